Background: an optimization exercise with open tools, aiming at small area and a short achievable clock period. Do not read the settings as production practice.
RTL that was checked went through simulation tests only; none was proved equivalent to the original.
The runs stand in the order in which they began. Some may have run side by side, so a run need not build on the results above it, and the first need not be the original design.
The series may have gaps, and a smaller design here may also do less where the tests do not look.
The RTL of runs 1 to 4 and 8 was laid out without a check of its function.
Power is estimated from default activity; no workload was simulated.

--- run.sh ---
#!/bin/bash
# synth_recipe.tcl (not shown) runs the flow's synth.tcl, then flattens the netlist and writes it again
# the make line also repeats each setting of config.mk as NAME=value (left out here)
make -C /OpenROAD-flow-scripts/flow DESIGN_CONFIG=/design/flow/config.mk WORK_HOME=/design/flow/orfs CLKGATE_MAP_FILE= SYNTH_SCRIPT=/design/flow/synth_recipe.tcl finish
--- config.mk ---
export PLATFORM = sky130hd
export DESIGN_NAME = MAIN2
export DESIGN_NICKNAME = MAIN2
export VERILOG_FILES = /design/flow/design.v
export SDC_FILE = /design/flow/constraint.sdc
export NUM_CORES = 4
export LEC_CHECK = 0
export CAP_MARGIN = 20
export CORE_MARGIN = 2
export CORE_UTILIZATION = 30
export SLEW_MARGIN = 20
--- constraint.sdc ---
create_clock -name core_clock -period 14.0 [get_ports {CLK}]
set_input_delay 2.8000 -clock core_clock [delete_from_list [all_inputs] [get_ports {CLK}]]
set_output_delay 2.8000 -clock core_clock [all_outputs]
set_load 0.01 [all_outputs]
--- design.v ---
`timescale 1ns / 1ps
module RegisterFile(clock, rs1, rs2, rd, we, inf, out1, out2);
	input clock;
	input [4:0] rs1, rs2, rd;
	input we;
	input [31:0] inf;
	output [31:0] out1, out2;
	reg [31:0] rf [31:1];
	always @(posedge clock)
		if (we && rd != 5'd0) rf[rd] <= inf;
	assign out1 = (rs1 == 5'd0) ? 32'd0 : rf[rs1];
	assign out2 = (rs2 == 5'd0) ? 32'd0 : rf[rs2];
endmodule
`timescale 1ns / 1ps
module memoria(clock, addr, we_w, we_b, wd, rd);
	input clock;
	input [5:0] addr;
	input we_w;             
	input we_b;             
	input [31:0] wd;        
	output [31:0] rd;       
	wire [1:0] o = addr[1:0];
	wire [3:0] w0 = addr[5:2];
	wire [3:0] w1 = addr[5:2] + 4'd1;
	reg [7:0] b0 [0:15];
	reg [7:0] b1 [0:15];
	reg [7:0] b2 [0:15];
	reg [7:0] b3 [0:15];
	wire [3:0] i0 = (o != 2'd0) ? w1 : w0;
	wire [3:0] i1 = (o[1])      ? w1 : w0;
	wire [3:0] i2 = (o == 2'd3) ? w1 : w0;
	wire [3:0] i3 = w0;
	wire [31:0] bk = {b3[i3], b2[i2], b1[i1], b0[i0]};
	wire [63:0] bk2 = {bk, bk};
	assign rd = bk2[{o, 3'b000} +: 32];
	wire [63:0] wd2 = {wd, wd};
	wire [31:0] wr = wd2[(6'd32 - {o, 3'b000}) +: 32];
	wire e0 = we_w | (we_b & (o == 2'd0));
	wire e1 = we_w | (we_b & (o == 2'd1));
	wire e2 = we_w | (we_b & (o == 2'd2));
	wire e3 = we_w | (we_b & (o == 2'd3));
	always @(posedge clock) begin
		if (e0) b0[i0] <= wr[7:0];
		if (e1) b1[i1] <= wr[15:8];
		if (e2) b2[i2] <= wr[23:16];
		if (e3) b3[i3] <= wr[31:24];
	end
endmodule
`timescale 1ns / 1ps
module MAIN2(rst, CLK, imem_addr, imem_data, wb_valid, wb_rd, wb_data, SALIDA);
	input rst;
	input CLK;
	output [11:0] imem_addr;
	input [31:0] imem_data;
	output reg wb_valid;
	output reg [4:0] wb_rd;
	output reg [31:0] wb_data;
	output reg [31:0] SALIDA;
	wire [31:0] ins = imem_data;
	wire [6:0] op  = ins[6:0];
	wire [4:0] rd  = ins[11:7];
	wire [2:0] f3  = ins[14:12];
	wire [4:0] rs1 = ins[19:15];
	wire [4:0] rs2 = ins[24:20];
	wire [6:0] f7  = ins[31:25];
	wire is_r    = (op == 7'b0110011);
	wire is_i    = (op == 7'b0010011);
	wire is_ld   = (op == 7'b0000011);
	wire is_st   = (op == 7'b0100011);
	wire is_br   = (op == 7'b1100011);
	wire is_jalr = (op == 7'b1100111);
	wire is_jal  = (op == 7'b1101111);
	wire is_lui  = (op == 7'b0110111);
	wire f7_0  = (f7 == 7'b0000000);
	wire f7_20 = (f7 == 7'b0100000);
	wire r_ok   = is_r & (f7_0 | f7_20);
	wire i_add  = is_i & (f3 == 3'b000);
	wire i_xor  = is_i & (f3 == 3'b100);
	wire i_and  = is_i & (f3 == 3'b111);
	wire i_sll  = is_i & (f3 == 3'b001);
	wire i_sr   = is_i & (f3 == 3'b101) & (f7_0 | f7_20);
	wire ld_bu  = is_ld & (f3 == 3'b100);
	wire ld_w   = is_ld & (f3 == 3'b010);
	wire st_w   = is_st & (f3 == 3'b010);
	wire st_b   = is_st & (f3 == 3'b000);
	wire wen = r_ok | i_add | i_xor | i_and | i_sll | i_sr | ld_bu | ld_w |
	           is_jal | is_jalr | is_lui;
	wire [31:0] a, b;
	reg [31:0] wdata;
	RegisterFile RegisterFile (
		.clock(CLK), .rs1(rs1), .rs2(rs2), .rd(rd),
		.we(wen & ~rst), .inf(wdata), .out1(a), .out2(b));
	wire [31:0] imm_i = {{20{ins[31]}}, ins[31:20]};
	wire [31:0] imm_s = {{20{ins[31]}}, ins[31:25], ins[11:7]};
	wire sub = is_r & f7_20;
	wire [31:0] opb = is_r ? (sub ? ~b : b) : imm_i;
	wire [31:0] sum = a + opb + {31'd0, sub};
	wire [31:0] xo  = a ^ imm_i;
	wire [31:0] an  = a & imm_i;
	wire [4:0] sh = ins[24:20];
	wire [31:0] sll = a << sh;
	wire [31:0] srl = $signed({f7[5] & a[31], a}) >>> sh;
	wire [31:0] ea = a + (is_st ? imm_s : imm_i);
	wire gpio_hit = (ea == 32'h0000ABCD);
	wire [31:0] mdata;
	memoria memoria (
		.clock(CLK), .addr(ea[5:0]), .we_w(st_w & ~gpio_hit & ~rst),
		.we_b(st_b & ~gpio_hit & ~rst), .wd(b), .rd(mdata));
	reg [11:0] pc;
	assign imem_addr = pc;
	wire [11:0] pc4 = pc + 12'd4;
	wire taken = is_jal | (is_br & (a != b));
	wire [9:0] joff = is_jal ? {ins[20], ins[30:22]} : {ins[7], ins[30:25], ins[11:9]};
	wire [11:0] target = pc + {joff, 2'b00};
	wire [11:0] npc = is_jalr ? {ea[11:2], 2'b00} : taken ? target : pc4;
	always @(posedge CLK) begin
		if (rst) pc <= 12'd0;
		else pc <= npc;
	end
	always @* begin
		wdata = sum;
		if (is_lui) wdata = {ins[31:12], 12'd0};
		else if (is_jal | is_jalr) wdata = {20'd0, pc4};
		else if (is_ld) wdata = ld_bu ? {24'd0, mdata[7:0]} : mdata;
		else if (i_xor) wdata = xo;
		else if (i_and) wdata = an;
		else if (i_sll) wdata = sll;
		else if (i_sr) wdata = srl;
	end
	always @(posedge CLK) begin
		if (rst) wb_valid <= 1'b0;
		else wb_valid <= wen & (rd != 5'd0);
		wb_rd <= rd;
		wb_data <= wdata;
	end
	always @(posedge CLK) begin
		if (rst) SALIDA <= 32'd0;
		else if ((st_w | st_b) & gpio_hit) SALIDA <= b;
	end
endmodule
==> flow_summary.ini, run 1 <==
[synth]
synthTopCellsByCount = 1504 x edfxtp_1, 523 x mux4_2, 430 x mux2i_1
synth-edff-count = 1504
yosysMostFrequentCell = edfxtp_1
yosysSeqAreaShare_pct = 56.8
synth.top_cells.by_area = edfxtp_1 55%, mux4_2 14%, mux2i_1 5.2%
ys_types = 124
synth.avg_cell_area_sq_um = 14.5
synth-async-reset-ratio_pct = 0
yosys.area.top_type = edfxtp_1
syn_inst = 5674
syn-cell-area_sq_um = 82400
ys_seq_elements = 1584
netlist.area_leader.share_pct = 54.8
ys_warn_count = 3
ys.flop_type = edfxtp_1

[flow_run]
maxCapViolCount = 0

[setup_path]
critical_path_required_ns = 14.50
worstSetupPathType = in2reg
cpPeakStageDelay_ns = 0.98
critical_path_arrival_ns = 11.83
path_cells = buf_4 -> buf_4 -> nand2b_1 -> o22ai_1 -> o21ai_0 -> nand4_1 -> inv_1 -> ha_1 -> a21o_1 -> a211oi_1 -> nor2_2 -> buf_4 -> ha_1 -> nand2_1 -> o31ai_4 -> buf_4 -> mux4_2 -> mux2_2 -> o21ai_0 -> o21ai_0 -> nor2_1 -> nor3_1 -> a221o_1
crit_path_top_delay_cell = a221o_1
critPathTopFamily = compound AO/OA/AOI/OAI gates
cp_num_buf_inv = 5
crit_top_cell = buf_4
path_max_fanout = 38
end_kind = flip-flop
startpoint_type = input pin

[sta]
fin_tns_setup_ns = 0
hold_slack_ns = 0.479
fin_crit_ns = 11.32
fin_ws_ns = 2.68
hold_violations = 0
slew_viol_final = 0
slew_headroom_pct = 16.0
finClkSkew_ns = 0.0492
setup_violations = 0
finalCritPeriodShare_pct = 80.9
max_freq_ghz = 0.0883
worstMarginPinSlew_ns = 1.26
rsz0062_at_grt = false

[outcome]
status = complete, no violations

[pwr]
switching_share_pct = 33.4
powerDensity_nw_per_um2 = 152
power_mw = 14.4
power.leakage_nw = 31.1
pwr-share-comb_pct = 28.6
irDropWorstVdd_mv = 0.144
p_sw_mw = 4.80
clkPwrFrac_pct = 31.1
power_frac_seq_pct = 40.3
p_int_mw = 9.58

[layout]
fin_area_sq_um = 94400
fin_util_pct = 34.5
area_delta_synth_final_pct = 14.5
nets = 5966
fin_cells = 9586
drive_above_1_share_pct = 22.4

[routing]
viasPerCell = 6.08
drc_errors = 0
drt_wl_total_microns = 331000
vias = 58300
dr.pass1.iters = 8
wire_per_inst_microns = 34.5
drt_first_iter_violations = 8832
ant_nets = 0

[clocking]
insertion_delay_ns = 0.87
cts_hold_buf = 0
clk_pin_slew_ns = 0.06
htreeDepth = 4
cts_resized = 0
cts_max_path_buffers = 3
cts_sinks = 1584
root_buffer = clkbuf_16
cts_tree = done
cts_buffers = 166
cts_setup_buffers = 0

[place]
dp_cells = 9259
dpl_cell_area_sq_um = 88700
hpwlAfterDp_microns = 220000
io_buffers = 113
pre_cts_slack_ns = 2.26
place_congestion = 1.02

[floorplan]
die_x_microns = 528
ios = 116
initial_core_util_pct = 30.1
die_h_microns = 528
coreArea_sq_um = 273000
dieArea_sq_um = 279000
fp-row-count = 192

[global_route]
grt_max_degree = 110
antenna_found_initial = 17
grt_usage_pct = 23.1
first_global_vias = 56200
grt_pass1_wl_microns = 455000
grt-ovfl-total = 0

[hold_path]
hp-class = reg2reg
-- kinds of logic after synthesis --
group	synth area share (%)
flops	56.8
simple gates	7.52
compound gates	9.12
mux	20.8
buf+inv	2.88
xor+xnor	1.49
fa+ha+maj	1.40
other cells	0.00455
-- power by group through the flow --
| stage | registers (mW) | logic, mW | clock network [mW] |
|---|---|---|---|
| floorplan | 5.90 | 2.29 | 0 |
| global placement | 5.90 | 3.95 | 0 |
| detailed placement | 5.90 | 4.00 | 0 |
| CTS | 5.80 | 4.01 | 4.53 |
| global route | 5.80 | 4.27 | 4.71 |
| finish | 5.80 | 4.11 | 4.47 |
-- tightest hold or removal path, stage by stage, from the launching register on --
cell and delay [ns]:
dfxtp_1 0.31, nand2b_1 0.07, mux2i_1 0.06
-- final cells by class --
type,count,area (sq um)
Antenna cell,14,35.0
Tap cell,3589,4490
Inverter,59,226
Timing Repair Buffer,401,3380
Clock inverter,92,950
Clock buffer,217,4520
Sequential cell,1584,46800
Fill cell,26200,179000
Multi-Input combinational cell,3630,34000
-- flip-flops by register name, summed over array words and instances (netlist names), 5 cells and up --
register / flops
RegisterFile.rf: 992
memoria.b0: 128
memoria.b1: 128
memoria.b2: 128
memoria.b3: 128
SALIDA: 32
wb_data: 32
pc: 10
wb_rd: 5
-- worst paths after layout --
path                                     from                           endpoint  slack, ns  depth (start not counted)
max                             imem_data[18]  RegisterFile.rf[23][19]$_DFFE_PP_       2.68                         23
min                   SALIDA[19]$_SDFFE_PP0P_            SALIDA[19]$_SDFFE_PP0P_       0.48                          2
max reg2reg  RegisterFile.rf[27][1]$_DFFE_PP_  RegisterFile.rf[23][19]$_DFFE_PP_       5.40                         21
min reg2reg           SALIDA[19]$_SDFFE_PP0P_            SALIDA[19]$_SDFFE_PP0P_       0.48                          2
-- per-layer routing --
metal  share of wire (%)  global-route usage, %  vias up
li1                    -                      -    23300
met3                  11                   6.08      863
met5               0.017                      0        -
met4                 6.1                   12.3       10
met2                  44                   35.0     3981
met1                  38                   30.3    30100
-- cell usage in the layout, fill, tap and decap left out, drive strengths merged, types with 74 or more instances in the layout --
master / instances
edfxtp: 1504
dfxtp: 80
nor2: 382
nand3: 83
mux2i: 430
ha: 86
mux2: 82
mux4: 529
o22ai: 94
nor3: 108
buf: 299
xnor2: 78
a211oi: 74
a21oi: 151
o21ai: 218
clkbuf: 217
nand2b: 75
clkdlybuf4s50: 102
nand2: 373
==> run 2, diff against run 1 <==
==> design.v (replaced) <==
`timescale 1ns / 1ps
module AOI222(a1, a2, b1, b2, c1, c2, y);
	input a1, a2, b1, b2, c1, c2;
	output y;
	assign y = ~((a1 & a2) | (b1 & b2) | (c1 & c2));
endmodule
module AOI22(a1, a2, b1, b2, y);
	input a1, a2, b1, b2;
	output y;
	assign y = ~((a1 & a2) | (b1 & b2));
endmodule
module RegRead(sel, bsel, d, bd, out);
	input [31:1] sel;
	input bsel;
	input [32*32-1:32] d;      
	input [31:0] bd;
	output [31:0] out;
	genvar i, g;
	generate
		for (i = 0; i < 32; i = i + 1) begin : g_bit
			wire [10:0] t;
			for (g = 0; g < 10; g = g + 1) begin : g_aoi
				AOI222 u (.a1(sel[3*g+1]), .a2(d[32*(3*g+1)+i]),
				          .b1(sel[3*g+2]), .b2(d[32*(3*g+2)+i]),
				          .c1(sel[3*g+3]), .c2(d[32*(3*g+3)+i]), .y(t[g]));
			end
			AOI22 u31 (.a1(sel[31]), .a2(d[32*31+i]), .b1(bsel), .b2(bd[i]), .y(t[10]));
			assign out[i] = ~&t;
		end
	endgenerate
endmodule
`timescale 1ns / 1ps
module BankRead(sel, d, out);
	input [15:0] sel;
	input [127:0] d;           
	output [7:0] out;
	genvar i, g;
	generate
		for (i = 0; i < 8; i = i + 1) begin : g_bit
			wire [5:0] t;
			for (g = 0; g < 5; g = g + 1) begin : g_aoi
				AOI222 u (.a1(sel[3*g]), .a2(d[8*(3*g)+i]),
				          .b1(sel[3*g+1]), .b2(d[8*(3*g+1)+i]),
				          .c1(sel[3*g+2]), .c2(d[8*(3*g+2)+i]), .y(t[g]));
			end
			assign t[5] = ~(sel[15] & d[8*15+i]);
			assign out[i] = ~&t;
		end
	endgenerate
endmodule
`timescale 1ns / 1ps
module MAIN2(rst, CLK, imem_addr, imem_data, wb_valid, wb_rd, wb_data, SALIDA);
	input rst;
	input CLK;
	output [11:0] imem_addr;
	input [31:0] imem_data;
	output reg wb_valid;
	output reg [4:0] wb_rd;
	output reg [31:0] wb_data;
	output reg [31:0] SALIDA;
	wire [31:0] ins = imem_data;
	wire [6:0] op  = ins[6:0];
	wire [4:0] rd  = ins[11:7];
	wire [2:0] f3  = ins[14:12];
	wire [4:0] rs1 = ins[19:15];
	wire [4:0] rs2 = ins[24:20];
	wire [6:0] f7  = ins[31:25];
	wire is_r    = (op == 7'b0110011);
	wire is_i    = (op == 7'b0010011);
	wire is_ld   = (op == 7'b0000011);
	wire is_st   = (op == 7'b0100011);
	wire is_br   = (op == 7'b1100011);
	wire is_jalr = (op == 7'b1100111);
	wire is_jal  = (op == 7'b1101111);
	wire is_lui  = (op == 7'b0110111);
	wire f7_0  = (f7 == 7'b0000000);
	wire f7_20 = (f7 == 7'b0100000);
	wire r_ok   = is_r & (f7_0 | f7_20);
	wire i_add  = is_i & (f3 == 3'b000);
	wire i_xor  = is_i & (f3 == 3'b100);
	wire i_and  = is_i & (f3 == 3'b111);
	wire i_sll  = is_i & (f3 == 3'b001);
	wire i_sr   = is_i & (f3 == 3'b101) & (f7_0 | f7_20);
	wire ld_bu  = is_ld & (f3 == 3'b100);
	wire ld_w   = is_ld & (f3 == 3'b010);
	wire st_w   = is_st & (f3 == 3'b010);
	wire st_b   = is_st & (f3 == 3'b000);
	wire wen = r_ok | i_add | i_xor | i_and | i_sll | i_sr | ld_bu | ld_w |
	           is_jal | is_jalr | is_lui;
	reg [32*32-1:32] rf;       
	genvar r;
	generate
		for (r = 1; r < 32; r = r + 1) begin : g_rf
			always @(posedge CLK)
				if (wb_valid && wb_rd == r) rf[32*r +: 32] <= wb_data;
		end
	endgenerate
	wire [31:1] pend, sel1, sel2;
	generate
		for (r = 1; r < 32; r = r + 1) begin : g_sel
			assign pend[r] = wb_valid & (wb_rd == r);
			assign sel1[r] = (rs1 == r) & ~pend[r];
			assign sel2[r] = (rs2 == r) & ~pend[r];
		end
	endgenerate
	wire byp1 = wb_valid & (wb_rd == rs1) & (rs1 != 5'd0);
	wire byp2 = wb_valid & (wb_rd == rs2) & (rs2 != 5'd0);
	wire [31:0] a, b;
	RegRead rp1 (.sel(sel1), .bsel(byp1), .d(rf), .bd(wb_data), .out(a));
	RegRead rp2 (.sel(sel2), .bsel(byp2), .d(rf), .bd(wb_data), .out(b));
	wire [31:0] imm_i = {{20{ins[31]}}, ins[31:20]};
	wire [31:0] imm_s = {{20{ins[31]}}, ins[31:25], ins[11:7]};
	wire sub = is_r & f7_20;
	wire [31:0] opb = is_r ? (sub ? ~b : b) : imm_i;
	wire [31:0] sum = a + opb + {31'd0, sub};      
	wire [31:0] xo  = a ^ imm_i;
	wire [31:0] an  = a & imm_i;
	wire [4:0] sh = ins[24:20];
	wire [31:0] sll = a << sh;
	wire [31:0] srl = $signed({f7[5] & a[31], a}) >>> sh;
	reg [511:0] mem;           
	wire [5:0] m = is_st ? {ins[25], ins[11:7]} : ins[25:20];
	wire [2:0] s2 = a[1:0] + m[1:0];
	wire [1:0] o = s2[1:0];
	wire [5:2] x = a[5:2] ^ m[5:2];
	wire [5:2] g = a[5:2] & m[5:2];
	wire [5:2] p = a[5:2] | m[5:2];
	wire [15:0] e;
	genvar j, k;
	generate
		for (k = 0; k < 16; k = k + 1) begin : g_row
			localparam [3:0] K = k;
			assign e[k] = ((x[2] ^ K[0]) == s2[2]) &
			              ((x[3] ^ K[1]) == (K[0] ? g[2] : p[2])) &
			              ((x[4] ^ K[2]) == (K[1] ? g[3] : p[3])) &
			              ((x[5] ^ K[3]) == (K[2] ? g[4] : p[4]));
		end
	endgenerate
	wire [63:0] msel;          
	wire [31:0] bo;            
	wire [31:0] wr;
	wire [63:0] b2 = {b, b};
	assign wr = b2[(6'd32 - {o, 3'b000}) +: 32];    
	wire gpio_hit;
	generate
		for (j = 0; j < 4; j = j + 1) begin : g_bank
			wire nxt = (o > j);
			assign msel[16*j +: 16] = nxt ? {e[14:0], e[15]} : e;
			wire bwe = ~rst & ~gpio_hit & (st_w | (st_b & (o == j)));
			for (k = 0; k < 16; k = k + 1) begin : g_wr
				always @(posedge CLK)
					if (bwe && msel[16*j+k]) mem[8*(4*k+j) +: 8] <= wr[8*j +: 8];
			end
			wire [127:0] bank;
			for (k = 0; k < 16; k = k + 1) begin : g_bk
				assign bank[8*k +: 8] = mem[8*(4*k+j) +: 8];
			end
			BankRead br (.sel(msel[16*j +: 16]), .d(bank), .out(bo[8*j +: 8]));
		end
	endgenerate
	wire [63:0] bk2 = {bo, bo};
	wire [31:0] mword = bk2[{o, 3'b000} +: 32];
	wire [31:0] ldv = ld_bu ? {24'd0, mword[7:0]} : mword;
	localparam [31:0] GPIO_ADDR = 32'h0000ABCD;
	wire [31:0] need_c = a ^ imm_s ^ GPIO_ADDR;
	wire [31:0] gen_c  = {(GPIO_ADDR[30:0] & a[30:0] & imm_s[30:0]) |
	                      (~GPIO_ADDR[30:0] & (a[30:0] | imm_s[30:0])), 1'b0};
	assign gpio_hit = (need_c == gen_c);
	always @(posedge CLK) begin
		if (rst) SALIDA <= 32'd0;
		else if ((st_w | st_b) & gpio_hit) SALIDA <= b;
	end
	reg [11:0] pc;
	assign imem_addr = pc;
	wire [11:0] pc4 = pc + 12'd4;
	wire taken = is_jal | (is_br & (a != b));
	wire [9:0] joff = is_jal ? {ins[20], ins[30:22]} : {ins[7], ins[30:25], ins[11:9]};
	wire [11:0] target = pc + {joff, 2'b00};
	wire [11:0] npc = is_jalr ? {sum[11:2], 2'b00} : taken ? target : pc4;
	always @(posedge CLK) begin
		if (rst) pc <= 12'd0;
		else pc <= npc;
	end
	reg [31:0] wdata;
	always @* begin
		wdata = sum;
		if (is_lui) wdata = {ins[31:12], 12'd0};
		else if (is_jal | is_jalr) wdata = {20'd0, pc4};
		else if (is_ld) wdata = ldv;
		else if (i_xor) wdata = xo;
		else if (i_and) wdata = an;
		else if (i_sll) wdata = sll;
		else if (i_sr) wdata = srl;
	end
	always @(posedge CLK) begin
		if (rst) wb_valid <= 1'b0;
		else wb_valid <= wen & (rd != 5'd0);
		wb_rd <= rd;
		wb_data <= wdata;
	end
endmodule
--- a/config.mk
+++ b/config.mk
@@ -9,3 +9,5 @@
 export CORE_MARGIN = 2
 export CORE_UTILIZATION = 30
 export SLEW_MARGIN = 20
+export SYNTH_HIERARCHICAL = 1
+export SYNTH_MINIMUM_KEEP_SIZE = 0
==> flow_summary.ini, run 2 <==
[floorplan]
coreArea_sq_um = 238000
ios = 116
die_x_microns = 494
initial_core_util_pct = 30.2
die_h_microns = 494
fp-row-count = 179
dieArea_sq_um = 244000

[synth]
yosysMostFrequentCell = edfxtp_1
syn_inst = 4982
ys_warn_count = 7
synth-async-reset-ratio_pct = 0
yosysSeqAreaShare_pct = 65.0
syn-cell-area_sq_um = 72000
synthTopCellsByCount = 1504 x edfxtp_1, 800 x a222oi_1, 278 x nor2_1
yosys.area.top_type = edfxtp_1
ys_seq_elements = 1584
ys_types = 82
ys.flop_type = edfxtp_1
netlist.area_leader.share_pct = 62.7
synth.top_cells.by_area = edfxtp_1 63%, a222oi_1 11%, dfxtp_1 2.2%
synth-edff-count = 1504
synth.avg_cell_area_sq_um = 14.5

[sta]
slew_viol_final = 0
finalCritPeriodShare_pct = 76.1
setup_violations = 0
max_freq_ghz = 0.0938
fin_crit_ns = 10.66
fin_tns_setup_ns = 0
rsz0062_at_grt = false
worstMarginPinSlew_ns = 1.30
finClkSkew_ns = 0.0847
slew_headroom_pct = 13.0
hold_violations = 0

[layout]
nets = 5467
area_delta_synth_final_pct = 17.0
final_common_cell = edfxtp_1
largestRegisters = rf: 992 flops, mem: 512 flops
fin_util_pct = 35.3
final_cell_mix = 1504 x edfxtp_1, 800 x a222oi_1, 275 x nand2_1, 249 x buf_4, 247 x nor2_1
regMostFlops = rf
drive_above_1_share_pct = 14.4
largest_register_ff_count = 992
fill_cells = 22800
fin_cells = 8635

[global_route]
met1_usage_pct = 30.8
grt_usage_pct = 23.2
grt_max_degree = 68
first_global_vias = 51800
grt_pass1_wl_microns = 405000
grt-ovfl-total = 0
grt_use_met2_pct = 34.3
antenna_found_initial = 27
busiest_layer = met2
gr-usage-met3_pct = 5.94

[clocking]
cts_setup_buffers = 0
cts_hold_buf = 0
cts_resized = 0
insertion_delay_ns = 0.87
cts_tree = done
cts_buffers = 169
root_buffer = clkbuf_16
clk_pin_slew_ns = 0.05
cts_sinks = 1584
htreeDepth = 4
cts_max_path_buffers = 3

[outcome]
status = complete, no violations

[pwr]
powerDensity_nw_per_um2 = 163
power_frac_seq_pct = 43.2
p_int_mw = 9.22
irDropWorstVdd_mv = 0.116
pwr-share-comb_pct = 24.4
clkPwrFrac_pct = 32.5
switching_share_pct = 32.9
power.leakage_nw = 27.1
p_sw_mw = 4.51

[hold_path]
hold_depth = 2
hp-class = reg2reg

[place]
dp_cells = 8315
hpwlAfterDp_microns = 193000
io_buffers = 113
place_congestion = 1.04

[routing]
drc_errors = 0
drt_wl_total_microns = 296000
dr.pass1.iters = 11
drt_first_iter_violations = 13200
ant_nets = 0
vias = 55400
viasPerCell = 6.41
wire_per_inst_microns = 34.2

[setup_path]
path_max_fanout = 32
critical_path_arrival_ns = 11.31
worstSetupPathType = in2reg
rr_worst_depth = 26
end_kind = flip-flop
critical_path_required_ns = 14.65
startpoint_type = input pin

[flow_run]
maxCapViolCount = 0
## run 2: changes by cell type after synthesis, sizes merged, moves of 43 or more
cell / change
o22ai: -77
a222oi: +795
mux2i: -292
mux4: -489
nand2: -94
clkbuf: -53
nor2: -103
nand4: +144
nand2b: -57
o21ai: -43
buf: -149
xor2: +53
or3: +54
## run 2: final timing paths
kind | startpoint | endpoint | slack (ns)
setup / recovery | imem_data[17] | wb_data[6]$_SDFF_PP0_ | 3.34
hold / removal | SALIDA[4]$_SDFFE_PP0P_ | SALIDA[4]$_SDFFE_PP0P_ | 0.49
setup reg to reg | wb_rd[4]$_DFF_P_ | wb_data[6]$_SDFF_PP0_ | 4.51
hold reg to reg | SALIDA[4]$_SDFFE_PP0P_ | SALIDA[4]$_SDFFE_PP0P_ | 0.49
## run 2: kinds of logic after synthesis
kind of cell,synth area share [%]
multiplexers,3.99
AO/OA/AOI/OAI,17.2
other,0.00521
AND/OR/NAND/NOR,8.23
flip-flops,65.0
buffers and inverters,1.64
adder cells (fa/ha/maj),1.99
XOR/XNOR,1.97
## run 2: layout make-up
class | instances | area [sq um] | area share, %
sequential | 1584 | 46800 | 55.5
multi-input combinational | 3134 | 24800 | 29.4
clock buffer | 215 | 4430 | 5.26
tap | 3167 | 3960 | 4.71
timing repair buffer | 364 | 2980 | 3.54
clock inverter | 94 | 1030 | 1.22
inverter | 68 | 255 | 0.303
antenna | 9 | 22.5 | 0.0267
## run 2: worst max-delay path, stage by stage
cell             delay (ns)
clkdlybuf4s50_1        1.20
nand2b_1               0.35
nor3_2                 0.07
buf_4                  0.33
a222oi_1               0.42
nand4_1                0.51
or3_1                  0.59
buf_4                  0.24
inv_1                  0.20
ha_1                   0.34
xor2_1                 0.19
nor2_1                 0.47
nand2_1                0.33
inv_1                  0.43
nand2_1                0.10
o21ai_1                0.51
a222oi_1               0.30
and3_1                 0.27
nand4_1                0.22
mux2i_1                0.14
mux2i_1                0.42
o22ai_1                0.17
nor2_1                 0.13
o41ai_1                0.10
a31oi_1                0.38
## run 2: power by group through the flow
stage	Clock (mW)	Combinational, mW	Sequential, mW
after floorplan	0	1.36	6.20
after global placement	0	3.19	6.02
after detailed placement	0	3.25	6.01
after CTS	4.50	3.26	5.92
after global routing	4.68	3.46	5.92
final	4.46	3.35	5.93
## run 2: per-layer routing
metal	vias up	part of all wire, %
met1	27700	37
met3	749	13
met2	4412	43
met4	16	6.4
li1	22500	-
met5	-	0.038
## run 2: per-module statistics from Yosys, one instance, submodules excluded
module	cell area [sq um]	cells
AOI22	12.5	1
AOI222	10.0	1
BankRead	135	25
MAIN2	61100	3762
RegRead	761	128
## run 2: stage by stage
step                      area [sq um]  setup WS, ns  power (mW)  hold WS (ns)
after floorplan                  72000          3.07        7.56         0.536
after global placement           78600          2.25        9.21         0.481
after detailed placement         78700          2.65        9.26         0.485
after CTS                        84100          3.50        13.7         0.498
after global routing             84200          3.27        14.1         0.519
final                            84200          3.34        13.7         0.494
==> run 3, diff against run 2 <==
--- a/design.v
+++ b/design.v
@@ -116,8 +116,18 @@
 	wire [31:0] xo  = a ^ imm_i;
 	wire [31:0] an  = a & imm_i;
 	wire [4:0] sh = ins[24:20];
-	wire [31:0] sll = a << sh;
-	wire [31:0] srl = $signed({f7[5] & a[31], a}) >>> sh;
+	wire [31:0] arev, srev;
+	genvar q;
+	generate
+		for (q = 0; q < 32; q = q + 1) begin : g_rev
+			assign arev[q] = a[31-q];
+			assign srev[q] = shr[31-q];
+		end
+	endgenerate
+	wire left = ~f3[2];
+	wire [31:0] shin = left ? arev : a;
+	wire [31:0] shr = $signed({~left & f7[5] & a[31], shin}) >>> sh;
+	wire [31:0] shv = left ? srev : shr;
 	reg [511:0] mem;           
 	wire [5:0] m = is_st ? {ins[25], ins[11:7]} : ins[25:20];
 	wire [2:0] s2 = a[1:0] + m[1:0];
@@ -189,8 +199,7 @@
 		else if (is_ld) wdata = ldv;
 		else if (i_xor) wdata = xo;
 		else if (i_and) wdata = an;
-		else if (i_sll) wdata = sll;
-		else if (i_sr) wdata = srl;
+		else if (i_sll | i_sr) wdata = shv;
 	end
 	always @(posedge CLK) begin
 		if (rst) wb_valid <= 1'b0;
--- a/config.mk
+++ b/config.mk
@@ -8,6 +8,9 @@
 export CAP_MARGIN = 20
 export CORE_MARGIN = 2
 export CORE_UTILIZATION = 30
+export CTS_CLUSTER_DIAMETER = 100
+export CTS_CLUSTER_SIZE = 30
+export SETUP_SLACK_MARGIN = 4
 export SLEW_MARGIN = 20
 export SYNTH_HIERARCHICAL = 1
 export SYNTH_MINIMUM_KEEP_SIZE = 0
==> flow_summary.ini, run 3 <==
[setup_path]
critical_path_required_ns = 14.68
rr_worst_depth = 28
regToRegEndpoint = wb_data[30]$_DFF_P_
worstSetupStartpoint = imem_data[17]
cpPeakStageDelay_ns = 0.97
crit_path_top_delay_cell = clkdlybuf4s50_1
r2r-start = wb_valid$_SDFF_PP0_
critical_path_arrival_ns = 10.58
ff2ff_setup_slack_ns = 5.30
end_kind = flip-flop
path_cells = clkdlybuf4s50_1 -> nand3b_1 -> nor3_2 -> buf_4 -> a222oi_1 -> nand3_1 -> or3_4 -> inv_1 -> fa_2 -> ha_1 -> buf_4 -> o21ai_1 -> a222oi_1 -> and3_1 -> nand4_1 -> mux2_2 -> o21ai_0 -> a21oi_1 -> a21oi_1 -> nor3_1
cp_num_buf_inv = 4
critPathTopFamily = compound AO/OA/AOI/OAI gates
startpoint_type = input pin
path_max_fanout = 35
worstSetupPathType = in2reg

[synth]
ys_types = 82
synth-edff-count = 1504
ys_seq_elements = 1584
synth-async-reset-ratio_pct = 0
yosysMostFrequentCell = edfxtp_1
yosys.area.top_type = edfxtp_1
syn-cell-area_sq_um = 70300
yosysSeqAreaShare_pct = 66.5
synth.top_cells.by_area = edfxtp_1 64%, a222oi_1 11%, dfxtp_1 2.3%
syn_inst = 4684
ys.flop_type = edfxtp_1
synthTopCellsByCount = 1504 x edfxtp_1, 802 x a222oi_1, 238 x nand2_1
ys_warn_count = 7
netlist.area_leader.share_pct = 64.2
synth.avg_cell_area_sq_um = 15.0

[floorplan]
dieArea_sq_um = 238000
fp-row-count = 177
initial_core_util_pct = 30.2
coreArea_sq_um = 233000
die_x_microns = 488
ios = 116
die_h_microns = 488

[global_route]
grt_max_degree = 74
first_global_vias = 49800
antenna_found_initial = 21
grt_usage_pct = 23.8
grt_pass1_wl_microns = 401000
grt-ovfl-total = 0

[layout]
regMostFlops = rf
nets = 5116
area_delta_synth_final_pct = 14.1
drive_above_1_share_pct = 12.8
largest_register_ff_count = 992
fin_cells = 8158
largestRegisters = rf: 992 flops, mem: 512 flops
fill_cells = 22300
final_cell_mix = 1504 x edfxtp_1, 802 x a222oi_1, 233 x nand2_1, 228 x buf_4, 181 x nor2_1
final_common_cell = edfxtp_1

[hold_path]
holdPathEnd = SALIDA[21]$_SDFFE_PP0P_
hold_start = SALIDA[21]$_SDFFE_PP0P_
hold_depth = 2
hp-class = reg2reg

[routing]
vias = 53500
dr.pass1.iters = 12
drt_wl_total_microns = 296000
ant_nets = 0
viasPerCell = 6.56
drt_first_iter_violations = 13200
drc_errors = 0
wire_per_inst_microns = 36.3

[sta]
hold_violations = 0
worstMarginPinSlew_ns = 1.20
slew_headroom_pct = 19.2
hold_slack_ns = 0.503
setup_violations = 0
rsz0062_at_grt = false
finClkSkew_ns = 0.0703
fin_tns_setup_ns = 0
slew_viol_final = 0
max_freq_ghz = 0.101
finalCritPeriodShare_pct = 70.7
fin_crit_ns = 9.90

[place]
hpwlAfterDp_microns = 186000
place_congestion = 0.972
io_buffers = 113
dp_cells = 8019

[outcome]
status = complete, no violations

[clocking]
cts_tree = done
htreeDepth = 3
cts_sinks = 1584
clk_pin_slew_ns = 0.11
cts_buffers = 81
cts_max_path_buffers = 3
root_buffer = clkbuf_16
insertion_delay_ns = 0.79

[flow_run]
maxCapViolCount = 0

[pwr]
powerDensity_nw_per_um2 = 151
power.leakage_nw = 25.2
irDropWorstVdd_mv = 0.0976
run 3: changes by cell type after synthesis, moves of 16 or more:
cell,change
nor2_1,-65
nand2_1,-38
mux2i_1,-31
buf_2,-22
mux2_2,-19
o21ai_0,-19
a211oi_1,-16
a31oi_1,-16
mux4_1,+16
run 3: layout make-up:
cell class              instances  area (sq um)  area share [%]
well taps                    3132          3920            4.89
multi-input cells            2890         23500            29.3
flip-flops and latches       1584         46800            58.3
inverters                      70           268           0.334
diodes                          9          22.5          0.0281
repair buffers                344          2870            3.58
clock inverters                42           774           0.965
clock buffers                  87          2110            2.63
run 3: cells by family (layout without fill, tap and decap cells):
logic type / count (synthesis) / after routing / share of synthesized area, %
AOI/OAI and AO/OA: 1365 / 1365 / 17.0
xor gates and xnor gates: 159 / 159 / 1.98
buffers and inverters: 211 / 543 / 1.23
DFF: 1584 / 1584 / 66.5
adders and majority gates: 111 / 111 / 2.02
muxes: 190 / 190 / 3.76
other: 1 / 11 / 0.00533
and+or+nand+nor: 1063 / 1063 / 7.57
run 3: worst register-to-register path: cells and delay by family, from the launching register on:
| family | cells | cell delay [ns] |
|---|---|---|
| AOI/OAI and AO/OA | 8 | 2.29 |
| xor gates and xnor gates | 1 | 0.31 |
| adders and majority gates | 1 | 0.37 |
| buffers and inverters | 6 | 1.84 |
| DFF | 1 | 0.65 |
| and+or+nand+nor | 12 | 3.12 |
run 3: worst max-delay path by stage:
stage / to / slack, ns / cells after the start
6_report: wb_data[18]$_DFF_P_ / 4.10 / 20
5_1_grt: wb_data[20]$_DFF_P_ / 4.00 / 28
4_1_cts: wb_data[20]$_DFF_P_ / 4.01 / 28
3_5_place_dp: wb_data[18]$_DFF_P_ / 3.22 / 26
3_3_place_gp: wb_data[18]$_DFF_P_ / 3.08 / 25
2_1_floorplan: wb_data[20]$_DFF_P_ / 3.62 / 29
run 3: repair_timing:
action / 4_1_cts / 5_1_grt
hold buffers: 0 / 0
setup buffers: 0 / 1
gates resized for setup: 0 / 13
setup endpoints to repair: 0 / 26
run 3: report_power, final:
| part | switching, mW | total (mW) | leakage, nW | internal, mW |
|---|---|---|---|---|
| registers | 0.0671 | 5.88 | 14.2 | 5.81 |
| logic | 2.38 | 3.26 | 9.62 | 0.880 |
| clock network | 1.73 | 2.97 | 1.37 | 1.23 |
run 3: through the flow:
stage	utilization [%]	area [sq um]	power, mW	worst slack (ns)
after floorplan	-	70600	7.51	3.62
after global placement	33.2	77200	9.09	3.08
after detailed placement	33.2	77200	9.12	3.22
after CTS	34.4	80100	12.0	4.01
after global routing	34.5	80200	12.4	4.00
final	34.5	80200	12.1	4.10
run 3: metal layers:
metal  share of wire (%)  GRT usage [%]  wire [microns]
met5               0.070          0.429             206
met4                 6.7           14.0           19800
met3                  13           6.59           39700
met2                  42           34.4          125000
met1                  38           31.7          112000
run 3: Yosys stat by module, one instance, submodules excluded:
| module | flip-flops and latches | cells | area (sq um) |
|---|---|---|---|
| AOI222 | 0 | 1 | 10.0 |
| AOI22 | 0 | 1 | 12.5 |
| MAIN2 | 1584 | 3464 | 59500 |
| BankRead | 0 | 25 | 135 |
| RegRead | 0 | 128 | 761 |
==> run 4, diff against run 3 <==
--- a/design.v
+++ b/design.v
@@ -96,11 +96,22 @@
 		end
 	endgenerate
 	wire [31:1] pend, sel1, sel2;
-	generate
+	wire [3:0] lo1, lo2;
+	wire [7:0] hi1, hi2;
+	genvar q;
+	generate
+		for (q = 0; q < 4; q = q + 1) begin : g_lo
+			assign lo1[q] = (rs1[1:0] == q);
+			assign lo2[q] = (rs2[1:0] == q);
+		end
+		for (q = 0; q < 8; q = q + 1) begin : g_hi
+			assign hi1[q] = (rs1[4:2] == q);
+			assign hi2[q] = (rs2[4:2] == q);
+		end
 		for (r = 1; r < 32; r = r + 1) begin : g_sel
 			assign pend[r] = wb_valid & (wb_rd == r);
-			assign sel1[r] = (rs1 == r) & ~pend[r];
-			assign sel2[r] = (rs2 == r) & ~pend[r];
+			assign sel1[r] = lo1[r % 4] & hi1[r / 4] & ~pend[r];
+			assign sel2[r] = lo2[r % 4] & hi2[r / 4] & ~pend[r];
 		end
 	endgenerate
 	wire byp1 = wb_valid & (wb_rd == rs1) & (rs1 != 5'd0);
@@ -117,7 +128,6 @@
 	wire [31:0] an  = a & imm_i;
 	wire [4:0] sh = ins[24:20];
 	wire [31:0] arev, srev;
-	genvar q;
 	generate
 		for (q = 0; q < 32; q = q + 1) begin : g_rev
 			assign arev[q] = a[31-q];
--- a/config.mk
+++ b/config.mk
@@ -10,7 +10,7 @@
 export CORE_UTILIZATION = 30
 export CTS_CLUSTER_DIAMETER = 100
 export CTS_CLUSTER_SIZE = 30
-export SETUP_SLACK_MARGIN = 4
+export SETUP_SLACK_MARGIN = 5
 export SLEW_MARGIN = 20
 export SYNTH_HIERARCHICAL = 1
 export SYNTH_MINIMUM_KEEP_SIZE = 0
==> flow_summary.ini, run 4 <==
[outcome]
status = complete, no violations

[synth]
synthTopCellsByCount = 1504 x edfxtp_1, 801 x a222oi_1, 221 x nand2_1
yosys.area.top_type = edfxtp_1
synth-edff-count = 1504
netlist.area_leader.share_pct = 63.5
ys.flop_type = edfxtp_1
synth-async-reset-ratio_pct = 0
ys_types = 83
syn-cell-area_sq_um = 71100
yosysSeqAreaShare_pct = 65.8
synth.top_cells.by_area = edfxtp_1 64%, a222oi_1 11%, dfxtp_1 2.3%
yosysMostFrequentCell = edfxtp_1
syn_inst = 4746
synth.avg_cell_area_sq_um = 15.0
ys_warn_count = 7
ys_seq_elements = 1584

[sta]
fin_tns_setup_ns = 0
rsz0062_at_grt = true
fin_crit_ns = 9.07
finalCritPeriodShare_pct = 64.8
finClkSkew_ns = 0.0915
hold_violations = 0
slew_viol_final = 0
setup_violations = 0
worstMarginPinSlew_ns = 1.23
max_freq_ghz = 0.110
slew_headroom_pct = 18.0

[setup_path]
critical_path_arrival_ns = 9.71
critical_path_required_ns = 14.64
cpPeakStageDelay_ns = 0.64
cp_num_buf_inv = 4
end_kind = flip-flop
path_cells = clkdlybuf4s18_2 -> or2_4 -> nor3_2 -> buf_4 -> a222oi_1 -> nand4_1 -> or3_4 -> inv_1 -> ha_1 -> xor2_1 -> nor2_2 -> nand2_2 -> inv_2 -> nand2_1 -> o21ai_2 -> a222oi_1 -> nand4_1 -> mux4_2 -> a221o_1 -> a221o_1 -> a211oi_2 -> nor4_1
path_max_fanout = 32
crit_path_top_delay_cell = or3_4
critPathTopFamily = simple AND/OR/NAND/NOR gates
worstSetupPathType = in2reg
startpoint_type = input pin

[place]
dpl_cell_area_sq_um = 78600
place_congestion = 0.973
hpwlAfterDp_microns = 187000
io_buffers = 113

[pwr]
power.leakage_nw = 25.1
powerDensity_nw_per_um2 = 147
power_frac_seq_pct = 49.4
clkPwrFrac_pct = 21.5
irDropWorstVdd_mv = 0.101
switching_share_pct = 34.7
pwr-share-comb_pct = 29.2
p_int_mw = 7.78
p_sw_mw = 4.13

[clocking]
cts_buffers = 69
cts_sinks = 1584
root_buffer = clkbuf_16
clk_pin_slew_ns = 0.11
insertion_delay_ns = 0.78
cts_hold_buf = 0
htreeDepth = 3
cts_tree = done
cts_max_path_buffers = 3

[routing]
drt_first_iter_violations = 13000
ant_nets = 0
drc_errors = 0
drt_wl_total_microns = 291000
vias = 53700
viasPerCell = 6.56
wire_per_inst_microns = 35.5
dr.pass1.iters = 14

[global_route]
grt-ovfl-total = 0
antenna_found_initial = 23
grt_usage_pct = 22.9
grt_pass1_wl_microns = 397000
grt_max_degree = 60
first_global_vias = 49800

[flow_run]
maxCapViolCount = 0

[floorplan]
die_x_microns = 491
coreArea_sq_um = 235000
dieArea_sq_um = 241000
ios = 116
fp-row-count = 178
initial_core_util_pct = 30.2
die_h_microns = 491

[hold_path]
hp-class = reg2reg

[layout]
largestRegisters = rf: 992 flops, mem: 512 flops
drive_above_1_share_pct = 16.8
fill_cells = 22500
area_delta_synth_final_pct = 14.4
final_common_cell = edfxtp_1
fin_area_sq_um = 81300
nets = 5139
final_cell_mix = 1504 x edfxtp_1, 801 x a222oi_1, 210 x buf_4, 188 x nand2_1, 177 x nand4_1
largest_register_ff_count = 992
regMostFlops = rf
run 4: cell count changes after synthesis, sizes merged, moves of 11 or more:
| cell | delta |
|---|---|
| buf | +25 |
| mux4 | +12 |
| nand2 | -17 |
| a21oi | -11 |
| o21ai | -17 |
| mux2i | +18 |
run 4: cells by family (layout without fill, tap and decap cells):
| group | Yosys count | in the layout | share of synthesized area [%] |
|---|---|---|---|
| AND/OR/NAND/NOR | 1062 | 1062 | 7.55 |
| XOR/XNOR | 153 | 153 | 1.89 |
| multiplexers | 220 | 220 | 4.27 |
| flip-flops | 1584 | 1584 | 65.8 |
| AO/OA/AOI/OAI | 1379 | 1379 | 17.1 |
| adder cells (fa/ha/maj) | 111 | 111 | 2.00 |
| buffers and inverters | 236 | 512 | 1.41 |
| other | 1 | 12 | 0.00528 |
run 4: worst reg2reg max path: stages (launching register included):
cell and delay, ns:
dfxtp_1 0.76, nor2b_1 0.36, nand3_1 0.43, nor2_4 0.21
buf_4 0.58, nor3_2 0.12, buf_4 0.32, a222oi_1 0.51
nand4_1 0.53, or3_4 0.64, inv_1 0.09, ha_1 0.27
xor2_1 0.28, nor2_2 0.13, nand2_2 0.28, inv_2 0.22
nand2_1 0.13, o21ai_2 0.17, a222oi_1 0.61, nand4_1 0.42
mux4_2 0.65, a221o_1 0.32, a221o_1 0.27, a211oi_2 0.20
nor4_1 0.06
run 4: worst paths after layout:
kind,start,endpoint,slack [ns],cells after the start
min,SALIDA[1]$_SDFFE_PP0P_,SALIDA[1]$_SDFFE_PP0P_,0.51,2
min reg2reg,SALIDA[1]$_SDFFE_PP0P_,SALIDA[1]$_SDFFE_PP0P_,0.51,2
max,imem_data[16],wb_data[10]$_SDFF_PP0_,4.93,22
max reg2reg,wb_valid$_SDFF_PP0_,wb_data[10]$_SDFF_PP0_,5.33,24
run 4: timing repair:
item                                    4_1_cts  5_1_grt
endpoints found under the setup margin      352       28
endpoints found under the hold margin         0        0
pin swaps                                     5       14
resized for setup                            32       46
buffers inserted                              4       29
run 4: layout make-up:
class | instances | area, sq um | area share [%]
Tap cell | 3150 | 3940 | 4.85
Timing Repair Buffer | 341 | 2920 | 3.59
Clock buffer | 78 | 1780 | 2.19
Sequential cell | 1584 | 46800 | 57.5
Clock inverter | 22 | 373 | 0.459
Inverter | 71 | 295 | 0.363
Multi-Input combinational cell | 2927 | 25200 | 31.0
Antenna cell | 10 | 25.0 | 0.0308
run 4: power groups by stage:
stage | clock network, mW | registers (mW) | logic, mW
6_report | 2.56 | 5.88 | 3.48
5_1_grt | 2.72 | 5.88 | 3.57
4_1_cts | 2.58 | 5.87 | 3.32
3_5_place_dp | 0 | 5.97 | 3.29
3_3_place_gp | 0 | 5.98 | 3.25
2_1_floorplan | 0 | 6.15 | 1.55
run 4: modules after synthesis (local to each module, per instance):
module,cells,flops+latches
MAIN2,3526,1584
RegRead,128,0
BankRead,25,0
AOI22,1,0
AOI222,1,0
run 4: layer usage:
metal / GRT usage [%] / wire length (microns) / vias up / share of wire (%)
met3: 6.37 / 40000 / 579 / 14
li1: - / - / 21500 / -
met2: 34.0 / 125000 / 4352 / 43
met5: 0 / 72 / - / 0.025
met4: 12.0 / 17600 / 10 / 6.1
met1: 30.4 / 108000 / 27200 / 37
run 4: stage by stage:
| step | power (mW) | util (%) | instances | worst slack, ns | hold WS, ns |
|---|---|---|---|---|---|
| after floorplan | 7.70 | - | 4747 | 4.05 | 0.524 |
| after global placement | 9.23 | 33.4 | 8038 | 3.02 | 0.480 |
| after detailed placement | 9.27 | 33.4 | 8040 | 2.96 | 0.485 |
| after CTS | 11.8 | 34.3 | 8144 | 5.00 | 0.512 |
| after global routing | 12.2 | 34.5 | 8179 | 4.96 | 0.542 |
| final | 11.9 | 34.5 | 8183 | 4.93 | 0.507 |
==> run 5, diff against run 4 <==
--- a/design.v
+++ b/design.v
@@ -1,3 +1,15 @@
+`timescale 1ns / 1ps
+module WbBit(ls, bk, ns, nv, y);
+	input [3:0] ls;       
+	input [3:0] bk;       
+	input ns;             
+	input nv;
+	output y;
+	wire t0, t1;
+	AOI222 u0 (.a1(ls[0]), .a2(bk[0]), .b1(ls[1]), .b2(bk[1]), .c1(ls[2]), .c2(bk[2]), .y(t0));
+	AOI22  u1 (.a1(ls[3]), .a2(bk[3]), .b1(ns), .b2(nv), .y(t1));
+	assign y = ~(t0 & t1);
+endmodule
 `timescale 1ns / 1ps
 module AOI222(a1, a2, b1, b2, c1, c2, y);
 	input a1, a2, b1, b2, c1, c2;
@@ -178,9 +190,15 @@
 			BankRead br (.sel(msel[16*j +: 16]), .d(bank), .out(bo[8*j +: 8]));
 		end
 	endgenerate
-	wire [63:0] bk2 = {bo, bo};
-	wire [31:0] mword = bk2[{o, 3'b000} +: 32];
-	wire [31:0] ldv = ld_bu ? {24'd0, mword[7:0]} : mword;
+	wire [15:0] lsel;          
+	genvar i, t;
+	generate
+		for (i = 0; i < 4; i = i + 1) begin : g_lane
+			for (t = 0; t < 4; t = t + 1) begin : g_ls
+				assign lsel[4*i+t] = is_ld & (o == ((t - i) & 3)) & ((i == 0) | ~ld_bu);
+			end
+		end
+	endgenerate
 	localparam [31:0] GPIO_ADDR = 32'h0000ABCD;
 	wire [31:0] need_c = a ^ imm_s ^ GPIO_ADDR;
 	wire [31:0] gen_c  = {(GPIO_ADDR[30:0] & a[30:0] & imm_s[30:0]) |
@@ -201,16 +219,23 @@
 		if (rst) pc <= 12'd0;
 		else pc <= npc;
 	end
-	reg [31:0] wdata;
+	reg [31:0] other;          
 	always @* begin
-		wdata = sum;
-		if (is_lui) wdata = {ins[31:12], 12'd0};
-		else if (is_jal | is_jalr) wdata = {20'd0, pc4};
-		else if (is_ld) wdata = ldv;
-		else if (i_xor) wdata = xo;
-		else if (i_and) wdata = an;
-		else if (i_sll | i_sr) wdata = shv;
-	end
+		other = sum;
+		if (is_lui) other = {ins[31:12], 12'd0};
+		else if (is_jal | is_jalr) other = {20'd0, pc4};
+		else if (i_xor) other = xo;
+		else if (i_and) other = an;
+		else if (i_sll | i_sr) other = shv;
+	end
+	wire [31:0] wdata;
+	generate
+		for (i = 0; i < 32; i = i + 1) begin : g_wb
+			WbBit u (.ls(lsel[4*(i / 8) +: 4]),
+			         .bk({bo[24 + i % 8], bo[16 + i % 8], bo[8 + i % 8], bo[i % 8]}),
+			         .ns(~is_ld), .nv(other[i]), .y(wdata[i]));
+		end
+	endgenerate
 	always @(posedge CLK) begin
 		if (rst) wb_valid <= 1'b0;
 		else wb_valid <= wen & (rd != 5'd0);
==> flow/run.sh (new file) <==
#!/bin/bash
set -euo pipefail
bash standard.sh MATCH_CELL_FOOTPRINT=0 SETUP_SLACK_MARGIN=7 finish > standard.log 2>&1
==> standard.sh (new file) <==
#!/bin/bash
# synth_recipe.tcl (not shown) runs the flow's synth.tcl, then flattens the netlist and writes it again
# the make line also repeats each setting of config.mk as NAME=value (left out here)
make -C /OpenROAD-flow-scripts/flow DESIGN_CONFIG=/design/flow/config.mk WORK_HOME=/design/flow/orfs CLKGATE_MAP_FILE= SYNTH_SCRIPT=/design/flow/synth_recipe.tcl "${@:-finish}"
removed: run.sh
==> flow_summary.ini, run 5 <==
[floorplan]
fp-row-count = 177
coreArea_sq_um = 233000
die_x_microns = 489
dieArea_sq_um = 239000
initial_core_util_pct = 30.2
die_h_microns = 489
ios = 116

[synth]
synth-xor-area-share_pct = 2.00
ys_seq_elements = 1584
synth-edff-count = 1504
syn_inst = 4676
syn-cell-area_sq_um = 70500
synth_fa_ha_area_share_pct = 2.03
yosys.area_share.simple_pct = 7.60
ys_warn_count = 7
ys.flop_type = edfxtp_1
synth_top_family_by_area = compound AO/OA/AOI/OAI gates
yosysMostFrequentCell = edfxtp_1
yosys.area.top_type = edfxtp_1
synth-async-reset-ratio_pct = 0
synth.top_cells.by_area = edfxtp_1 64%, a222oi_1 12%, dfxtp_1 2.3%
netlist.area_leader.share_pct = 64.1
yosysSeqAreaShare_pct = 66.3
synth_compound_area_share_pct = 17.7
synth.avg_cell_area_sq_um = 15.1
ys_types = 79
synthMuxAreaShare_pct = 3.17
synthTopCellsByCount = 1504 x edfxtp_1, 839 x a222oi_1, 232 x nand2_1

[routing]
drt_wl_total_microns = 302000
vias = 55500
drt_first_iter_violations = 12800
drc_errors = 0
wire_per_inst_microns = 35.8
dr.pass1.iters = 13
viasPerCell = 6.57
ant_nets = 0

[setup_path]
startpoint_type = input pin
worstSetupPathType = in2reg
regToRegEndpoint = wb_data[5]$_DFF_P_
rr_worst_depth = 21
path_max_fanout = 6
critical_path_arrival_ns = 8.20
ff2ff_setup_slack_ns = 6.46
end_kind = flip-flop
critical_path_required_ns = 14.59
r2r-start = wb_rd[1]$_DFF_P_

[pwr]
power.leakage_nw = 27.7
irDropWorstVdd_mv = 0.100
power_mw = 12.3
powerDensity_nw_per_um2 = 141

[layout]
fin_util_pct = 37.5
final_cell_mix = 1504 x edfxtp_1, 839 x a222oi_1, 354 x buf_4, 184 x nand4_1, 181 x nand2_1
fin_area_sq_um = 87400
largest_register_ff_count = 992
largestRegisters = rf: 992 flops, mem: 512 flops
area_delta_synth_final_pct = 23.9
seqCellArea_sq_um = 46800
regMostFlops = rf
fin_cells = 8445
final_common_cell = edfxtp_1
drive_above_1_share_pct = 27.0
fill_cells = 21600
multiInputGateArea_sq_um = 27200
nets = 5418

[global_route]
first_global_vias = 51500
grt_max_degree = 55
antenna_found_initial = 14
grt_usage_pct = 23.8
grt-ovfl-total = 0
grt_pass1_wl_microns = 406000

[sta]
worstMarginPinSlew_ns = 1.16
max_freq_ghz = 0.131
rsz0062_at_grt = true
slew_viol_final = 0
finClkSkew_ns = 0.0950
fin_crit_ns = 7.61
hold_slack_ns = 0.516
slew_headroom_pct = 21.9
finalCritPeriodShare_pct = 54.4
hold_violations = 0
fin_tns_setup_ns = 0
setup_violations = 0
fin_ws_ns = 6.39

[clocking]
cts_sinks = 1584
root_buffer = clkbuf_16
htreeDepth = 3
cts_max_path_buffers = 3
cts_hold_buf = 0
insertion_delay_ns = 0.81
clk_pin_slew_ns = 0.11
cts_tree = done
cts_buffers = 69

[hold_path]
hold_start = SALIDA[18]$_SDFFE_PP0P_
hold_depth = 2
hp-class = reg2reg
holdPathEnd = SALIDA[18]$_SDFFE_PP0P_

[outcome]
status = complete, no violations

[place]
hpwlAfterDp_microns = 186000
dpl_cell_area_sq_um = 79100
io_buffers = 113
dp_cells = 7952
pre_cts_slack_ns = 3.74
place_congestion = 0.996

[flow_run]
maxCapViolCount = 0
## run 5: cell families after synthesis
group / Yosys count
flip-flops: 1584
AO/OA/AOI/OAI: 1378
AND/OR/NAND/NOR: 1071
buffers and inverters: 207
multiplexers: 162
XOR/XNOR: 161
adder cells (fa/ha/maj): 112
other: 1
## run 5: what timing repair did
action                                  4_1_cts  5_1_grt
resized for setup                           408      175
endpoints found under the setup margin     1098      838
setup buffers                               222      114
pin swaps                                   259      181
gates cloned                                 32       13
## run 5: cell type report
cell class / count / share of cell area (%)
timing repair inverter: 1 / 0.00573
inverter: 68 / 0.397
tap: 3132 / 4.49
timing repair buffer: 655 / 7.95
antenna: 8 / 0.0229
sequential: 1584 / 53.5
clock inverter: 19 / 0.349
clock buffer: 85 / 2.11
multi-input combinational: 2893 / 31.1
## run 5: power breakdown
group | switching [mW] | internal, mW
logic | 2.63 | 1.24
registers | 0.113 | 5.82
clock network | 1.56 | 0.985
total | 4.31 | 8.04
## run 5: layer usage
metal	global-route usage [%]	vias to the layer above	wire (microns)
met5	0	-	69
met4	14.4	10	22300
met3	7.21	826	42300
met2	35.0	4514	129000
met1	30.9	28100	109000
li1	-	22000	-
## run 5: worst max path at each step
stage,from,end,slack [ns],cells past startpoint
CTS,imem_data[15],wb_data[5]$_DFF_P_,6.76,24
global route,imem_data[16],wb_data[5]$_DFF_P_,6.37,24
detailed placement,imem_data[16],wb_data[6]$_DFF_P_,3.74,22
finish,imem_data[16],wb_data[5]$_DFF_P_,6.39,24
global placement,imem_data[16],wb_data[20]$_DFF_P_,3.70,22
floorplan,imem_data[20],wb_data[22]$_DFF_P_,4.87,25
## run 5: Yosys stat by module, one instance, submodules excluded
module,area (sq um),flops+latches
AOI222,10.0,0
WbBit,3.75,0
RegRead,761,0
AOI22,12.5,0
MAIN2,58800,1584
BankRead,135,0
## run 5: worst max-delay path, stage by stage
cell      delay [ns]
buf_12          0.11
or2_4           0.28
nor3_4          0.18
nor3_2          0.08
a21oi_2         0.16
nor4_2          0.05
and3_4          0.23
buf_12          0.15
a22oi_2         0.11
nand4_1         0.36
or3_4           0.61
inv_4           0.09
ha_4            0.28
xor2_4          0.25
nor2_4          0.08
nand2_4         0.12
clkinv_8        0.07
nand2_4         0.07
o21ai_4         0.08
a222oi_1        0.60
and3_4          0.34
nand4_1         0.23
a222oi_1        0.57
nand2_1         0.24
==> run 6, diff against run 5 <==
==> run.sh (new file) <==
#!/bin/bash
# synth_recipe.tcl (not shown) runs the flow's synth.tcl, then flattens the netlist and writes it again
# the make line also repeats each setting of config.mk as NAME=value (left out here)
make -C /OpenROAD-flow-scripts/flow DESIGN_CONFIG=/design/flow/config.mk WORK_HOME=/design/flow/orfs CLKGATE_MAP_FILE= SYNTH_SCRIPT=/design/flow/synth_recipe.tcl finish
--- a/config.mk
+++ b/config.mk
@@ -7,9 +7,9 @@
 export LEC_CHECK = 0
 export CAP_MARGIN = 20
 export CORE_MARGIN = 2
-export CORE_UTILIZATION = 30
-export CTS_CLUSTER_DIAMETER = 100
-export CTS_CLUSTER_SIZE = 30
+export CORE_UTILIZATION = 50
+export CTS_CLUSTER_DIAMETER = 80
+export CTS_CLUSTER_SIZE = 25
 export SETUP_SLACK_MARGIN = 5
 export SLEW_MARGIN = 20
 export SYNTH_HIERARCHICAL = 1
removed: flow/run.sh
removed: standard.sh
==> flow_summary.ini, run 6 <==
[sta]
setup_violations = 0
fin_tns_setup_ns = 0
fin_crit_ns = 9.03
rsz0062_at_grt = true
hold_slack_ns = 0.501
slew_viol_final = 0
max_freq_ghz = 0.111
slew_headroom_pct = 17.3
finClkSkew_ns = 0.0455
hold_violations = 0
finalCritPeriodShare_pct = 64.5
worstMarginPinSlew_ns = 1.23

[setup_path]
rr_worst_depth = 21
ff2ff_setup_slack_ns = 6.04
end_kind = flip-flop
path_max_fanout = 32
r2r-start = wb_rd[2]$_DFF_P_
worstSetupPathType = in2reg
regToRegEndpoint = wb_data[20]$_DFF_P_
critical_path_required_ns = 14.61
startpoint_type = input pin
critical_path_arrival_ns = 9.64

[layout]
fin_util_pct = 56.7
largest_register_ff_count = 992
regMostFlops = rf
drive_above_1_share_pct = 16.2
final_cell_mix = 1504 x edfxtp_1, 839 x a222oi_1, 208 x nand2_1, 203 x buf_4, 194 x nor2_1
nets = 5095
area_delta_synth_final_pct = 12.3
largestRegisters = rf: 992 flops, mem: 512 flops
fill_cells = 11000
final_common_cell = edfxtp_1

[synth]
yosys.area.top_type = edfxtp_1
syn_inst = 4676
synthTopCellsByCount = 1504 x edfxtp_1, 839 x a222oi_1, 232 x nand2_1
ys.flop_type = edfxtp_1
ys_warn_count = 7
synth.avg_cell_area_sq_um = 15.1
yosysSeqAreaShare_pct = 66.3
synth.top_cells.by_area = edfxtp_1 64%, a222oi_1 12%, dfxtp_1 2.3%
synth-async-reset-ratio_pct = 0
syn-cell-area_sq_um = 70500
ys_seq_elements = 1584
yosysMostFrequentCell = edfxtp_1
ys_types = 79
synth-edff-count = 1504
netlist.area_leader.share_pct = 64.1

[floorplan]
coreArea_sq_um = 140000
die_x_microns = 380
ios = 116
initial_core_util_pct = 50.5
dieArea_sq_um = 144000
die_h_microns = 380
fp-row-count = 137

[global_route]
antenna_found_initial = 10
first_global_vias = 49800
grt-ovfl-total = 0
grt_pass1_wl_microns = 391000
grt_usage_pct = 38.4
grt_max_degree = 48

[pwr]
power.leakage_nw = 25.1
powerDensity_nw_per_um2 = 150
irDropWorstVdd_mv = 0.109
power_mw = 11.9

[clocking]
root_buffer = clkbuf_16
cts_sinks = 1584
insertion_delay_ns = 0.76
cts_hold_buf = 0
cts_max_path_buffers = 3
cts_tree = done
cts_buffers = 84
clk_pin_slew_ns = 0.09
htreeDepth = 3

[hold_path]
holdPathEnd = SALIDA[8]$_SDFFE_PP0P_
hp-class = reg2reg
hold_depth = 2
hold_start = SALIDA[8]$_SDFFE_PP0P_

[routing]
ant_nets = 0
drt_wl_total_microns = 288000
dr.pass1.iters = 14
wire_per_inst_microns = 41.8
drt_first_iter_violations = 14000
drc_errors = 0
vias = 54300
viasPerCell = 7.89

[outcome]
status = complete, no violations

[place]
io_buffers = 113
place_congestion = 1.03
hpwlAfterDp_microns = 183000

[flow_run]
maxCapViolCount = 0
[run 6: where the power goes]
group	switching [mW]	internal, mW
registers	0.0633	5.82
clock network	1.60	1.23
logic	2.35	0.802
total	4.02	7.85
[run 6: final cells by class]
type / count / area (sq um) / area share [%]
inverter: 68 / 270 / 0.341
antenna: 5 / 12.5 / 0.0158
sequential: 1584 / 46800 / 59.1
tap: 1876 / 2350 / 2.96
clock inverter: 34 / 433 / 0.547
clock buffer: 101 / 2240 / 2.83
multi-input combinational: 2886 / 24400 / 30.8
timing repair buffer: 325 / 2770 / 3.49
[run 6: logic make-up (layout without fill, tap and decap cells)]
kind of cell	Yosys count	after routing	share of synthesized area [%]
XOR/XNOR	161	161	2.00
buffers and inverters	207	528	1.21
adder cells (fa/ha/maj)	112	112	2.03
AND/OR/NAND/NOR	1071	1071	7.60
other	1	7	0.00532
flip-flops	1584	1584	66.3
AO/OA/AOI/OAI	1378	1378	17.7
multiplexers	162	162	3.17
[run 6: metrics by stage]
| step | setup WS, ns | cell area, sq um | std cells |
|---|---|---|---|
| after CTS | 5.00 | 78800 | 6851 |
| after detailed placement | 3.95 | 76000 | 6714 |
| after global routing | 4.97 | 79200 | 6875 |
| final | 4.97 | 79200 | 6879 |
| after floorplan | 4.81 | 71400 | 4677 |
| after global placement | 3.95 | 76000 | 6712 |
[run 6: Yosys stat by module (local to each module, per instance)]
module    area, sq um  flip-flops and latches  cells inside
MAIN2           58800                    1584          3360
RegRead           761                       0           128
BankRead          135                       0            25
AOI22            12.5                       0             1
AOI222           10.0                       0             1
WbBit            3.75                       0             1
[run 6: layer usage]
layer	GRT usage (%)	wire, microns	up-vias
li1	-	-	21400
met1	51.5	101000	27100
met2	56.3	124000	4885
met3	10.6	42100	875
met4	22.3	20500	10
met5	0	69	-
[run 6: worst max-delay path by stage]
stage | end | cells after the start | slack, ns | start
finish | wb_data[20]$_DFF_P_ | 19 | 4.97 | imem_data[15]
global route | mem[223]$_DFFE_PP_ | 17 | 4.97 | imem_data[15]
CTS | wb_data[11]$_DFF_P_ | 23 | 5.00 | imem_data[23]
detailed placement | wb_data[11]$_DFF_P_ | 24 | 3.95 | imem_data[23]
global placement | wb_data[11]$_DFF_P_ | 25 | 3.95 | imem_data[23]
floorplan | wb_data[22]$_DFF_P_ | 25 | 4.81 | imem_data[20]
[run 6: timing repair]
item	CTS	global route
pin swaps	3	16
endpoints found under the hold margin	0	0
endpoints found under the setup margin	16	240
resized for setup	8	39
setup buffers	2	23
[run 6: critical path, stage by stage]
cell	delay (ns)
clkdlybuf4s50_1	0.66
nand2b_1	0.57
nor3_2	0.09
buf_4	0.40
a222oi_1	0.53
nand4_1	0.48
or3_4	0.61
buf_4	0.22
ha_1	0.30
xnor2_1	0.23
nor2_1	0.10
nand2_1	0.23
inv_1	0.25
nand2_1	0.14
o21ai_2	0.23
a222oi_1	0.57
nand4_1	0.44
a222oi_1	0.62
nand2_1	0.11
==> run 7, diff against run 6 <==
==> flow/run.sh (new file) <==
#!/bin/bash
set -euo pipefail
bash standard.sh MATCH_CELL_FOOTPRINT=0 SETUP_SLACK_MARGIN=6.5 finish > standard.log 2>&1
==> standard.sh (new file) <==
#!/bin/bash
# synth_recipe.tcl (not shown) runs the flow's synth.tcl, then flattens the netlist and writes it again
# the make line also repeats each setting of config.mk as NAME=value (left out here)
make -C /OpenROAD-flow-scripts/flow DESIGN_CONFIG=/design/flow/config.mk WORK_HOME=/design/flow/orfs CLKGATE_MAP_FILE= SYNTH_SCRIPT=/design/flow/synth_recipe.tcl "${@:-finish}"
--- a/config.mk
+++ b/config.mk
@@ -7,7 +7,7 @@
 export LEC_CHECK = 0
 export CAP_MARGIN = 20
 export CORE_MARGIN = 2
-export CORE_UTILIZATION = 50
+export CORE_UTILIZATION = 55
 export CTS_CLUSTER_DIAMETER = 80
 export CTS_CLUSTER_SIZE = 25
 export SETUP_SLACK_MARGIN = 5
removed: run.sh
==> flow_summary.ini, run 7 <==
[clocking]
cts_buffers = 83
cts_sinks = 1584
cts_hold_buf = 0
root_buffer = clkbuf_16
clk_pin_slew_ns = 0.10
cts_tree = done
htreeDepth = 3
cts_max_path_buffers = 3
insertion_delay_ns = 0.74

[layout]
final_common_cell = edfxtp_1
fin_area_sq_um = 83200
regMostFlops = rf
fill_cells = 9055
nets = 5266
final_cell_mix = 1504 x edfxtp_1, 839 x a222oi_1, 288 x buf_4, 186 x nand2_1, 184 x nand4_1
drive_above_1_share_pct = 22.9
largest_register_ff_count = 992
area_delta_synth_final_pct = 18.0
largestRegisters = rf: 992 flops, mem: 512 flops

[synth]
ys_types = 79
syn_inst = 4676
synth-async-reset-ratio_pct = 0
synth-edff-count = 1504
synth.top_cells.by_area = edfxtp_1 64%, a222oi_1 12%, dfxtp_1 2.3%
synth_fa_ha_area_share_pct = 2.03
yosys.area_share.simple_pct = 7.60
ys.flop_type = edfxtp_1
synthTopCellsByCount = 1504 x edfxtp_1, 839 x a222oi_1, 232 x nand2_1
ys_seq_elements = 1584
syn-cell-area_sq_um = 70500
synth.avg_cell_area_sq_um = 15.1
synthMuxAreaShare_pct = 3.17
synth_compound_area_share_pct = 17.7
synth-xor-area-share_pct = 2.00
yosys.area.top_type = edfxtp_1
netlist.area_leader.share_pct = 64.1
yosysMostFrequentCell = edfxtp_1
yosysSeqAreaShare_pct = 66.3
ys_warn_count = 7
synth_top_family_by_area = compound AO/OA/AOI/OAI gates

[routing]
vias = 55500
drt_wl_total_microns = 293000
drc_errors = 0
ant_nets = 0
dr.pass1.iters = 13
viasPerCell = 8.12
wire_per_inst_microns = 42.8
drt_first_iter_violations = 13700

[sta]
slew_headroom_pct = 13.8
fin_crit_ns = 7.95
fin_tns_setup_ns = 0
finalCritPeriodShare_pct = 56.8
worstMarginPinSlew_ns = 1.29
finClkSkew_ns = 0.0438
max_freq_ghz = 0.126
setup_violations = 0
slew_viol_final = 0
hold_violations = 0
rsz0062_at_grt = true

[global_route]
grt_usage_pct = 43.5
grt_max_degree = 45
grt-ovfl-total = 0
first_global_vias = 51100
antenna_found_initial = 15
grt_pass1_wl_microns = 400000

[floorplan]
die_h_microns = 362
fp-row-count = 131
initial_core_util_pct = 55.4
die_x_microns = 362
coreArea_sq_um = 127000
ios = 116
dieArea_sq_um = 131000

[place]
io_buffers = 113
place_congestion = 1.04
hpwlAfterDp_microns = 186000
dpl_cell_area_sq_um = 77400

[pwr]
power.leakage_nw = 26.8
irDropWorstVdd_mv = 0.130
powerDensity_nw_per_um2 = 146

[setup_path]
startpoint_type = input pin
path_max_fanout = 9
critPathTopFamily = simple AND/OR/NAND/NOR gates
cpPeakStageDelay_ns = 1.06
worstSetupPathType = in2reg
crit_path_top_delay_cell = a222oi_1
end_kind = flip-flop
crit_top_cell = buf_12
critical_path_required_ns = 14.54
cp_num_buf_inv = 5
path_cells = buf_12 -> or2_4 -> nor3_2 -> nor3_1 -> a21oi_1 -> nor4_1 -> and3_4 -> buf_12 -> a22oi_2 -> nand3_1 -> or3_4 -> ha_4 -> inv_2 -> fa_2 -> ha_4 -> nor2_4 -> buf_12 -> buf_4 -> o21ai_4 -> a222oi_1 -> and3_1 -> nand4_1 -> a222oi_1 -> nand2_1
critical_path_arrival_ns = 8.49

[outcome]
status = complete, no violations

[flow_run]
maxCapViolCount = 0

[hold_path]
hp-class = reg2reg
==> run 7: cell count changes in the layout (fill, tap and decap cells not counted), sizes merged <==
cell / change
bufinv: +1
clkbuf: +26
inv: -2
clkinvlp: -5
diode: +1
clkdlybuf4s50: -5
dlymetal6s2s: -1
buf: +158
==> run 7: cell type report <==
class / instances / area (sq um) / share of cell area, %
clock buffer: 107 / 2230 / 2.68
multi-input combinational: 2886 / 26500 / 31.8
sequential: 1584 / 46800 / 56.2
antenna: 6 / 15.0 / 0.0180
timing repair buffer: 497 / 4880 / 5.86
tap: 1662 / 2080 / 2.50
clock inverter: 28 / 394 / 0.474
inverter: 68 / 342 / 0.411
==> run 7: path summary, 6_finish.rpt <==
path,start,to,slack (ns),cells after the start
worst max-delay path,imem_data[16],wb_data[8]$_DFF_P_,6.05,24
worst min-delay path,SALIDA[25]$_SDFFE_PP0P_,SALIDA[25]$_SDFFE_PP0P_,0.50,2
worst max register to register,wb_rd[0]$_DFF_P_,wb_data[8]$_DFF_P_,6.11,20
worst min register to register,SALIDA[25]$_SDFFE_PP0P_,SALIDA[25]$_SDFFE_PP0P_,0.50,2
==> run 7: power by group <==
part	total, mW	leakage, nW	switching (mW)	internal, mW
Sequential	5.89	14.4	0.0752	5.82
Combinational	3.45	11.1	2.41	1.04
Clock	2.82	1.28	1.60	1.22
Total	12.2	26.8	4.09	8.07
==> run 7: cell families after synthesis <==
family,count (synthesis)
flip-flops,1584
other,1
XOR/XNOR,161
AND/OR/NAND/NOR,1071
buffers and inverters,207
AO/OA/AOI/OAI,1378
multiplexers,162
adder cells (fa/ha/maj),112
==> run 7: metal layers <==
layer	part of all wire [%]	track usage, %	vias up
li1	-	-	21800
met1	34	56.9	27600
met2	44	66.0	5106
met3	14	11.8	1035
met4	7.2	24.3	18
met5	0.057	0	-
==> run 7: worst min-delay path, stage by stage (launching register included) <==
cell and delay, ns:
dfxtp_1 0.34, mux2i_1 0.07, nor2_1 0.07
==> run 7: what timing repair did <==
item                       4_1_cts  5_1_grt
buffers inserted               138       50
pin swaps                       90      106
gates cloned                    10        6
resized for setup              263       96
setup endpoints to repair     1098      160
==> run 7: modules after synthesis (local to each module, per instance) <==
| module | times used | cells inside | flops+latches | cell area (sq um) |
|---|---|---|---|---|
| MAIN2 | 1 | 3360 | 1584 | 58800 |
| RegRead | 2 | 128 | 0 | 761 |
| BankRead | 4 | 25 | 0 | 135 |
| AOI22 | 96 | 1 | 0 | 12.5 |
| AOI222 | 832 | 1 | 0 | 10.0 |
| WbBit | 32 | 1 | 0 | 3.75 |
==> run 7: through the flow <==
stage / util [%] / setup WS (ns) / power [mW] / hold WS [ns] / cells
after CTS: 64.6 / 6.48 / 11.9 / 0.507 / 6774
after detailed placement: 60.7 / 3.76 / 9.02 / 0.483 / 6491
after global routing: 65.3 / 6.15 / 12.4 / 0.543 / 6832
after global placement: 60.7 / 3.73 / 9.00 / 0.480 / 6491
final: 65.3 / 6.05 / 12.2 / 0.504 / 6838
after floorplan: - / 4.87 / 7.72 / 0.536 / 4677
==> run 8, diff against run 7 <==
--- a/design.v
+++ b/design.v
@@ -41,6 +41,12 @@
 		end
 	endgenerate
 endmodule
+module BypEq(x, y, v, e);
+	input [4:0] x, y;
+	input v;
+	output e;
+	assign e = v & (x == y) & (x != 5'd0);
+endmodule
 `timescale 1ns / 1ps
 module BankRead(sel, d, out);
 	input [15:0] sel;
@@ -68,7 +74,7 @@
 	input [31:0] imem_data;
 	output reg wb_valid;
 	output reg [4:0] wb_rd;
-	output reg [31:0] wb_data;
+	output [31:0] wb_data;
 	output reg [31:0] SALIDA;
 	wire [31:0] ins = imem_data;
 	wire [6:0] op  = ins[6:0];
@@ -126,8 +132,9 @@
 			assign sel2[r] = lo2[r % 4] & hi2[r / 4] & ~pend[r];
 		end
 	endgenerate
-	wire byp1 = wb_valid & (wb_rd == rs1) & (rs1 != 5'd0);
-	wire byp2 = wb_valid & (wb_rd == rs2) & (rs2 != 5'd0);
+	wire byp1, byp2;
+	BypEq be1 (.x(rs1), .y(wb_rd), .v(wb_valid), .e(byp1));
+	BypEq be2 (.x(rs2), .y(wb_rd), .v(wb_valid), .e(byp2));
 	wire [31:0] a, b;
 	RegRead rp1 (.sel(sel1), .bsel(byp1), .d(rf), .bd(wb_data), .out(a));
 	RegRead rp2 (.sel(sel2), .bsel(byp2), .d(rf), .bd(wb_data), .out(b));
@@ -154,40 +161,39 @@
 	wire [5:0] m = is_st ? {ins[25], ins[11:7]} : ins[25:20];
 	wire [2:0] s2 = a[1:0] + m[1:0];
 	wire [1:0] o = s2[1:0];
-	wire [5:2] x = a[5:2] ^ m[5:2];
-	wire [5:2] g = a[5:2] & m[5:2];
-	wire [5:2] p = a[5:2] | m[5:2];
-	wire [15:0] e;
-	genvar j, k;
-	generate
-		for (k = 0; k < 16; k = k + 1) begin : g_row
-			localparam [3:0] K = k;
-			assign e[k] = ((x[2] ^ K[0]) == s2[2]) &
-			              ((x[3] ^ K[1]) == (K[0] ? g[2] : p[2])) &
-			              ((x[4] ^ K[2]) == (K[1] ? g[3] : p[3])) &
-			              ((x[5] ^ K[3]) == (K[2] ? g[4] : p[4]));
-		end
-	endgenerate
 	wire [63:0] msel;          
+	reg [63:0] msel_q;         
 	wire [31:0] bo;            
 	wire [31:0] wr;
 	wire [63:0] b2 = {b, b};
 	assign wr = b2[(6'd32 - {o, 3'b000}) +: 32];    
 	wire gpio_hit;
+	genvar j, k;
 	generate
 		for (j = 0; j < 4; j = j + 1) begin : g_bank
-			wire nxt = (o > j);
-			assign msel[16*j +: 16] = nxt ? {e[14:0], e[15]} : e;
-			wire bwe = ~rst & ~gpio_hit & (st_w | (st_b & (o == j)));
+			wire [5:0] mj = m + 6'd3 - j;
+			wire [5:2] x = a[5:2] ^ mj[5:2];
+			wire [5:2] g = a[5:2] & mj[5:2];
+			wire [5:2] p = a[5:2] | mj[5:2];
+			wire c = (a[1] & mj[1]) | ((a[1] | mj[1]) & a[0] & mj[0]);
+			for (k = 0; k < 16; k = k + 1) begin : g_row
+				localparam [3:0] K = k;
+				assign msel[16*j+k] = ((x[2] ^ K[0]) == c) &
+				                      ((x[3] ^ K[1]) == (K[0] ? g[2] : p[2])) &
+				                      ((x[4] ^ K[2]) == (K[1] ? g[3] : p[3])) &
+				                      ((x[5] ^ K[3]) == (K[2] ? g[4] : p[4]));
+			end
+			wire bwe = ~rst & (st_w | (st_b & (o == j)));
 			for (k = 0; k < 16; k = k + 1) begin : g_wr
+				wire we = bwe & msel[16*j+k] & ((k != (16 - j) / 4) | ~gpio_hit);
 				always @(posedge CLK)
-					if (bwe && msel[16*j+k]) mem[8*(4*k+j) +: 8] <= wr[8*j +: 8];
+					if (we) mem[8*(4*k+j) +: 8] <= wr[8*j +: 8];
 			end
 			wire [127:0] bank;
 			for (k = 0; k < 16; k = k + 1) begin : g_bk
 				assign bank[8*k +: 8] = mem[8*(4*k+j) +: 8];
 			end
-			BankRead br (.sel(msel[16*j +: 16]), .d(bank), .out(bo[8*j +: 8]));
+			BankRead br (.sel(msel_q[16*j +: 16]), .d(bank), .out(bo[8*j +: 8]));
 		end
 	endgenerate
 	wire [15:0] lsel;          
@@ -228,18 +234,25 @@
 		else if (i_and) other = an;
 		else if (i_sll | i_sr) other = shv;
 	end
-	wire [31:0] wdata;
+	reg [31:0] other_q;
+	reg [15:0] lsel_q;
+	reg ns_q;
+	always @(posedge CLK) begin
+		msel_q <= msel;
+		lsel_q <= lsel;
+		ns_q <= ~is_ld;
+		other_q <= other;
+	end
 	generate
 		for (i = 0; i < 32; i = i + 1) begin : g_wb
-			WbBit u (.ls(lsel[4*(i / 8) +: 4]),
+			WbBit u (.ls(lsel_q[4*(i / 8) +: 4]),
 			         .bk({bo[24 + i % 8], bo[16 + i % 8], bo[8 + i % 8], bo[i % 8]}),
-			         .ns(~is_ld), .nv(other[i]), .y(wdata[i]));
+			         .ns(ns_q), .nv(other_q[i]), .y(wb_data[i]));
 		end
 	endgenerate
 	always @(posedge CLK) begin
 		if (rst) wb_valid <= 1'b0;
 		else wb_valid <= wen & (rd != 5'd0);
 		wb_rd <= rd;
-		wb_data <= wdata;
-	end
-endmodule
+	end
+endmodule
==> flow/run.sh (replaced) <==
#!/bin/bash
set -euo pipefail
bash standard.sh MATCH_CELL_FOOTPRINT=0 SETUP_SLACK_MARGIN=7.5 finish > standard.log 2>&1
==> flow_summary.ini, run 8 <==
[outcome]
status = complete, no violations

[synth]
netlist.area_leader.share_pct = 61.6
syn-cell-area_sq_um = 73300
ys_seq_elements = 1657
syn_inst = 4871
synth-edff-count = 1504
ys_warn_count = 7
synth.avg_cell_area_sq_um = 15.0
synth-async-reset-ratio_pct = 0
yosysSeqAreaShare_pct = 65.8
yosys.area.top_type = edfxtp_1
ys.flop_type = edfxtp_1
synthTopCellsByCount = 1504 x edfxtp_1, 834 x a222oi_1, 257 x nor2_1
yosysMostFrequentCell = edfxtp_1
synth.top_cells.by_area = edfxtp_1 62%, a222oi_1 11%, dfxtp_1 4.2%
ys_types = 85

[layout]
largest_register_ff_count = 992
drive_above_1_share_pct = 24.7
regMostFlops = rf
final_cell_mix = 1504 x edfxtp_1, 834 x a222oi_1, 331 x buf_4, 194 x nand2_1, 185 x nor2_1
multiInputGateArea_sq_um = 28100
area_delta_synth_final_pct = 20.5
seqCellArea_sq_um = 48200
fill_cells = 9264
largestRegisters = rf: 992 flops, mem: 512 flops, msel_q: 64 flops
nets = 5606
final_common_cell = edfxtp_1

[setup_path]
r2r-start = wb_rd[0]$_DFF_P_
end_kind = flip-flop
critical_path_arrival_ns = 7.74
critical_path_required_ns = 14.59
startpoint_type = input pin
worstSetupStartpoint = imem_data[23]
worstSetupPathType = in2reg
path_max_fanout = 8

[sta]
hold_slack_ns = 0.503
slew_viol_final = 0
fin_tns_setup_ns = 0
setup_violations = 0
rsz0062_at_grt = true
finClkSkew_ns = 0.0565
max_freq_ghz = 0.140
finalCritPeriodShare_pct = 51.1
slew_headroom_pct = 22.4
hold_violations = 0
worstMarginPinSlew_ns = 1.16
fin_crit_ns = 7.15

[clocking]
htreeDepth = 3
cts_hold_buf = 0
insertion_delay_ns = 0.76
root_buffer = clkbuf_16
cts_buffers = 84
cts_max_path_buffers = 3
cts_sinks = 1657
cts_tree = done
clk_pin_slew_ns = 0.09

[floorplan]
initial_core_util_pct = 55.6
dieArea_sq_um = 136000
fp-row-count = 133
coreArea_sq_um = 132000
die_x_microns = 369
ios = 116
die_h_microns = 369

[routing]
ant_nets = 0
drc_errors = 0
dr.pass1.iters = 14
drt_wl_total_microns = 296000
viasPerCell = 7.85
drt_first_iter_violations = 14300
wire_per_inst_microns = 40.8
vias = 57000

[pwr]
powerDensity_nw_per_um2 = 150
irDropWorstVdd_mv = 0.128
power.leakage_nw = 29.0

[global_route]
antenna_found_initial = 21
grt-ovfl-total = 0
grt_max_degree = 57
first_global_vias = 52600
grt_usage_pct = 41.4
grt_pass1_wl_microns = 399000

[place]
place_congestion = 1.01
hpwlAfterDp_microns = 180000
io_buffers = 113

[hold_path]
hold_start = SALIDA[31]$_SDFFE_PP0P_
hp-class = reg2reg

[flow_run]
maxCapViolCount = 0
run 8: timing repair:
item                        CTS  global route
setup endpoints to repair  1190           664
pin swaps                   228           174
buffers inserted            206            89
resized for setup           392           161
cloned                       18            14
run 8: path summary, 6_finish.rpt:
path | slack, ns | end | depth (start not counted)
setup / recovery | 6.85 | other_q[31]$_DFF_P_ | 24
hold / removal | 0.50 | SALIDA[31]$_SDFFE_PP0P_ | 2
setup reg to reg | 7.20 | other_q[30]$_DFF_P_ | 22
hold reg to reg | 0.50 | SALIDA[31]$_SDFFE_PP0P_ | 2
run 8: Yosys stat by module, one instance, submodules excluded:
module	cells inside	times used
BankRead	25	4
BypEq	10	2
AOI222	1	832
AOI22	1	96
WbBit	1	32
RegRead	128	2
MAIN2	3535	1
run 8: final cells by class:
type / count / share of cell area, %
antenna: 10 / 0.0284
clock buffer: 113 / 2.54
clock inverter: 31 / 0.452
inverter: 66 / 0.319
multi-input combinational: 3017 / 31.9
sequential: 1657 / 54.7
tap: 1755 / 2.49
timing repair buffer: 611 / 7.63
run 8: worst max-delay path: stages:
cell and delay, ns:
buf_8 0.10, buf_12 0.13, clkinvlp_4 0.09, buf_12 0.15, nor2_4 0.05, nand2_4 0.11, nor3_4 0.05, buf_12 0.17
buf_6 0.16, a222oi_1 0.39, nand4_1 0.42, or3_4 0.57, xor2_1 0.18, a21oi_1 0.09, ha_2 0.46, and4_4 0.27
nand4_1 0.14, a211oi_4 0.28, nor3_2 0.10, o21bai_1 0.24, a311oi_2 0.15, xnor2_1 0.20, a221oi_2 0.27, o21ai_1 0.10
run 8: layer usage:
metal  track usage (%)  routed length [microns]  vias to the layer above
met2              64.1                   132000                     5135
met5                 0                      107                        -
met4              23.2                    23000                       18
li1                  -                        -                    22600
met1              53.2                    99000                    28100
met3              10.9                    42300                     1108
run 8: cells by family (layout without fill, tap and decap cells):
group	after synthesis	after routing	share of synthesized area (%)
flops	1657	1657	65.8
compound gates	1338	1338	16.6
simple gates	1115	1121	7.60
xor+xnor	211	211	2.74
mux	209	209	3.73
buf+inv	204	821	1.12
fa+ha+maj	136	136	2.35
other cells	1	12	0.00512
run 8: power by group:
| group | leakage (nW) | internal, mW | switching (mW) |
|---|---|---|---|
| clock | 1.27 | 1.20 | 1.63 |
| combinational | 12.7 | 1.46 | 2.73 |
| sequential | 15.0 | 6.07 | 0.172 |
run 8: per-stage QoR:
stage	util (%)	setup WS (ns)	instance area (sq um)	total power, mW	instances
floorplan	-	4.77	75600	8.25	4872
global placement	60.6	4.16	79900	9.64	6778
detailed placement	60.6	4.25	79900	9.66	6778
CTS	65.6	7.00	86500	12.9	7146
global route	66.9	6.72	88200	13.6	7251
finish	67.0	6.85	88300	13.3	7260
==> run 9, diff against run 8 <==
--- a/design.v
+++ b/design.v
@@ -1,13 +1,15 @@
 `timescale 1ns / 1ps
-module WbBit(ls, bk, ns, nv, y);
+module WbBit(ls, bk, ss, sv, ns, nv, y);
 	input [3:0] ls;       
 	input [3:0] bk;       
+	input ss;             
+	input sv;
 	input ns;             
 	input nv;
 	output y;
 	wire t0, t1;
 	AOI222 u0 (.a1(ls[0]), .a2(bk[0]), .b1(ls[1]), .b2(bk[1]), .c1(ls[2]), .c2(bk[2]), .y(t0));
-	AOI22  u1 (.a1(ls[3]), .a2(bk[3]), .b1(ns), .b2(nv), .y(t1));
+	AOI222 u1 (.a1(ls[3]), .a2(bk[3]), .b1(ss), .b2(sv), .c1(ns), .c2(nv), .y(t1));
 	assign y = ~(t0 & t1);
 endmodule
 `timescale 1ns / 1ps
@@ -227,27 +229,29 @@
 	end
 	reg [31:0] other;          
 	always @* begin
-		other = sum;
+		other = 32'd0;
 		if (is_lui) other = {ins[31:12], 12'd0};
 		else if (is_jal | is_jalr) other = {20'd0, pc4};
 		else if (i_xor) other = xo;
 		else if (i_and) other = an;
 		else if (i_sll | i_sr) other = shv;
 	end
-	reg [31:0] other_q;
+	reg [31:0] sum_q, other_q;
 	reg [15:0] lsel_q;
-	reg ns_q;
+	reg ss_q, ns_q;
 	always @(posedge CLK) begin
 		msel_q <= msel;
 		lsel_q <= lsel;
-		ns_q <= ~is_ld;
+		ss_q <= r_ok | i_add;
+		ns_q <= is_lui | is_jal | is_jalr | i_xor | i_and | i_sll | i_sr;
+		sum_q <= sum;
 		other_q <= other;
 	end
 	generate
 		for (i = 0; i < 32; i = i + 1) begin : g_wb
 			WbBit u (.ls(lsel_q[4*(i / 8) +: 4]),
 			         .bk({bo[24 + i % 8], bo[16 + i % 8], bo[8 + i % 8], bo[i % 8]}),
-			         .ns(ns_q), .nv(other_q[i]), .y(wb_data[i]));
+			         .ss(ss_q), .sv(sum_q[i]), .ns(ns_q), .nv(other_q[i]), .y(wb_data[i]));
 		end
 	endgenerate
 	always @(posedge CLK) begin
==> flow_summary.ini, run 9 <==
[synth]
synth.top_cells.by_area = edfxtp_1 61%, a222oi_1 12%, dfxtp_1 5.1%
ys.flop_type = edfxtp_1
ys_seq_elements = 1690
yosysMostFrequentCell = edfxtp_1
syn-cell-area_sq_um = 73500
synth.avg_cell_area_sq_um = 15.3
ys_types = 82
netlist.area_leader.share_pct = 61.5
yosysSeqAreaShare_pct = 66.5
synth-edff-count = 1504
yosys.area.top_type = edfxtp_1
syn_inst = 4791
ys_warn_count = 7
synth-async-reset-ratio_pct = 0
synthTopCellsByCount = 1504 x edfxtp_1, 879 x a222oi_1, 270 x nor2_1

[place]
place_congestion = 0.984
hpwlAfterDp_microns = 181000
dpl_cell_area_sq_um = 80000
io_buffers = 113

[setup_path]
regToRegEndpoint = sum_q[21]$_DFF_P_
path_max_fanout = 32
worstSetupPathType = in2reg
cpPeakStageDelay_ns = 0.74
critPathTopFamily = compound AO/OA/AOI/OAI gates
end_kind = flip-flop
startpoint_type = input pin
r2r-start = wb_rd[0]$_DFF_P_
critical_path_required_ns = 14.64
path_depth = 22
crit_top_cell = buf_12
cp_num_buf_inv = 6
critical_path_arrival_ns = 7.86
ff2ff_setup_slack_ns = 6.86
rr_worst_depth = 22
crit_path_top_delay_cell = a222oi_1
path_cells = buf_12 -> buf_12 -> nand3_4 -> nor3_2 -> buf_12 -> a222oi_1 -> nand4_1 -> or3_4 -> xor2_1 -> a21oi_1 -> ha_2 -> a211oi_4 -> o21ai_2 -> a221oi_2 -> buf_4 -> a21boi_4 -> o31ai_4 -> a21boi_2 -> buf_4 -> buf_6 -> o211ai_1 -> nand3_1

[routing]
wire_per_inst_microns = 42.3
dr.pass1.iters = 14
drt_first_iter_violations = 14300
drc_errors = 0
ant_nets = 0
vias = 57700
drt_wl_total_microns = 309000
viasPerCell = 7.89

[sta]
setup_violations = 0
max_freq_ghz = 0.139
finClkSkew_ns = 0.0504
rsz0062_at_grt = true
finalCritPeriodShare_pct = 51.6
hold_violations = 0
hold_slack_ns = 0.584
slew_viol_final = 0
fin_tns_setup_ns = 0
worstMarginPinSlew_ns = 1.21
fin_crit_ns = 7.22
slew_headroom_pct = 19.0

[floorplan]
fp-row-count = 134
die_h_microns = 370
dieArea_sq_um = 137000
initial_core_util_pct = 55.3
coreArea_sq_um = 133000
ios = 116
die_x_microns = 370

[layout]
fin_area_sq_um = 90600
largestRegisters = rf: 992 flops, mem: 512 flops, msel_q: 64 flops
final_cell_mix = 1504 x edfxtp_1, 879 x a222oi_1, 384 x buf_4, 181 x dfxtp_1, 174 x nor2_1
drive_above_1_share_pct = 28.2
final_common_cell = edfxtp_1
nets = 5657
fin_util_pct = 68.1
area_delta_synth_final_pct = 23.3
regMostFlops = rf
largest_register_ff_count = 992

[global_route]
grt_pass1_wl_microns = 405000
antenna_found_initial = 14
gr-usage-met3_pct = 13.0
met1_usage_pct = 54.0
grt_usage_pct = 42.5
grt-ovfl-total = 0
first_global_vias = 52200
busiest_layer = met2
grt_max_degree = 47
grt_use_met2_pct = 62.6

[pwr]
power.leakage_nw = 28.5
power_mw = 12.8
irDropWorstVdd_mv = 0.127
powerDensity_nw_per_um2 = 141

[clocking]
cts_hold_buf = 0
cts_sinks = 1690
insertion_delay_ns = 0.77
clk_pin_slew_ns = 0.10
htreeDepth = 3
root_buffer = clkbuf_16
cts_max_path_buffers = 3
cts_buffers = 87
cts_tree = done

[flow_run]
maxCapViolCount = 0

[hold_path]
hp-class = reg2reg
holdPathEnd = SALIDA[25]$_SDFFE_PP0P_
hold_depth = 2
hold_start = SALIDA[25]$_SDFFE_PP0P_

[outcome]
status = complete, no violations
==> run 9: cell count changes after synthesis, moves of 15 or more <==
| cell | previous run | this run |
|---|---|---|
| a222oi_1 | 834 | 879 |
| a22oi_2 | 96 | 64 |
| dfxtp_1 | 153 | 186 |
| mux2_2 | 37 | 19 |
| mux2i_1 | 124 | 96 |
| mux4_2 | 45 | 72 |
| nand2_1 | 230 | 187 |
| nand3_1 | 104 | 119 |
==> run 9: layout make-up <==
class                   count  area, sq um
flip-flops and latches   1690        48900
fillers                  9117        42400
multi-input cells        2903        28400
repair buffers            730         8000
clock buffers             111         2340
well taps                1768         2210
clock inverters            32          402
inverters                  74          363
repair inverters            2         22.5
diodes                      5         12.5
==> run 9: power by group <==
group          switching, mW  internal (mW)  total, mW
registers              0.110           5.80       5.91
logic                   2.47           1.46       3.92
clock network           1.72           1.24       2.96
total                   4.29           8.50       12.8
==> run 9: cells by family after synthesis <==
family	synth area share, %
buffers and inverters	1.12
XOR/XNOR	2.73
multiplexers	3.86
flip-flops	66.5
other	0.00510
adder cells (fa/ha/maj)	2.36
AO/OA/AOI/OAI	16.1
AND/OR/NAND/NOR	7.26
==> run 9: through the flow <==
stage	cells	worst slack, ns
6_report	7315	6.78
5_1_grt	7310	6.83
4_1_cts	7129	7.14
3_5_place_dp	6696	4.69
3_3_place_gp	6696	4.72
2_1_floorplan	4792	4.70
==> run 9: worst max-delay path by stage <==
stage	from	to	slack, ns
2_1_floorplan	imem_data[20]	sum_q[21]$_DFF_P_	4.70
3_3_place_gp	imem_data[24]	sum_q[21]$_DFF_P_	4.72
3_5_place_dp	imem_data[24]	sum_q[21]$_DFF_P_	4.69
4_1_cts	imem_data[24]	sum_q[21]$_DFF_P_	7.14
5_1_grt	imem_data[24]	sum_q[30]$_DFF_P_	6.83
6_report	imem_data[24]	sum_q[21]$_DFF_P_	6.78
==> run 9: repair_timing <==
item,in CTS,in global routing
gates cloned,17,18
setup endpoints to repair,1233,947
resized for setup,395,339
pin swaps,261,234
buffers inserted,273,163
==> run 9: worst register-to-register path, delay by kind of cell, from the launching register on <==
family                   cells  cell delay (ns)
AND/OR/NAND/NOR              6             2.40
AO/OA/AOI/OAI                9             2.22
buffers and inverters        5             1.16
flip-flops                   1             0.78
adder cells (fa/ha/maj)      1             0.26
XOR/XNOR                     1             0.19
==> run 9: modules after synthesis, one instance, submodules excluded <==
| module | times used | area [sq um] | flip-flops and latches |
|---|---|---|---|
| BypEq | 2 | 70.1 | 0 |
| RegRead | 2 | 761 | 0 |
| AOI22 | 64 | 12.5 | 0 |
| BankRead | 4 | 135 | 0 |
| WbBit | 32 | 3.75 | 0 |
| MAIN2 | 1 | 61700 | 1690 |
| AOI222 | 864 | 10.0 | 0 |
==> run 9: metal layers <==
metal | wire (microns) | vias to the layer above
li1 | - | 22700
met1 | 102000 | 28600
met2 | 132000 | 5284
met3 | 46000 | 1157
met4 | 28700 | 22
met5 | 356 | -
==> run 10, diff against run 9 <==
--- a/design.v
+++ b/design.v
@@ -170,6 +170,13 @@
 	wire [63:0] b2 = {b, b};
 	assign wr = b2[(6'd32 - {o, 3'b000}) +: 32];    
 	wire gpio_hit;
+	wire [3:0] sbe;            
+	reg [3:0] sbe_q;
+	reg [31:0] wr_q;
+	always @(posedge CLK) begin
+		sbe_q <= sbe;
+		wr_q <= wr;
+	end
 	genvar j, k;
 	generate
 		for (j = 0; j < 4; j = j + 1) begin : g_bank
@@ -185,11 +192,10 @@
 				                      ((x[4] ^ K[2]) == (K[1] ? g[3] : p[3])) &
 				                      ((x[5] ^ K[3]) == (K[2] ? g[4] : p[4]));
 			end
-			wire bwe = ~rst & (st_w | (st_b & (o == j)));
+			assign sbe[j] = ~rst & ~gpio_hit & (st_w | (st_b & (o == j)));
 			for (k = 0; k < 16; k = k + 1) begin : g_wr
-				wire we = bwe & msel[16*j+k] & ((k != (16 - j) / 4) | ~gpio_hit);
 				always @(posedge CLK)
-					if (we) mem[8*(4*k+j) +: 8] <= wr[8*j +: 8];
+					if (sbe_q[j] && msel_q[16*j+k]) mem[8*(4*k+j) +: 8] <= wr_q[8*j +: 8];
 			end
 			wire [127:0] bank;
 			for (k = 0; k < 16; k = k + 1) begin : g_bk
==> flow_summary.ini, run 10 <==
[global_route]
grt_use_met2_pct = 62.8
grt-ovfl-total = 0
grt_pass1_wl_microns = 408000
first_global_vias = 52100
met1_usage_pct = 54.2
grt_usage_pct = 42.7
antenna_found_initial = 32
busiest_layer = met2
gr-usage-met3_pct = 12.9
grt_max_degree = 53

[synth]
synth-async-reset-ratio_pct = 0
synth.avg_cell_area_sq_um = 15.4
syn-cell-area_sq_um = 74000
netlist.area_leader.share_pct = 61.1
ys_types = 86
synthTopCellsByCount = 1504 x edfxtp_1, 876 x a222oi_1, 225 x nor2_1
ys_warn_count = 7
yosysSeqAreaShare_pct = 67.1
syn_inst = 4800
synth-edff-count = 1504
ys.flop_type = edfxtp_1
yosys.area.top_type = edfxtp_1
synth.top_cells.by_area = edfxtp_1 61%, a222oi_1 12%, dfxtp_1 6.0%
ys_seq_elements = 1726
yosysMostFrequentCell = edfxtp_1

[setup_path]
end_kind = flip-flop
path_max_fanout = 32
critical_path_arrival_ns = 7.80
worstSetupPathType = in2reg
critical_path_required_ns = 14.61
regToRegEndpoint = other_q[23]$_DFF_P_
ff2ff_setup_slack_ns = 7.18
startpoint_type = input pin
r2r-start = wb_rd[1]$_DFF_P_
path_cells = buf_6 -> or2_4 -> nor3_2 -> buf_6 -> a222oi_1 -> nand4_1 -> or3_4 -> mux4_2 -> mux4_2 -> mux4_2 -> a211oi_2 -> a21oi_1
crit_path_top_delay_cell = nand4_1
crit_top_cell = mux4_2
rr_worst_depth = 13
cpPeakStageDelay_ns = 0.83

[routing]
ant_nets = 0
viasPerCell = 7.83
drt_wl_total_microns = 302000
drc_errors = 0
wire_per_inst_microns = 41.8
dr.pass1.iters = 13
drt_first_iter_violations = 13700
vias = 56500

[floorplan]
coreArea_sq_um = 133000
ios = 116
fp-row-count = 134
die_h_microns = 371
dieArea_sq_um = 137000
initial_core_util_pct = 55.4
die_x_microns = 371

[outcome]
status = complete, no violations

[sta]
hold_violations = 0
finalCritPeriodShare_pct = 51.4
worstMarginPinSlew_ns = 1.14
fin_crit_ns = 7.19
fin_tns_setup_ns = 0
hold_slack_ns = 0.503
setup_violations = 0
rsz0062_at_grt = true
slew_headroom_pct = 24.0
slew_viol_final = 0
max_freq_ghz = 0.139
finClkSkew_ns = 0.0503

[layout]
largestRegisters = rf: 992 flops, mem: 512 flops, msel_q: 64 flops
fill_cells = 9519
area_delta_synth_final_pct = 18.7
fin_cells = 7216
final_common_cell = edfxtp_1
regMostFlops = rf
drive_above_1_share_pct = 23.2
final_cell_mix = 1504 x edfxtp_1, 876 x a222oi_1, 328 x buf_4, 202 x dfxtp_1, 176 x nand4_1
largest_register_ff_count = 992
fin_area_sq_um = 87800
nets = 5554

[clocking]
cts_max_path_buffers = 3
root_buffer = clkbuf_16
cts_tree = done
htreeDepth = 3
insertion_delay_ns = 0.77
clk_pin_slew_ns = 0.10
cts_sinks = 1726
cts_buffers = 88
cts_hold_buf = 0

[pwr]
irDropWorstVdd_mv = 0.127
power_mw = 11.6
power.leakage_nw = 28.1
powerDensity_nw_per_um2 = 132

[hold_path]
hold_depth = 2
hp-class = reg2reg
holdPathEnd = SALIDA[18]$_SDFFE_PP0P_
hold_start = SALIDA[18]$_SDFFE_PP0P_

[place]
io_buffers = 113
dpl_cell_area_sq_um = 79100
place_congestion = 1.04
dp_cells = 6713
hpwlAfterDp_microns = 180000

[flow_run]
maxCapViolCount = 0
-- run 10: cell count changes in the layout (fill, tap and decap cells not counted), sizes merged, moves of 13 or more --
cell   previous run  this run
o21ai            77        96
buf             604       481
and2             16        79
nor3            116        99
a21oi            98       111
nand3           119       102
dfxtp           186       222
mux2             20         6
nor2            271       227
-- run 10: stage by stage --
| stage | worst slack, ns | util (%) |
|---|---|---|
| 3_5_place_dp | 4.86 | 59.3 |
| 2_1_floorplan | 4.46 | - |
| 5_1_grt | 6.87 | 65.8 |
| 6_report | 6.81 | 65.8 |
| 4_1_cts | 7.22 | 64.6 |
| 3_3_place_gp | 4.93 | 59.3 |
-- run 10: where the power goes --
part | internal [mW] | switching, mW
clock network | 1.28 | 1.71
logic | 1.04 | 1.71
registers | 5.67 | 0.204
total | 7.99 | 3.62
-- run 10: routing by layer --
| layer | up-vias | wire length, microns |
|---|---|---|
| met1 | 28000 | 102000 |
| met2 | 4969 | 130000 |
| met4 | 44 | 27600 |
| met3 | 1066 | 42100 |
| met5 | - | 435 |
| li1 | 22400 | - |
-- run 10: layout make-up --
class	count	area [sq um]	share of cell area, %
Timing Repair inverter	1	5.00	0.00570
Clock inverter	31	475	0.541
Sequential cell	1726	49600	56.5
Antenna cell	10	25.0	0.0285
Tap cell	1768	2210	2.52
Multi-Input combinational cell	2880	26300	29.9
Timing Repair Buffer	616	6550	7.46
Inverter	72	305	0.348
Clock buffer	112	2330	2.66
-- run 10: timing repair --
action,CTS,global route
pin swaps,219,203
buffers inserted,217,88
cloned,41,4
gates resized for setup,510,219
setup endpoints to repair,242,147
-- run 10: worst max path at each step --
stage	endpoint	depth (start not counted)	from
2_1_floorplan	sum_q[30]$_DFF_P_	24	imem_data[21]
3_3_place_gp	sum_q[30]$_DFF_P_	23	imem_data[24]
3_5_place_dp	sum_q[30]$_DFF_P_	23	imem_data[24]
4_1_cts	sum_q[30]$_DFF_P_	24	imem_data[23]
5_1_grt	sum_q[31]$_DFF_P_	22	imem_data[24]
6_report	other_q[23]$_DFF_P_	12	imem_data[16]
-- run 10: cell families after synthesis --
group / Yosys count / synth area share [%]
flip-flops: 1726 / 67.1
AO/OA/AOI/OAI: 1298 / 15.9
AND/OR/NAND/NOR: 1058 / 7.31
XOR/XNOR: 208 / 2.54
buffers and inverters: 201 / 1.15
multiplexers: 172 / 3.66
adder cells (fa/ha/maj): 136 / 2.33
other: 1 / 0.00507
-- run 10: critical path, delay by kind of cell --
family	cells	cell delay, ns
AND/OR/NAND/NOR	4	1.96
AO/OA/AOI/OAI	3	0.98
buffers and inverters	2	0.43
multiplexers	3	1.56
-- run 10: per-module statistics from Yosys, one instance, submodules excluded --
module,area [sq um],flops+latches
MAIN2,62200,1726
BypEq,70.1,0
BankRead,135,0
RegRead,761,0
AOI22,12.5,0
AOI222,10.0,0
WbBit,3.75,0
==> run 11, diff against run 10 <==
==> flow/run.sh (replaced) <==
#!/bin/bash
set -euo pipefail
bash standard.sh MATCH_CELL_FOOTPRINT=0 SETUP_SLACK_MARGIN=7 finish > standard.log 2>&1
==> flow_summary.ini, run 11 <==
[layout]
final_cell_mix = 1504 x edfxtp_1, 876 x a222oi_1, 222 x dfxtp_1, 203 x buf_4, 188 x nor2_1
nets = 5326
final_common_cell = edfxtp_1
fin_cells = 6995
largestRegisters = rf: 992 flops, mem: 512 flops, msel_q: 64 flops
fill_cells = 9877
drive_above_1_share_pct = 16.9
area_delta_synth_final_pct = 13.9
largest_register_ff_count = 992
fin_area_sq_um = 84200
regMostFlops = rf

[synth]
yosysMostFrequentCell = edfxtp_1
ys_types = 86
syn_inst = 4800
ys.flop_type = edfxtp_1
syn-cell-area_sq_um = 74000
synth-async-reset-ratio_pct = 0
synth-edff-count = 1504
ys_seq_elements = 1726
yosys.area.top_type = edfxtp_1
synth.top_cells.by_area = edfxtp_1 61%, a222oi_1 12%, dfxtp_1 6.0%
synthTopCellsByCount = 1504 x edfxtp_1, 876 x a222oi_1, 225 x nor2_1
synth.avg_cell_area_sq_um = 15.4
ys_warn_count = 7
yosysSeqAreaShare_pct = 67.1
netlist.area_leader.share_pct = 61.1

[place]
dp_cells = 6713
place_congestion = 1.04
dpl_cell_area_sq_um = 79100
hpwlAfterDp_microns = 180000
io_buffers = 113

[sta]
slew_viol_final = 0
fin_tns_setup_ns = 0
rsz0062_at_grt = true
setup_violations = 0
hold_violations = 0
worstMarginPinSlew_ns = 0.998
finClkSkew_ns = 0.0541
fin_crit_ns = 7.25
max_freq_ghz = 0.138
slew_headroom_pct = 33.4
finalCritPeriodShare_pct = 51.8
hold_slack_ns = 0.506

[setup_path]
critical_path_required_ns = 14.60
crit_path_top_delay_cell = or3_4
cp_num_buf_inv = 6
path_max_fanout = 7
critical_path_arrival_ns = 7.86
rr_worst_depth = 16
worstSetupPathType = in2reg
startpoint_type = input pin
r2r-start = wb_valid$_SDFF_PP0_
critPathTopFamily = simple AND/OR/NAND/NOR gates
cpPeakStageDelay_ns = 0.76
crit_top_cell = mux4_2
regToRegEndpoint = other_q[23]$_DFF_P_
ff2ff_setup_slack_ns = 7.11
path_cells = buf_6 -> buf_8 -> nand3b_1 -> buf_4 -> nor3_2 -> clkbuf_16 -> buf_4 -> a222oi_1 -> nand4_1 -> or3_4 -> buf_12 -> mux4_2 -> mux4_2 -> mux4_2 -> a211oi_2 -> a21oi_1
end_kind = flip-flop

[floorplan]
die_h_microns = 371
ios = 116
dieArea_sq_um = 137000
initial_core_util_pct = 55.4
fp-row-count = 134
die_x_microns = 371
coreArea_sq_um = 133000

[hold_path]
hp-class = reg2reg
holdPathEnd = SALIDA[18]$_SDFFE_PP0P_
hold_start = SALIDA[18]$_SDFFE_PP0P_
hold_depth = 2

[global_route]
grt_pass1_wl_microns = 387000
grt_usage_pct = 40.2
first_global_vias = 49900
antenna_found_initial = 20
grt_max_degree = 53
grt-ovfl-total = 0

[clocking]
clk_pin_slew_ns = 0.10
insertion_delay_ns = 0.77
cts_tree = done
cts_sinks = 1726
root_buffer = clkbuf_16
cts_max_path_buffers = 3
htreeDepth = 3
cts_buffers = 88

[routing]
dr.pass1.iters = 15
drt_wl_total_microns = 288000
ant_nets = 0
drc_errors = 0
vias = 54500
wire_per_inst_microns = 41.1
drt_first_iter_violations = 13100
viasPerCell = 7.79

[outcome]
status = complete, no violations

[pwr]
powerDensity_nw_per_um2 = 133
irDropWorstVdd_mv = 0.126
power.leakage_nw = 26.1

[flow_run]
maxCapViolCount = 0
==> run 11: area by class of cell <==
type                       instances  area (sq um)  share of cell area, %
multi-input combinational       2875         25300                   30.0
tap                             1768          2210                   2.63
timing repair buffer             393          3970                   4.71
inverter                          72           298                  0.353
sequential                      1726         49600                   58.9
clock inverter                    31           475                  0.564
clock buffer                     112          2330                   2.77
antenna                           17          42.5                 0.0505
timing repair inverter             1          5.00                0.00594
==> run 11: modules after synthesis, one instance, submodules excluded <==
module    flops+latches  cells inside
RegRead               0           128
AOI222                0             1
BankRead              0            25
MAIN2              1726          3464
BypEq                 0            10
WbBit                 0             1
AOI22                 0             1
==> run 11: worst register-to-register path: stages, from the launching register on <==
cell and delay, ns:
dfxtp_1 0.77, nor2b_1 0.35, nand3_1 0.37, nor2_4 0.17, buf_4 0.50, nor3_2 0.22
clkbuf_16 0.23, buf_4 0.20, a222oi_1 0.30, nand4_1 0.69, or3_4 0.77, buf_12 0.20
mux4_2 0.49, mux4_2 0.50, mux4_2 0.58, a211oi_2 0.35, a21oi_1 0.07
==> run 11: through the flow <==
| step | setup slack, ns | util [%] | total power [mW] |
|---|---|---|---|
| 2_1_floorplan | 4.46 | - | 7.14 |
| 3_3_place_gp | 4.93 | 59.3 | 8.09 |
| 3_5_place_dp | 4.86 | 59.3 | 8.10 |
| 4_1_cts | 6.95 | 62.1 | 11.0 |
| 5_1_grt | 6.89 | 63.1 | 11.5 |
| 6_report | 6.75 | 63.1 | 11.2 |
==> run 11: worst max-delay path by stage <==
stage	startpoint	cells after the start	to	slack [ns]
finish	imem_data[19]	16	other_q[23]$_DFF_P_	6.75
global route	imem_data[24]	22	sum_q[30]$_DFF_P_	6.89
CTS	imem_data[23]	23	sum_q[30]$_DFF_P_	6.95
detailed placement	imem_data[24]	23	sum_q[30]$_DFF_P_	4.86
global placement	imem_data[24]	23	sum_q[30]$_DFF_P_	4.93
floorplan	imem_data[21]	24	sum_q[30]$_DFF_P_	4.46
==> run 11: kinds of logic after synthesis <==
kind of cell / Yosys count / synth area share [%]
flip-flops: 1726 / 67.1
AO/OA/AOI/OAI: 1298 / 15.9
AND/OR/NAND/NOR: 1058 / 7.31
XOR/XNOR: 208 / 2.54
adder cells (fa/ha/maj): 136 / 2.33
multiplexers: 172 / 3.66
buffers and inverters: 201 / 1.15
other: 1 / 0.00507
==> run 11: repair_timing <==
item                                    CTS  global route
cloned                                    8            12
setup buffers                            37            65
gates resized for setup                 176           143
pin swaps                                47           107
hold buffers                              0             0
endpoints found under the setup margin  145           101
==> run 11: report_power, final <==
group          internal, mW  switching [mW]  total [mW]
combinational         0.799            1.55        2.35
sequential             5.67           0.202        5.87
clock                  1.28            1.71        2.99
total                  7.74            3.47        11.2
==> run 11: metal layers <==
layer  part of all wire, %  up-vias  global-route usage (%)
met5                 0.052        -                       0
li1                      -    21900                       -
met4                   8.3       18                    25.7
met1                    35    27300                    52.9
met3                    13      884                    9.26
met2                    44     4410                    60.5
==> run 12, diff against run 11 <==
==> flow/run.sh (replaced) <==
#!/bin/bash
set -euo pipefail
bash standard.sh MATCH_CELL_FOOTPRINT=0 SETUP_SLACK_MARGIN=6 finish > standard.log 2>&1
==> flow_summary.ini, run 12 <==
[outcome]
status = complete, no violations

[routing]
drc_errors = 0
wirelength_met1_microns = 96600
vias = 53400
dr_wl_met2_microns = 125000
viasPerCell = 7.77
dr.pass1.iters = 14
wire_per_inst_microns = 40.4
route.met3.wl_microns = 35700
top_layer = met5
drt_wl_total_microns = 278000
drt_first_iter_violations = 12800
ant_nets = 0

[layout]
final_common_cell = edfxtp_1
seqCellArea_sq_um = 49600
largest_register_ff_count = 992
final_cell_mix = 1504 x edfxtp_1, 876 x a222oi_1, 222 x dfxtp_1, 191 x nor2_1, 186 x nand2_1
fin_util_pct = 61.4
largestRegisters = rf: 992 flops, mem: 512 flops, msel_q: 64 flops
area_delta_synth_final_pct = 10.8
fill_cells = 10200
nets = 5212
drive_above_1_share_pct = 13.2
multiInputGateArea_sq_um = 24600
fin_area_sq_um = 82000
regMostFlops = rf

[setup_path]
startpoint_type = input pin
end_kind = flip-flop
ff2ff_setup_slack_ns = 6.91
path_max_fanout = 32
critPathCapture = other_q[10]$_SDFF_PP0_
regToRegEndpoint = other_q[18]$_DFF_P_
rr_worst_depth = 14
worstSetupPathType = in2reg
critical_path_arrival_ns = 8.41
worstSetupStartpoint = imem_data[19]
critical_path_required_ns = 14.55
r2r-start = wb_rd[0]$_DFF_P_

[place]
place_congestion = 0.995
hpwlAfterDp_microns = 176000
dpl_cell_area_sq_um = 79000
io_buffers = 113

[synth]
synth.top_cells.by_area = edfxtp_1 61%, a222oi_1 12%, dfxtp_1 6.0%
synth.avg_cell_area_sq_um = 15.4
synth-edff-count = 1504
ys_seq_elements = 1726
yosysSeqAreaShare_pct = 67.1
netlist.area_leader.share_pct = 61.1
ys.flop_type = edfxtp_1
yosysMostFrequentCell = edfxtp_1
yosys.area.top_type = edfxtp_1
syn-cell-area_sq_um = 74000
synth-async-reset-ratio_pct = 0
ys_types = 86
synthTopCellsByCount = 1504 x edfxtp_1, 876 x a222oi_1, 225 x nor2_1
syn_inst = 4800
ys_warn_count = 7

[clocking]
cts_buffers = 88
cts_max_path_buffers = 3
htreeDepth = 3
root_buffer = clkbuf_16
cts_hold_buf = 0
cts_tree = done
cts_sinks = 1726
clk_pin_slew_ns = 0.10
insertion_delay_ns = 0.76

[sta]
max_freq_ghz = 0.127
finClkSkew_ns = 0.0532
fin_crit_ns = 7.86
slew_viol_final = 0
hold_violations = 0
finalCritPeriodShare_pct = 56.2
rsz0062_at_grt = true
worstMarginPinSlew_ns = 0.996
fin_tns_setup_ns = 0
slew_headroom_pct = 33.5
setup_violations = 0

[pwr]
irDropWorstVdd_mv = 0.127
powerDensity_nw_per_um2 = 135
power.leakage_nw = 25.3
power_mw = 11.0

[global_route]
first_global_vias = 50000
grt_usage_pct = 39.5
grt_pass1_wl_microns = 381000
grt-ovfl-total = 0
grt_max_degree = 72
antenna_found_initial = 11

[floorplan]
die_x_microns = 371
die_h_microns = 371
initial_core_util_pct = 55.4
fp-row-count = 134
ios = 116
coreArea_sq_um = 133000
dieArea_sq_um = 137000

[hold_path]
hp-class = reg2reg

[flow_run]
maxCapViolCount = 0
## run 12: per-module statistics from Yosys (local to each module, per instance)
module    cells  area [sq um]
AOI22         1          12.5
BankRead     25           135
MAIN2      3464         62200
RegRead     128           761
WbBit         1          3.75
AOI222        1          10.0
BypEq        10          70.1
## run 12: routing by layer
metal	vias to the layer above	track usage (%)
li1	21700	-
met1	26800	51.0
met2	4188	60.7
met3	709	9.09
met4	6	25.0
met5	-	0
## run 12: worst min path at each step
stage,end,start,depth (start not counted)
2_1_floorplan,SALIDA[10]$_SDFFE_PP0P_,SALIDA[10]$_SDFFE_PP0P_,2
3_3_place_gp,SALIDA[30]$_SDFFE_PP0P_,SALIDA[30]$_SDFFE_PP0P_,2
3_5_place_dp,SALIDA[30]$_SDFFE_PP0P_,SALIDA[30]$_SDFFE_PP0P_,2
4_1_cts,SALIDA[30]$_SDFFE_PP0P_,SALIDA[30]$_SDFFE_PP0P_,2
5_1_grt,SALIDA[22]$_SDFFE_PP0P_,SALIDA[22]$_SDFFE_PP0P_,2
6_report,SALIDA[30]$_SDFFE_PP0P_,SALIDA[30]$_SDFFE_PP0P_,2
## run 12: metrics by stage
stage               std cells  hold WS [ns]  setup slack [ns]
finish                   6879         0.503              6.14
global route             6872         0.553              6.00
CTS                      6865         0.509              6.00
detailed placement       6714         0.486              4.58
global placement         6714         0.483              4.65
floorplan                4801         0.536              4.46
## run 12: layout make-up
cell class,count,share of cell area [%]
Sequential cell,1726,60.5
Clock buffer,117,2.91
Timing Repair Buffer,279,2.94
Inverter,72,0.354
Clock inverter,30,0.495
Timing Repair inverter,2,0.0122
Tap cell,1768,2.70
Antenna cell,11,0.0336
Multi-Input combinational cell,2874,30.0
## run 12: cells by family (layout without fill, tap and decap cells)
group	Yosys count	in the layout	synth area share (%)
flops	1726	1726	67.1
compound gates	1298	1298	15.9
simple gates	1058	1058	7.31
xor+xnor	208	208	2.54
buf+inv	201	500	1.15
mux	172	172	3.66
fa+ha+maj	136	136	2.33
other cells	1	13	0.00507
## run 12: worst max-delay path, stage by stage
cell,delay [ns]
dlymetal6s2s_1,0.66
nand3b_1,0.37
nor3_2,0.06
buf_4,0.33
a222oi_1,0.46
nand4_1,0.78
or3_4,0.73
buf_12,0.20
mux4_2,0.48
mux4_2,0.49
inv_1,0.06
mux4_2,0.24
nor2_1,0.05
a21oi_1,0.39
o221ai_1,0.27
## run 12: timing repair
item / 4_1_cts / 5_1_grt
setup buffers: 2 / 3
endpoints found under the setup margin: 36 / 57
pin swaps: 1 / 9
gates cloned: 2 / 0
resized for setup: 7 / 27
## run 12: power by group
group	switching, mW	internal, mW	total [mW]
sequential	0.194	5.67	5.86
clock	1.71	1.27	2.99
combinational	1.49	0.699	2.19
==> run 13, diff against run 12 <==
==> flow/run.sh (replaced) <==
#!/bin/bash
set -euo pipefail
bash standard.sh MATCH_CELL_FOOTPRINT=0 SETUP_SLACK_MARGIN=6.5 finish > standard.log 2>&1
==> flow_summary.ini, run 13 <==
[floorplan]
coreArea_sq_um = 133000
die_x_microns = 371
ios = 116
die_h_microns = 371
fp-row-count = 134
initial_core_util_pct = 55.4
dieArea_sq_um = 137000

[place]
place_congestion = 1.01
hpwlAfterDp_microns = 183000
io_buffers = 113
dpl_cell_area_sq_um = 79100
pre_cts_slack_ns = 4.93
dp_cells = 6712

[flow_run]
maxCapViolCount = 0

[sta]
rsz0062_at_grt = true
hold_violations = 0
worstMarginPinSlew_ns = 1.14
hold_slack_ns = 0.508
finClkSkew_ns = 0.0537
slew_viol_final = 0
setup_violations = 0
fin_tns_setup_ns = 0
max_freq_ghz = 0.132
finalCritPeriodShare_pct = 54.0
fin_ws_ns = 6.45
slew_headroom_pct = 24.0
fin_crit_ns = 7.55

[layout]
fin_area_sq_um = 82300
final_common_cell = edfxtp_1
final_cell_mix = 1504 x edfxtp_1, 876 x a222oi_1, 222 x dfxtp_1, 191 x nor2_1, 186 x nand2_1
fin_cells = 6881
regMostFlops = rf
drive_above_1_share_pct = 14.0
largestRegisters = rf: 992 flops, mem: 512 flops, msel_q: 64 flops
nets = 5216
area_delta_synth_final_pct = 11.3
fin_util_pct = 61.7
largest_register_ff_count = 992

[synth]
ys.flop_type = edfxtp_1
synth.top_cells.by_area = edfxtp_1 61%, a222oi_1 12%, dfxtp_1 6.0%
syn_inst = 4800
synth-edff-count = 1504
synth-async-reset-ratio_pct = 0
synthTopCellsByCount = 1504 x edfxtp_1, 876 x a222oi_1, 225 x nor2_1
synth_fa_ha_area_share_pct = 2.33
ys_seq_elements = 1726
ys_warn_count = 7
yosysMostFrequentCell = edfxtp_1
synth.avg_cell_area_sq_um = 15.4
yosysSeqAreaShare_pct = 67.1
synthMuxAreaShare_pct = 3.66
synth_top_family_by_area = compound AO/OA/AOI/OAI gates
ys_types = 86
yosys.area_share.simple_pct = 7.31
synth-xor-area-share_pct = 2.54
yosys.area.top_type = edfxtp_1
syn-cell-area_sq_um = 74000
synth_compound_area_share_pct = 15.9
netlist.area_leader.share_pct = 61.1

[clocking]
htreeDepth = 3
root_buffer = clkbuf_16
cts_max_path_buffers = 3
cts_buffers = 89
clk_pin_slew_ns = 0.10
cts_sinks = 1726
insertion_delay_ns = 0.77
cts_tree = done

[routing]
dr.pass1.iters = 15
viasPerCell = 7.84
vias = 53900
drc_errors = 0
wire_per_inst_microns = 41.3
drt_wl_total_microns = 284000
ant_nets = 0
drt_first_iter_violations = 13900

[pwr]
powerDensity_nw_per_um2 = 134
irDropWorstVdd_mv = 0.0998
power.leakage_nw = 25.3
power_mw = 11.1

[global_route]
first_global_vias = 50100
grt_usage_pct = 40.5
grt-ovfl-total = 0
grt_max_degree = 61
grt_pass1_wl_microns = 391000
antenna_found_initial = 16

[setup_path]
startpoint_type = input pin
end_kind = flip-flop
path_max_fanout = 32
worstSetupPathType = in2reg
critical_path_arrival_ns = 8.17
critical_path_required_ns = 14.62

[hold_path]
hp-class = reg2reg

[outcome]
status = complete, no violations
run 13: cell counts after synthesis:
Identical to the previous run, type by type.
run 13: logic make-up (layout without fill, tap and decap cells):
family,count (synthesis),count (layout)
DFF,1726,1726
AOI/OAI and AO/OA,1298,1298
and+or+nand+nor,1058,1058
xor gates and xnor gates,208,208
buffers and inverters,201,501
muxes,172,172
adders and majority gates,136,136
other,1,14
run 13: final timing paths:
path / startpoint / to / slack [ns] / depth (start not counted)
max: imem_data[19] / SALIDA[25]$_SDFFE_PP0P_ / 6.45 / 17
min: SALIDA[24]$_SDFFE_PP0P_ / SALIDA[24]$_SDFFE_PP0P_ / 0.51 / 2
max reg2reg: wb_valid$_SDFF_PP0_ / SALIDA[25]$_SDFFE_PP0P_ / 6.96 / 18
min reg2reg: SALIDA[24]$_SDFFE_PP0P_ / SALIDA[24]$_SDFFE_PP0P_ / 0.51 / 2
run 13: final cells by class:
| class | instances | area (sq um) |
|---|---|---|
| fillers | 10000 | 51100 |
| flip-flops and latches | 1726 | 49600 |
| multi-input cells | 2874 | 24900 |
| repair buffers | 284 | 2520 |
| clock buffers | 113 | 2380 |
| well taps | 1768 | 2210 |
| clock inverters | 32 | 427 |
| inverters | 72 | 289 |
| diodes | 12 | 30.0 |
run 13: modules after synthesis, one instance, submodules excluded:
module / cells / area, sq um / copies in the design / flops+latches
RegRead: 128 / 761 / 2 / 0
AOI222: 1 / 10.0 / 864 / 0
BypEq: 10 / 70.1 / 2 / 0
BankRead: 25 / 135 / 4 / 0
AOI22: 1 / 12.5 / 64 / 0
MAIN2: 3464 / 62200 / 1 / 1726
WbBit: 1 / 3.75 / 32 / 0
run 13: what timing repair did:
action	CTS	global route
endpoints found under the hold margin	0	0
buffers inserted	7	4
endpoints found under the setup margin	106	83
cloned	1	0
hold buffers	0	0
resized for setup	40	52
pin swaps	16	19
run 13: where the power goes:
group | switching, mW | internal, mW
sequential | 0.200 | 5.67
combinational | 1.50 | 0.726
clock | 1.69 | 1.28
run 13: worst max-delay path: stages:
cell and delay, ns:
clkbuf_2 0.38, nor2_1 0.10, nand2_1 0.23, nor3_2 0.06, buf_4 0.34, a222oi_1 0.63
nand4_1 0.54, or3_4 0.67, inv_1 0.13, ha_1 0.37, xnor2_2 0.38, nand4_1 0.17
nor4_2 0.38, nand4_1 0.15, buf_4 0.32, mux2i_1 0.34, nor2_1 0.06
run 13: per-layer routing:
layer | track usage (%) | routed length [microns] | up-vias
met5 | 0.245 | 100 | -
met4 | 26.2 | 22900 | 10
met3 | 9.58 | 37400 | 784
met2 | 60.7 | 125000 | 4617
met1 | 53.3 | 99100 | 26800
li1 | - | - | 21700

port drivers added, routing unchanged:
In the flow no input, the clock included, has a driving cell. The finished layouts below were timed again as built, in two steps. Step 1 assumes that a clkbuf_16 drives the clock port and a buf_2 every other input. Step 2 also shifts input and output timing later by t, the mid clock arrival at the registers, as if the neighbouring blocks saw the same clock. a / b / c = no drivers / after step 1 / after step 2; a / b = the first two.
run	shift t [ns]	setup slack, ns	latest minus earliest clock arrival (ns)	worst slew at a driven data input, ns	pins driven straight from the clock port
run 1	0.930	2.677 / 2.737 / 1.806	0.051 / 0.051	0.15	1
run 2	0.914	3.339 / 3.407 / 2.493	0.085 / 0.084	0.10	1
run 3	0.857	4.101 / 4.085 / 3.228	0.070 / 0.071	0.12	1
run 4	0.815	4.926 / 4.927 / 4.112	0.091 / 0.091	0.14	1
run 5	0.856	6.391 / 6.384 / 5.528	0.100 / 0.100	0.17	1
run 6	0.811	4.970 / 4.950 / 4.139	0.052 / 0.051	0.09	1
run 7	0.798	6.046 / 6.057 / 5.259	0.044 / 0.044	0.12	1
run 8	0.816	6.847 / 6.867 / 6.052	0.056 / 0.057	0.09	1
run 9	0.830	6.781 / 6.726 / 5.896	0.051 / 0.050	0.32	1
run 10	0.831	6.807 / 6.639 / 5.808	0.051 / 0.051	0.42	1
run 11	0.829	6.749 / 6.709 / 5.880	0.054 / 0.054	0.30	1
run 12	0.818	6.138 / 6.195 / 5.377	0.057 / 0.056	0.06	1
run 13	0.822	6.447 / 6.396 / 5.575	0.056 / 0.055	0.19	1
After both steps every run listed still meets setup and hold. The setup slack of run 10, which loses most, moves by -0.168 ns with the drivers and by -0.999 ns with both steps.
